This is an optimization exercise on Yosys and OpenROAD, whose aim is small area and a short achievable clock period, not a production implementation.
Where RTL was checked, it was by simulation tests only, not by an equivalence proof against the original.
Runs are listed by start time; runs that overlapped did not see each other's results, and the first one shown may already differ from the original design.
The series may have gaps, and a smaller design here may also do less where the tests do not look.
The RTL of runs 2 and 6 was laid out without a check of its function.
Power is estimated from default activity; no workload was simulated.

==> flow/design.v <==
module pipelined_RISC(clk, rst, start, imem_addr, imem_rdata, dmem_addr, dmem_wdata, dmem_we, dmem_re, dmem_rdata);
  parameter word_size = 32;
  parameter reg_size = 5;
  parameter opcode_size = 6;
  input clk, rst, start;
  output [word_size-1:0] imem_addr;
  input [word_size-1:0] imem_rdata;
  output [word_size-1:0] dmem_addr, dmem_wdata;
  output dmem_we, dmem_re;
  input [word_size-1:0] dmem_rdata;
  wire [word_size-1:0] instruction_fetch_out;
  wire [word_size-1:0] PC_next_normal_fetch_out;
  wire [word_size-1:0] PC_next_branch;
  wire PCSrc;
  wire [63:0] IF_ID_data_in, IF_ID_data_out;
  assign IF_ID_data_in = {PC_next_normal_fetch_out, instruction_fetch_out};
  fetch_unit F (instruction_fetch_out, PC_next_normal_fetch_out, PC_next_branch, PCSrc, start, clk, rst, imem_addr, imem_rdata);
  Register_Unit IF_ID (IF_ID_data_out, IF_ID_data_in, 1'b1, clk, rst);
  defparam IF_ID.word_size = 64;
  wire [3:0] ex_control_signals_decode_out;
  wire [2:0] mem_control_signals_decode_out;
  wire [1:0] wb_control_signals_decode_out;
  wire [word_size-1: 0] PC_out_decode_out, ReadData1_decode_out, ReadData2_decode_out, sign_extend_out_decode_out;
  wire [reg_size-1:0] rt_decode_out, rd_decode_out;
  wire [word_size-1: 0] PC_next_normal_decode_in, instruction_decode_in, WriteData;
  wire RegWrite;
  wire [reg_size-1:0] WriteReg;
  wire [146:0] ID_EX_data_in, ID_EX_data_out;
  assign instruction_decode_in = IF_ID_data_out[31:0];
  assign PC_next_normal_decode_in = IF_ID_data_out[63:32];
  assign ID_EX_data_in = {ex_control_signals_decode_out, mem_control_signals_decode_out, wb_control_signals_decode_out, PC_out_decode_out, ReadData1_decode_out, ReadData2_decode_out, sign_extend_out_decode_out, rt_decode_out, rd_decode_out};
  decode_unit D (ex_control_signals_decode_out, mem_control_signals_decode_out, wb_control_signals_decode_out, PC_out_decode_out, ReadData1_decode_out, ReadData2_decode_out, sign_extend_out_decode_out, rt_decode_out, rd_decode_out, instruction_decode_in, PC_next_normal_decode_in, WriteReg, WriteData, RegWrite, clk, rst);
  Register_Unit ID_EX (ID_EX_data_out, ID_EX_data_in, 1'b1, clk, rst);
  defparam ID_EX.word_size = 147;
  wire zero_ex_out;
  wire [word_size-1:0] AddResult_ex_out, alu_result_ex_out;
  wire [word_size-1:0] WriteData_ex_out;
  wire [reg_size-1:0] destination_reg_ex_out;
  wire [2:0] mem_control_signals_out_ex_out;
  wire [1:0] wb_control_signals_out_ex_out;
  wire [3:0] ex_control_signals_ex_in;
  wire [reg_size-1:0] rt_ex_in, rd_ex_in;
  wire [word_size-1:0] PC_in_ex_in;
  wire [word_size-1:0] ReadData1_ex_in, ReadData2_ex_in, sign_extended_ex_in;
  wire [2:0] mem_control_signals_ex_in;
  wire [1:0] wb_control_signals_ex_in;
  wire [106:0] EX_MEM_data_out, EX_MEM_data_in;
  assign rd_ex_in = ID_EX_data_out[4:0];
  assign rt_ex_in = ID_EX_data_out[9:5];
  assign sign_extended_ex_in = ID_EX_data_out[41:10];
  assign ReadData2_ex_in = ID_EX_data_out[73:42];
  assign ReadData1_ex_in = ID_EX_data_out[105:74];
  assign PC_in_ex_in = ID_EX_data_out[137:106];
  assign wb_control_signals_ex_in = ID_EX_data_out[139:138];
  assign mem_control_signals_ex_in = ID_EX_data_out[142:140];
  assign ex_control_signals_ex_in = ID_EX_data_out[146:143];
  assign EX_MEM_data_in = {mem_control_signals_out_ex_out, wb_control_signals_out_ex_out, AddResult_ex_out, zero_ex_out, alu_result_ex_out, WriteData_ex_out, destination_reg_ex_out};
  EXStage E (WriteData_ex_out, alu_result_ex_out, zero_ex_out, AddResult_ex_out, destination_reg_ex_out, mem_control_signals_out_ex_out, wb_control_signals_out_ex_out, PC_in_ex_in, ReadData1_ex_in, ReadData2_ex_in, sign_extended_ex_in, rt_ex_in, rd_ex_in, ex_control_signals_ex_in, mem_control_signals_ex_in, wb_control_signals_ex_in);
  Register_Unit EX_MEM (EX_MEM_data_out, EX_MEM_data_in, 1'b1, clk, rst);
  defparam EX_MEM.word_size = 107;
  wire [word_size-1:0] ReadData_mem_out;
  wire [word_size-1:0] Address_mem_out;
  wire [reg_size-1:0] destination_reg_out_mem_out;
  wire [1:0] wb_control_signals_out_mem_out;
  wire [2:0] mem_control_signals_mem_in;
  wire [1:0] wb_control_signals_mem_in;
  wire [word_size-1:0] AddResult_mem_in;
  wire [word_size-1:0] WriteData_mem_in;
  wire [reg_size-1:0] destination_reg_mem_in;
  wire [word_size-1:0] Address_mem_in;
  wire zero_mem_in;
  wire [70:0] MEM_WB_data_out, MEM_WB_data_in;
  assign destination_reg_mem_in = EX_MEM_data_out[4:0];
  assign WriteData_mem_in = EX_MEM_data_out[36:5];
  assign Address_mem_in = EX_MEM_data_out[68:37];
  assign zero_mem_in = EX_MEM_data_out[69];
  assign AddResult_mem_in = EX_MEM_data_out[101:70];
  assign wb_control_signals_mem_in = EX_MEM_data_out[103:102];
  assign mem_control_signals_mem_in = EX_MEM_data_out[106:104];
  assign MEM_WB_data_in = {wb_control_signals_out_mem_out, ReadData_mem_out, Address_mem_out, destination_reg_out_mem_out};
  MEMStage M (ReadData_mem_out, Address_mem_out, destination_reg_out_mem_out, wb_control_signals_out_mem_out, PC_next_branch, PCSrc, AddResult_mem_in, Address_mem_in, zero_mem_in, WriteData_mem_in, destination_reg_mem_in,  mem_control_signals_mem_in, wb_control_signals_mem_in, clk, dmem_addr, dmem_wdata, dmem_we, dmem_re, dmem_rdata);
  Register_Unit MEM_WB (MEM_WB_data_out, MEM_WB_data_in, 1'b1, clk, rst);
  defparam MEM_WB.word_size = 71;
  wire [1:0] wb_control_signals_wb_in;
  wire [word_size-1:0] ReadData_wb_in;
  wire [reg_size-1:0] destination_reg_wb_in;
  wire [word_size-1:0] Address_wb_in;
  assign destination_reg_wb_in = MEM_WB_data_out[4:0];
  assign Address_wb_in = MEM_WB_data_out[36:5];
  assign ReadData_wb_in = MEM_WB_data_out[68:37];
  assign wb_control_signals_wb_in = MEM_WB_data_out[70:69];
  WBStage WB (WriteReg, WriteData, RegWrite, ReadData_wb_in, Address_wb_in, destination_reg_wb_in, wb_control_signals_wb_in);
endmodule
module fetch_unit (instruction, PC_next_normal, PC_next_branch, PCSrc, start, clk, rst, imem_addr, imem_rdata);
  parameter word_size = 32;
  output [word_size-1:0] instruction;
  output [word_size-1:0] PC_next_normal;
  input [word_size-1:0] PC_next_branch;
  input PCSrc, start;
  input clk, rst;
  output [word_size-1:0] imem_addr;
  input [word_size-1:0] imem_rdata;
  wire [word_size-1: 0] mux_out, inst_address, reg_out;
  wire cout;
  wire [word_size-1: 0] start_address = 0;
  mux_2 mux_fetch (mux_out, PC_next_normal, PC_next_branch, PCSrc);
  defparam mux_fetch.word_size = 32;
  mux_2 mux_start (reg_out, mux_out, start_address, start);
  defparam mux_start.word_size = 32;
  Register_Unit PC (inst_address, reg_out, 1'b1, clk, rst);
  carry_select_32bit CSA_fetch (PC_next_normal, cout, inst_address, 32'd4, 1'b0);
  assign imem_addr = inst_address;
  assign instruction = imem_rdata;
endmodule
module decode_unit (ex_control_signals, mem_control_signals, wb_control_signals, PC_out, ReadData1, ReadData2, sign_extend_out, rt, rd, instruction, PC_in, WriteReg, WriteData, RegWrite, clk, rst);
  parameter word_size = 32;
  parameter reg_size = 5;
  parameter opcode_size = 6;
  output [3:0] ex_control_signals;
  output [2:0] mem_control_signals;
  output [1:0] wb_control_signals;
  output [word_size-1: 0] PC_out, ReadData1, ReadData2, sign_extend_out;
  output [reg_size-1:0] rt, rd;
  input [word_size-1: 0] PC_in, instruction, WriteData;
  input RegWrite, clk, rst;
  input [reg_size-1:0] WriteReg;
  wire [opcode_size-1:0] opcode;
  wire [reg_size-1:0] rs, rt, rd;
  wire [15:0] address;
  assign rs = instruction[25:21];
  assign rt = instruction[20:16];
  assign rd = instruction[15:11];
  assign PC_out = PC_in;
  assign opcode = instruction[31:26];
  assign address = instruction[15:0];
  control_unit C (ex_control_signals, mem_control_signals, wb_control_signals, opcode);
  Register_Bank regs (ReadData1, ReadData2, rs, rt, WriteReg, WriteData, RegWrite, clk, rst);
  sign_extend S (.out(sign_extend_out), .in(address));
endmodule
module EXStage (WriteData, alu_result, zero, AddResult, destination_reg, mem_control_signals_out, wb_control_signals_out, PC_in, ReadData1, ReadData2, sign_extended, rt, rd, ex_control_signals, mem_control_signals, wb_control_signals);
  parameter word_size = 32;
  parameter reg_size = 5;
  parameter fun_size = 6;
  output zero;
  output [word_size-1:0] AddResult, alu_result;
  output [word_size-1:0] WriteData;
  output [reg_size-1:0] destination_reg;
  output [2:0] mem_control_signals_out;
  output [1:0] wb_control_signals_out;
  input [3:0] ex_control_signals;
  input [reg_size-1:0] rt, rd;
  input [word_size-1:0] PC_in;
  input [word_size-1:0] ReadData1, ReadData2, sign_extended;
  input [2:0] mem_control_signals;
  input [1:0] wb_control_signals;
  wire [word_size-1:0] mux_output;
  wire [fun_size-1:0] Functfield;
  wire [word_size-1:0] shift_left_out;
  wire [3:0] aluCTRL;
  wire RegDst, ALUSrc, ALUOp1, ALUOp0,Cout;
  wire [1:0] ALUOp;
  assign {RegDst, ALUSrc, ALUOp1, ALUOp0} = ex_control_signals;
  assign Functfield = sign_extended [5:0];
  assign ALUOp = {ALUOp1,ALUOp0};
  assign WriteData = ReadData2;
  assign mem_control_signals_out = mem_control_signals;
  assign wb_control_signals_out = wb_control_signals;
  mux_2 MUX1 (mux_output, ReadData2, sign_extended, ALUSrc);
  defparam MUX1.word_size = 32;
  mux_2 MUX2 (destination_reg, rt, rd, RegDst);
  defparam MUX2.word_size = 5;
  ALU_control alc (aluCTRL, ALUOp, Functfield);
  Shiftleft sl2 (.dout(shift_left_out), .din(sign_extended));
  carry_select_32bit Add (AddResult, Cout, PC_in, shift_left_out, 1'b0);
  alu  ALU (alu_result, zero, ReadData1, mux_output, aluCTRL);
endmodule
module MEMStage (ReadData, AluResult_out, destination_reg_out, wb_control_signals_out, PC_next_branch, PCSrc, AddResult, Address, zero, WriteData, destination_reg,  mem_control_signals, wb_control_signals, clk, dmem_addr, dmem_wdata, dmem_we, dmem_re, dmem_rdata);
    parameter word_size = 32;
    parameter reg_size = 5;
    output [word_size-1:0] ReadData;
    output [word_size-1:0] AluResult_out;
  	output [word_size-1:0] PC_next_branch;
    output [reg_size-1:0] destination_reg_out;
    output [1:0] wb_control_signals_out;
    output PCSrc;
    input [2:0] mem_control_signals;
    input [1:0] wb_control_signals;
    input [word_size-1:0] AddResult;
    input [word_size-1:0] WriteData;
    input [reg_size-1:0] destination_reg;
    input [word_size-1:0] Address;
    input zero;
    input clk;
    output [word_size-1:0] dmem_addr, dmem_wdata;
    output dmem_we, dmem_re;
    input [word_size-1:0] dmem_rdata;
    wire MemRead, MemWrite, Branch;
    assign PC_next_branch = AddResult;
    assign {MemRead, MemWrite, Branch} = mem_control_signals;
    assign wb_control_signals_out = wb_control_signals;
    assign AluResult_out = Address;
    assign destination_reg_out = destination_reg;
    and (PCSrc, Branch, zero);
    assign dmem_addr = Address;
    assign dmem_wdata = WriteData;
    assign dmem_we = MemWrite;
    assign dmem_re = MemRead;
    assign ReadData = dmem_rdata;
endmodule
module WBStage (WriteReg, WriteData, RegWrite, ReadData, AluResult, destination_reg, wb_control_signals);
    parameter word_size = 32;
    parameter reg_size = 5;
    output [word_size-1:0] WriteData;
    output [reg_size-1:0] WriteReg;
    output RegWrite;
    input [1:0] wb_control_signals;
    input [word_size-1:0] ReadData;
    input [reg_size-1:0] destination_reg;
    input [word_size-1:0] AluResult;
    wire MemtoReg;
    assign {RegWrite, MemtoReg} = wb_control_signals;
    assign WriteReg = destination_reg;
    mux_2 MUX3(WriteData, AluResult, ReadData, MemtoReg);
    defparam MUX3.word_size = 32;
endmodule
module Shiftleft(dout, din);
  parameter word_size = 32;
  output [word_size-1:0] dout;
  input [word_size-1:0] din;  
  assign dout = din << 2;  
endmodule 
module ALU_control (aluCTRL, ALUOp, Functfield);
  parameter fun_size = 6;
  output [3:0] aluCTRL;
  input [1:0] ALUOp;
  input [fun_size-1:0] Functfield;
  wire t1, t2;
  or (t1, Functfield[0], Functfield[3]);
  and (aluCTRL[0], ALUOp[1], t1);
  and (t2, Functfield[1], ALUOp[1]);
  or (aluCTRL[2], ALUOp[0], t2);
  or (aluCTRL[1], ~ALUOp[1], ~Functfield[2]);
  assign aluCTRL[3]= 1'b0;
endmodule
module alu (alu_result, zero, data1, data2, aluCTRL);
  parameter word_size = 32;
  output zero;
  output reg [word_size-1:0] alu_result;
  input [word_size-1:0] data1, data2;
  input [3:0] aluCTRL;
  reg [word_size-1:0] b;     
  reg [word_size-1:0] out;   
  wire [word_size-1:0] out_addsub;   
  reg cin;
  wire cout;
  carry_select_32bit CSA (out_addsub, cout, data1, b, cin);
  assign zero = ~|alu_result;   
  parameter ADD = 4'b0010;
  parameter SUB = 4'b0110;
  parameter AND = 4'b0000;
  parameter  OR = 4'b0001;
  parameter SLT = 4'b0111;
  parameter NOR = 4'b1100;
  always @(aluCTRL or data1 or data2) begin
    b = data2;
    cin = 1'b0;
    out = 0;
	case (aluCTRL)
      ADD: begin
        b = data2;
        cin = 1'b0;
      end
      SUB: begin
        b = ~data2;
        cin = 1'b1;
      end
      AND: out = data1 & data2;
      OR: out = data1 | data2;
      NOR: out = ~(data1 | data2);
      SLT: begin
        if(data1 < data2) out = 1'b1;
        else out = 1'b0;
      end
	endcase
  end
  always @(*) begin
    if (aluCTRL == ADD | aluCTRL == SUB) alu_result = out_addsub;
    else alu_result = out;
  end
endmodule
module control_unit (ex_control_signals, mem_control_signals, wb_control_signals, opcode);
  parameter opcode_size = 6;
  input [opcode_size-1:0] opcode;
  output [3:0] ex_control_signals;
  output [2:0] mem_control_signals;
  output [1:0] wb_control_signals;
  wire RegDst, ALUSrc, MemtoReg, RegWrite, MemRead, MemWrite, Branch, ALUOp1, ALUOp0;
  wire Rformat, lw, sw, beq;
  wire op2_neg, op3_neg, op4_neg;
  assign op2_neg = ~opcode[2];
  assign op3_neg = ~opcode[3];
  assign op4_neg = ~opcode[4];
  nor a1 (Rformat, opcode[0], opcode[1], opcode[2], opcode[3], opcode[4], opcode[5]);
  and a2 (lw, opcode[0], opcode[1], op2_neg, op3_neg, op4_neg, opcode[5]);
  and a3 (sw, opcode[0], opcode[1], op2_neg, opcode[3], op4_neg, opcode[5]);
  nor a4 (beq, opcode[0], opcode[1], op2_neg, opcode[3], opcode[4], opcode[5]);
  assign RegDst = Rformat;
  assign ALUSrc = (lw | sw);
  assign MemtoReg = lw;
  assign RegWrite = (Rformat | lw);
  assign MemRead = lw;
  assign MemWrite = sw;
  assign Branch = beq;
  assign ALUOp1 = Rformat;
  assign ALUOp0 = beq;
  assign ex_control_signals = {RegDst, ALUSrc, ALUOp1, ALUOp0};
  assign mem_control_signals = {MemRead, MemWrite, Branch};
  assign wb_control_signals = {RegWrite, MemtoReg};
endmodule
module Register_Bank (ReadData1, ReadData2, ReadReg1, ReadReg2, WriteReg, WriteData, RegWrite, clk, rst);
  parameter word_size = 32;
  parameter reg_size = 5;
  parameter RegTotal = 32;
  input [reg_size-1: 0] ReadReg1, ReadReg2, WriteReg;
  input [word_size-1: 0] WriteData;
  input RegWrite, clk, rst;
  output reg [word_size-1: 0] ReadData1, ReadData2;
  reg [RegTotal-1:0] LoadRegVector;
  wire [word_size-1: 0] RegDataOut [RegTotal-1: 0];
  genvar i;
  generate
    for (i = 0; i < RegTotal; i = i + 1) begin
      Register_Unit regs (.data_out(RegDataOut[i]), .data_in(WriteData), .load(LoadRegVector[i]), .clk(clk), .rst(rst));
    end
  endgenerate
  always @(*) begin 
    ReadData1 = RegDataOut[ReadReg1];
    ReadData2 = RegDataOut[ReadReg2];
    if (RegWrite) LoadRegVector = (1 << WriteReg);    
    else LoadRegVector = 0;
  end
endmodule
module sign_extend (out, in);
  parameter word_size = 32;
  input [(word_size/2)-1: 0] in;
  output wire [word_size-1: 0] out;
  assign out[(word_size/2)-1: 0] = in;
  assign out[word_size-1: word_size/2] = {(word_size/2){in[(word_size/2)-1]}};
endmodule
module Register_Unit (data_out, data_in, load, clk, rst);
  parameter word_size = 32;
  output [word_size-1: 0] data_out;
  input [word_size-1: 0] data_in;
  input load;
  input clk, rst;
  reg [word_size-1: 0] data_out;
  always @ (posedge clk or negedge rst) begin
    if (rst == 0) data_out <= 0; 
  	else if (load) data_out <= data_in;
  end
endmodule
module carry_select_32bit (out, cout, a, b, cin);
  parameter word_size = 32;
  output [word_size-1:0] out;
  output cout;
  input [word_size-1:0] a, b;
  input cin;
  wire c4, c8, c12, c16, c20, c24, c28;
  ripple_carry_4bit unit0 (out[3:0], c4, a[3:0], b[3:0], cin);
  adder_4bit unit1 (out[7:4], c8, a[7:4], b[7:4], c4);
  adder_4bit unit2 (out[11:8], c12, a[11:8], b[11:8], c8);
  adder_4bit unit3 (out[15:12], c16, a[15:12], b[15:12], c12);
  adder_4bit unit4 (out[19:16], c20, a[19:16], b[19:16], c16);
  adder_4bit unit5 (out[23:20], c24, a[23:20], b[23:20], c20);
  adder_4bit unit6 (out[27:24], c28, a[27:24], b[27:24], c24);
  adder_4bit unit7 (out[31:28], cout, a[31:28], b[31:28], c28);
endmodule
module adder_4bit (out, cout, a, b, cin);
  output [3:0] out;
  output cout;
  input [3:0] a, b;
  input cin;
  wire [3:0] out0, out1;
  wire cout_0, cout_1;
  ripple_carry_4bit RCA0 (out0, cout_0, a, b, 1'b0);
  ripple_carry_4bit RCA1 (out1, cout_1, a, b, 1'b1);
  mux_2 mbit0 (out[0], out0[0], out1[0], cin);
  mux_2 mbit1 (out[1], out0[1], out1[1], cin);
  mux_2 mbit2 (out[2], out0[2], out1[2], cin);
  mux_2 mbit3 (out[3], out0[3], out1[3], cin);
  mux_2 carry (cout, cout_0, cout_1, cin);
endmodule
module ripple_carry_4bit (out, cout, a, b, cin);
  output [3:0] out;
  output cout;
  input [3:0] a, b;
  input cin;
  wire c1, c2, c3;
  full_adder F0 (out[0], c1, a[0], b[0], cin);
  full_adder F1 (out[1], c2, a[1], b[1], c1);
  full_adder F2 (out[2], c3, a[2], b[2], c2);
  full_adder F3 (out[3], cout, a[3], b[3], c3);
endmodule
module full_adder (out, cout, a, b, cin);  
  output reg out, cout;
  input a, b, cin;
  always @ (*) begin
    out = a ^ b ^ cin;
    cout = (a & b) | (b & cin) | (a & cin);
  end
endmodule
module mux_2 (mux_out, data_a, data_b, sel);
  parameter word_size = 1;
  output reg [word_size-1: 0] mux_out;
  input [word_size-1: 0] data_a, data_b;
  input sel;
  always @ (*) begin
  	mux_out = (sel == 0) ? data_a: data_b; 
  end
endmodule
==> flow/run.sh <==
#!/bin/bash
# synth_recipe.tcl (not shown) runs the flow's synth.tcl, then flattens the netlist and writes it again
# the make line also repeats each setting of config.mk as NAME=value (left out here)
make -C /OpenROAD-flow-scripts/flow DESIGN_CONFIG=/design/flow/config.mk WORK_HOME=/design/flow/orfs CLKGATE_MAP_FILE= SYNTH_SCRIPT=/design/flow/synth_recipe.tcl finish
==> flow/config.mk <==
export PLATFORM = sky130hd
export DESIGN_NAME = pipelined_RISC
export DESIGN_NICKNAME = pipelined_RISC
export VERILOG_FILES = /design/flow/design.v
export SDC_FILE = /design/flow/constraint.sdc
export NUM_CORES = 4
export LEC_CHECK = 0
export CAP_MARGIN = 20
export CORE_MARGIN = 2
export CORE_UTILIZATION = 40
export SLEW_MARGIN = 20
==> flow/constraint.sdc <==
create_clock -name core_clock -period 8.0 [get_ports {clk}]
set_input_delay 1.6000 -clock core_clock [delete_from_list [all_inputs] [get_ports {clk}]]
set_output_delay 1.6000 -clock core_clock [all_outputs]
set_load 0.01 [all_outputs]
==> flow_summary.toml, run 1 <==
[outcome]
outcome = "timing/DRC/antenna clean"

[timing]
period_needed_ns = 6.95
tns_ns = 0
period_share = 0.869
worstMarginPinSlew_ns = 1.30
fmax_mhz = 144
final-hold-violation-count = 0
maxSlewHeadroom = 0.133
setup_ws_ns = 1.05
skew_ns = 0.0369
final_max_slew_viol_count = 0
rsz0062_at_grt = "false"
finalSetupViolCount = 0

[drt]
wirelength_met1_mm = 111
met2WireLength_mm = 123
drcViolationCount = 0
wl_met3_mm = 49.3
via_per_inst = 6.76
routed_wl_mm = 306
drtIter0Drc = 10017
antenna_left = 0
via_count = 59333
dr.pass1.iters = 12
wl_per_cell_um = 34.9
top_layer = "met5"

[pwr]
power_leakage_nw = 33.3
peakVddDrop_mv = 0.252
powerDensity_nw_per_um2 = 221

[floorplanning]
row_count = 149
fp.dieH_um = 411
core-area_um2 = 165000
dieArea_um2 = 169000
die_w_um = 411
start_util = 0.402
design.portCount = 165

[cells_and_area]
fillers = 15399
final_nets = 6705
layout.cells.non_filler = 8775
drive_above_1_share = 0.0982
final_cell_area_um2 = 75400
multi_input_area_um2 = 28400
post-route-util = 0.458
synthToLayoutAreaGrowth_pct = 13.8
seq_area_um2 = 35500

[placement]
dp_worst_setup_slack_ns = 1.13
dp.cells = 8479
place_hpwl_mm = 166
dpl_cell_area_um2 = 70100
io_buffers = 164
place.gp.congestion = 0.935

[yosys]
synth_edf_count = 0
ys_warn_count = 11
async_reset_ff_frac = 1.00
syn_inst = 6612
synth_seq_cells = 1420
ys.flop_type = "dfrtp_1"
syn_area_um2 = 66300
avgSynthCellArea_um2 = 10.0
ys_seq_area_frac = 0.536
ys_types = 103

[global_routing]
grt_antenna_before_repair = 20
grt_pass1_wl_mm = 428
grtUsageTotal = 0.355
gr-total-overflow = 0
grt_pass1_vias = 56513
grt_max_degree = 172

[worst_setup_path]
critical_path_buf_inv_count = 2
worstSetupPathType = "flip-flop to flip-flop"
critPathSlowestCell = "a2111oi_1"
cp-end-kind = "flip-flop"
cp_slowest_stage_delay_ns = 0.62
timing.rr.start = "ID_EX.data_out[144]"
crit_chain = "a21oi_2 -> buf_4 -> nor2_8 -> xnor2_1 -> fa_1 -> inv_1 -> fa_1 -> fa_1 -> mux2i_1 -> o31ai_1 -> nand4_1 -> a31oi_4 -> nor4b_1 -> or4b_4 -> nand4bb_1 -> a2111oi_1 -> nand4bb_1 -> nor4_1 -> o2111ai_1 -> nor4b_2"
arrival_ns = 7.65
critPathTopFamily = "compound AO/OA/AOI/OAI gates"
cp.required_ns = 8.70
path_max_fanout = 19
cp-startpoint = "ID_EX.data_out[144]"
cpMostUsedCell = "fa_1"
startpoint_type = "flip-flop"

[run]
maxCapViolations = 0

[clocking]
cts-resized-gates = 0
cts.sinks = 1420
cts_hold_buf = 0
tritoncts = "built"
cts-root-buf = "clkbuf_16"
numCtsBuffers = 152
h-tree-depth = 4
insertion_delay_ns = 0.82
postCtsSetupBuffers = 0
clkTransAtPathRegs_ns = 0.06
cts.path.max_buffers = 3

[worst_hold_path]
hp-start = "EX_MEM.data_out[4]"
hold_class = "flip-flop to flip-flop"
## per-layer routing
layer	track usage	vias up
met5	0.00735	-
met2	0.496	5065
met4	0.205	26
met3	0.170	1577
li1	-	23777
met1	0.446	28888
## report_power, final
part / internal [mW] / switching (mW) / total [mW]
Sequential: 7.48 / 0.304 / 7.79
Combinational: 0.448 / 1.04 / 1.49
Clock: 4.29 / 3.12 / 7.41
## final timing paths
path | to | cells past startpoint | slack, ns
setup / recovery | EX_MEM.data_out[69] | 20 | 1.05
hold / removal | MEM_WB.data_out[4] | 0 | 0.34
setup reg to reg | EX_MEM.data_out[69] | 20 | 1.05
hold reg to reg | MEM_WB.data_out[4] | 0 | 0.34
max in group asynchronous | D.regs.genblk1[6].regs.data_out[5] | 3 | 5.25
min in group asynchronous | IF_ID.data_out[33] | 1 | 0.82
## metrics by stage
step                      total power [mW]  hold WS (ns)
after floorplan                       8.54         0.331
after global placement                9.30         0.333
after detailed placement              9.33         0.335
after CTS                             16.6         0.343
after global routing                  17.1         0.350
final                                 16.7         0.343
## cells in the mapped netlist, types with 8 or more instances
master    instances  share of area
a211o_1           8         0.0011
a211oi_1         12         0.0014
a21oi_1         767          0.058
a221oi_1        322          0.043
a22o_1          354          0.047
a22oi_1         321          0.036
a31oi_1          12         0.0011
and3_1           13         0.0012
buf_1            30         0.0017
buf_4           101          0.011
clkbuf_1        511          0.029
dfrtp_1        1420           0.54
ha_1            186          0.035
inv_1           117         0.0066
mux2_2           21         0.0036
mux2i_1          58         0.0088
nand2_1         455          0.026
nand2b_1         11         0.0010
nand3_1          90         0.0068
nand4_1         139          0.013
nor2_1          810          0.046
nor2b_1          14         0.0013
nor3_1           34         0.0026
nor3b_1          10         0.0011
nor4_1           18         0.0017
o211ai_1         14         0.0016
o21ai_0         429          0.032
o21bai_1         11         0.0012
o22ai_1           8        0.00076
o31ai_1          16         0.0018
o32a_1           64         0.0097
or2_2            21         0.0020
or3_1             9        0.00085
xnor2_1          61         0.0081
xor2_1           13         0.0017
## cell families after synthesis
| group | Yosys count | share of synthesized area |
|---|---|---|
| AND/OR/NAND/NOR | 1671 | 0.110 |
| XOR/XNOR | 74 | 0.00978 |
| flip-flops | 1420 | 0.536 |
| adder cells (fa/ha/maj) | 190 | 0.0363 |
| buffers and inverters | 767 | 0.0494 |
| multiplexers | 85 | 0.0139 |
| AO/OA/AOI/OAI | 2405 | 0.244 |
## layout by cell type (no fill, tap or decap), types with 26 or more instances in the layout
cell type and count:
clkbuf_16 159, a22oi_1 321, nand2_1 443, nor2_1 732, a21oi_1 766, a22o_1 354
nand3_1 90, dfrtp_1 1418, buf_4 153, nor3_1 30, clkdlybuf4s50_1 163, inv_1 117
nand4_1 139, ha_1 186, mux2i_1 26, clkinv_2 27, a221oi_1 322, o32a_1 64
o21ai_0 429, mux2i_2 27, nor2_4 77, clkbuf_8 35, xnor2_1 61
## sequential cells by signal, indices dropped and copies added, names as in the netlist
signal / count
D.regs.genblk1.regs.data_out: 1024
IF_ID.data_out: 64
EX_MEM.data_out: 106
MEM_WB.data_out: 71
ID_EX.data_out: 123
F.PC.data_out: 32
## worst reg2reg max path, delay by kind of cell, from the launching register on
family	cells	cell delay [ns]
AO/OA/AOI/OAI	5	2.16
AND/OR/NAND/NOR	8	2.16
adder cells (fa/ha/maj)	3	1.18
flip-flops	1	0.56
buffers and inverters	2	0.34
XOR/XNOR	1	0.24
multiplexers	1	0.21
## cell type report
type                            instances  share of cell area
Sequential cell                      1420               0.471
Multi-Input combinational cell       4425               0.377
Clock buffer                          219              0.0604
Timing Repair Buffer                  329              0.0406
Tap cell                             2189              0.0363
Clock inverter                         58             0.00843
Inverter                              120             0.00597
Antenna cell                           15            0.000498
==> run 2: changes to the inputs <==
==> flow/design.v (replaced) <==
module pipelined_RISC(clk, rst, start, imem_addr, imem_rdata, dmem_addr, dmem_wdata, dmem_we, dmem_re, dmem_rdata);
  input clk, rst, start;
  output [31:0] imem_addr;
  input  [31:0] imem_rdata;
  output [31:0] dmem_addr, dmem_wdata;
  output dmem_we, dmem_re;
  input  [31:0] dmem_rdata;
  reg  [31:2] pc;
  wire [31:2] pc_inc = pc + 30'd1;
  reg  [31:2] m_target;
  reg         m_take;
  always @(posedge clk or negedge rst)
    if (!rst)          pc <= 30'd0;
    else if (start)    pc <= 30'd0;
    else if (m_take)   pc <= m_target;
    else               pc <= pc_inc;
  assign imem_addr = {pc, 2'b00};
  wire [5:0] f_op  = imem_rdata[31:26];
  wire       f_isR = (f_op == 6'b000000);
  reg [31:0] d_ohs, d_oht;
  reg [15:0] d_imm;
  reg [31:2] d_pc;
  reg [4:0]  d_dest;
  reg        d_isR, d_isLW, d_isSW, d_isBEQ;
  reg [3:0]  d_fn;
  integer k;
  always @(posedge clk) begin
    for (k = 0; k < 32; k = k + 1) begin
      d_ohs[k] <= (imem_rdata[25:21] == k);
      d_oht[k] <= (imem_rdata[20:16] == k);
    end
    d_imm <= imem_rdata[15:0];
    d_pc  <= pc_inc;
  end
  always @(posedge clk or negedge rst)
    if (!rst) begin
      d_dest <= 5'd0; d_isR <= 1'b1; d_isLW <= 1'b0; d_isSW <= 1'b0;
      d_isBEQ <= 1'b0; d_fn <= 4'd0;
    end else begin
      d_dest  <= f_isR ? imem_rdata[15:11] : imem_rdata[20:16];
      d_isR   <= f_isR;
      d_isLW  <= (f_op == 6'b100011);
      d_isSW  <= (f_op == 6'b101011);
      d_isBEQ <= (f_op == 6'b000100);
      d_fn    <= imem_rdata[3:0];
    end
  wire f2  = d_fn[2];
  wire f1  = d_fn[1];
  wire f03 = d_fn[0] | d_fn[3];
  wire sub = d_isR & ~f2 & f1;            
  wire [31:0] se_imm = {{16{d_imm[15]}}, d_imm};
  reg [31:0] R [0:31];
  reg [31:0] valid;
  reg [31:0] w_data;
  reg [4:0]  w_dest;
  reg        w_regw;
  wire [31:0] sel1 = d_ohs & valid;
  wire [31:0] sel2 = d_oht & valid;
  reg  [31:0] rd1, rd2;
  integer j;
  always @(*) begin
    rd1 = 32'd0;
    rd2 = 32'd0;
    for (j = 0; j < 32; j = j + 1) begin
      rd1 = rd1 | ({32{sel1[j]}} & R[j]);
      rd2 = rd2 | ({32{sel2[j]}} & R[j]);
    end
  end
  reg [31:0] e_a, e_b, e_bx;
  reg [31:2] e_target;
  reg [4:0]  e_dest;
  reg        e_regw, e_lw, e_sw, e_beq;
  reg        e_sub, e_arith, e_and, e_or, e_slt;
  always @(posedge clk) begin
    e_a      <= rd1;
    e_b      <= rd2;
    e_bx     <= d_isR ? (rd2 ^ {32{sub}}) : se_imm;
    e_target <= d_pc + se_imm[29:0];
    e_dest   <= d_dest;
    e_sub    <= sub;
    e_arith  <= ~d_isR | (~f2 & ~f03);
    e_and    <= d_isR & f2 & ~f1 & ~f03;
    e_or     <= d_isR & f2 & ~f1 & f03;
    e_slt    <= d_isR & ~f2 & f1 & f03;
  end
  always @(posedge clk or negedge rst)
    if (!rst) begin
      e_regw <= 1'b0; e_lw <= 1'b0; e_sw <= 1'b0; e_beq <= 1'b0;
    end else begin
      e_regw <= d_isR | d_isLW;
      e_lw   <= d_isLW;
      e_sw   <= d_isSW;
      e_beq  <= d_isBEQ;
    end
  wire [33:0] sumx = {1'b0, e_a, 1'b1} + {1'b0, e_bx, e_sub};
  wire [32:0] sum  = sumx[33:1];
  wire [31:0] res  = ({32{e_arith}} & sum[31:0])
                   | ({32{e_and}} & (e_a & e_b))
                   | ({32{e_or}}  & (e_a | e_b))
                   | {31'd0, e_slt & ~sum[32]};
  wire eq = (e_a == e_b);
  reg [31:0] m_addr, m_wdata;
  reg [4:0]  m_dest;
  reg        m_we, m_re, m_regw;
  always @(posedge clk) begin
    m_addr   <= res;
    m_wdata  <= e_b;
    m_target <= e_target;
    m_dest   <= e_dest;
  end
  always @(posedge clk or negedge rst)
    if (!rst) begin
      m_take <= 1'b0; m_we <= 1'b0; m_re <= 1'b0; m_regw <= 1'b0;
    end else begin
      m_take <= e_beq & eq;
      m_we   <= e_sw;
      m_re   <= e_lw;
      m_regw <= e_regw;
    end
  assign dmem_addr  = m_addr;
  assign dmem_wdata = m_wdata;
  assign dmem_we    = m_we;
  assign dmem_re    = m_re;
  always @(posedge clk) begin
    w_data <= m_re ? dmem_rdata : m_addr;
    w_dest <= m_dest;
  end
  always @(posedge clk or negedge rst)
    if (!rst) w_regw <= 1'b0;
    else      w_regw <= m_regw;
  integer i;
  always @(posedge clk)
    for (i = 0; i < 32; i = i + 1)
      if (w_regw && w_dest == i) R[i] <= w_data;
  always @(posedge clk or negedge rst)
    if (!rst) valid <= 32'd0;
    else if (w_regw) valid[w_dest] <= 1'b1;
endmodule
--- a/flow/config.mk
+++ b/flow/config.mk
@@ -7,5 +7,7 @@
 export LEC_CHECK = 0
+export ABC_CLOCK_PERIOD_IN_PS = 3000
 export CAP_MARGIN = 20
 export CORE_MARGIN = 2
-export CORE_UTILIZATION = 40
+export CORE_UTILIZATION = 55
+export SETUP_SLACK_MARGIN = 5
 export SLEW_MARGIN = 20
==> run 2 against run 1 <==
  * Clock power about the same
  * First-iteration DRC count up 3.5%
  * Still clean
  * Largest cell class unchanged
  * Die area down 34%
==> flow_summary.toml, run 2 <==
[outcome]
outcome = "timing/DRC/antenna clean"

[yosys]
synth_top_area_cell = "edfxtp_1"
synth_edf_count = 1024
synth_seq_cells = 1490
synthMostInstantiatedCell = "edfxtp_1"
ys.flop_type = "edfxtp_1"
ys_seq_area_frac = 0.679
ys_warn_count = 2
ys_types = 75
syn_inst = 4285
avgSynthCellArea_um2 = 13.9
synth_area_leaders = "edfxtp_1 52%, dfxtp_1 13%, a22oi_1 8.1%"
synthTopCellsByCount = "1024 x edfxtp_1, 643 x a22oi_1, 382 x dfxtp_1, 272 x clkbuf_1"
async_reset_ff_frac = 0.0564
yosysTopAreaCellShare = 0.515
syn_area_um2 = 59700

[drt]
routed_wl_mm = 264
via_per_inst = 7.76
via_count = 46392
wl_per_cell_um = 44.2
drtIter0Drc = 10371
drcViolationCount = 0
antenna_left = 0
dr.pass1.iters = 13

[placement]
place_hpwl_mm = 141
place.gp.congestion = 0.931
dp_worst_setup_slack_ns = 4.59
io_buffers = 162
dp.cells = 5650

[global_routing]
met2_usage = 0.646
gr-usage-met1 = 0.586
grtUsageTotal = 0.468
grt_max_degree = 53
gr-max-usage-layer = "met2"
use_met3 = 0.237
grt_pass1_wl_mm = 354
grt_pass1_vias = 43348
grt_antenna_before_repair = 19
gr-total-overflow = 0

[pwr]
power_leakage_nw = 24.3
peakVddDrop_mv = 0.211
powerDensity_nw_per_um2 = 244

[cells_and_area]
post-route-util = 0.639
final_cell_mix = "1024 x edfxtp_1, 643 x a22oi_1, 368 x dfxtp_1, 192 x a22o_1, 192 x a221oi_1"
layout.cells.non_filler = 5976
final_common_cell = "edfxtp_1"
multi_input_area_um2 = 18100
final_nets = 4639
fillers = 7914
drive_above_1_share = 0.150
synthToLayoutAreaGrowth_pct = 14.9
largest_reg_flops = 1024
seq_area_um2 = 40500
top_register = "R"

[timing]
final-hold-violation-count = 0
worstMarginPinSlew_ns = 1.22
final_max_slew_viol_count = 0
tns_ns = 0
finalSetupViolCount = 0
skew_ns = 0.0354
period_needed_ns = 3.14
fmax_mhz = 318
setup_ws_ns = 4.86
period_share = 0.392
maxSlewHeadroom = 0.186
rsz0062_at_grt = "true"

[floorplanning]
core-area_um2 = 107000
design.portCount = 165
fp.dieH_um = 333
dieArea_um2 = 111000
die_w_um = 333
row_count = 120
start_util = 0.556

[clocking]
tritoncts = "built"
numCtsBuffers = 151
cts.path.max_buffers = 3
cts_hold_buf = 0
cts.sinks = 1490
insertion_delay_ns = 0.79
h-tree-depth = 4
cts-root-buf = "clkbuf_16"
clkTransAtPathRegs_ns = 0.06

[run]
maxCapViolations = 0

[worst_hold_path]
hold_class = "flip-flop to flip-flop"

[worst_setup_path]
cp.required_ns = 8.66
path_max_fanout = 19
worstSetupPathType = "flip-flop to flip-flop"
arrival_ns = 3.80
cp-end-kind = "flip-flop"
startpoint_type = "flip-flop"
run 2: changes by cell type after synthesis, moves of 322 or more:
cell	before	now
a21oi_1	767	68
a22oi_1	321	643
dfrtp_1	1420	83
dfxtp_1	0	382
edfxtp_1	0	1024
nand2_1	455	100
nor2_1	810	173
o21ai_0	429	26
run 2: area by class of cell:
cell class                 count  area share
sequential                  1490       0.591
timing repair buffer         311      0.0384
clock buffer                 207      0.0622
clock inverter                75      0.0128
inverter                      97     0.00531
antenna                        7    0.000255
tap                         1403      0.0256
multi-input combinational   2386       0.264
run 2: per-layer routing:
layer / vias to the layer above / share of wire
li1: 17432 / -
met1: 22292 / 0.33
met2: 5091 / 0.40
met3: 1551 / 0.19
met4: 26 / 0.081
met5: - / 0.0011
run 2: cell families (layout without fill, tap and decap cells):
family | Yosys count | count (layout) | share of synthesized area
xor gates and xnor gates | 118 | 118 | 0.0173
DFF | 1490 | 1490 | 0.679
buffers and inverters | 410 | 690 | 0.0260
AOI/OAI and AO/OA | 1277 | 1277 | 0.168
muxes | 59 | 59 | 0.0109
other | 1 | 9 | 0.0000628
and+or+nand+nor | 795 | 795 | 0.0710
adders and majority gates | 135 | 135 | 0.0286
run 2: what timing repair did:
| item | CTS | global route |
|---|---|---|
| pin swaps | 3 | 4 |
| endpoints found under the setup margin | 171 | 123 |
| buffers inserted | 33 | 4 |
| gates resized for setup | 255 | 67 |
run 2: final timing paths:
kind,from,end,slack (ns),cells past startpoint
worst max-delay path,valid[27],e_bx[7],4.86,8
worst min register to register,e_target[16],m_target[16],0.32,0
max in group asynchronous,rst,pc[26],5.83,2
worst min-delay path,e_target[16],m_target[16],0.32,0
min in group asynchronous,rst,m_regw,0.80,1
worst max register to register,valid[27],e_bx[7],4.86,8
run 2: power by group:
part / leakage (nW) / internal [mW] / switching, mW
Combinational: 8.27 / 0.230 / 0.380
Clock: 2.52 / 4.31 / 3.08
Sequential: 13.5 / 8.50 / 0.255
run 2: through the flow:
step                      instance area [µm²]  total power, mW  hold WS [ns]
after floorplan                         59700             9.09         0.310
after global placement                  63000             9.49         0.310
after detailed placement                63100             9.49         0.312
after CTS                               68400             16.7         0.319
after global routing                    68500             17.1         0.322
final                                   68600             16.8         0.319
run 2: critical path, stage by stage, from the launching register on:
cell and delay [ns]:
dfrtp_1 0.39, and2_2 0.41, buf_6 0.37, a22o_1 0.28, a221oi_1 0.24, nand4_1 0.12, or3_1 0.64, xnor2_1 0.21
mux2_2 0.28
==> run 3: changes to the inputs <==
--- a/flow/design.v
+++ b/flow/design.v
@@ -9,3 +9,3 @@
   wire [31:2] pc_inc = pc + 30'd1;
-  reg  [31:2] m_target;
+  reg  [31:0] m_wdata;
   reg         m_take;
@@ -14,3 +14,3 @@
     else if (start)    pc <= 30'd0;
-    else if (m_take)   pc <= m_target;
+    else if (m_take)   pc <= m_wdata[31:2];
     else               pc <= pc_inc;
@@ -19,3 +19,3 @@
   wire       f_isR = (f_op == 6'b000000);
-  reg [31:0] d_ohs, d_oht;
+  reg [31:0] d_sel1, d_sel2;    
   reg [15:0] d_imm;
@@ -25,8 +25,14 @@
   reg [3:0]  d_fn;
+  reg [31:0] R [0:31];
+  reg [31:0] valid;
+  reg [31:0] w_data;
+  reg [31:0] w_en;              
+  wire [31:0] valid_next = valid | w_en;
   integer k;
+  always @(posedge clk)
+      for (k = 0; k < 32; k = k + 1) begin
+        d_sel1[k] <= (imem_rdata[25:21] == k) & valid_next[k];
+        d_sel2[k] <= (imem_rdata[20:16] == k) & valid_next[k];
+      end
   always @(posedge clk) begin
-    for (k = 0; k < 32; k = k + 1) begin
-      d_ohs[k] <= (imem_rdata[25:21] == k);
-      d_oht[k] <= (imem_rdata[20:16] == k);
-    end
     d_imm <= imem_rdata[15:0];
@@ -37,3 +43,3 @@
       d_dest <= 5'd0; d_isR <= 1'b1; d_isLW <= 1'b0; d_isSW <= 1'b0;
-      d_isBEQ <= 1'b0; d_fn <= 4'd0;
+      d_isBEQ <= 1'b0; d_fn <= 4'b0110;
     end else begin
@@ -49,11 +55,7 @@
   wire f03 = d_fn[0] | d_fn[3];
-  wire sub = d_isR & ~f2 & f1;            
+  wire sub = (d_isR & ~f2 & f1) | d_isBEQ;    
   wire [31:0] se_imm = {{16{d_imm[15]}}, d_imm};
-  reg [31:0] R [0:31];
-  reg [31:0] valid;
-  reg [31:0] w_data;
-  reg [4:0]  w_dest;
-  reg        w_regw;
-  wire [31:0] sel1 = d_ohs & valid;
-  wire [31:0] sel2 = d_oht & valid;
+  wire use_rt = d_isR | d_isBEQ;
+  wire [31:0] sel1 = d_sel1;
+  wire [31:0] sel2 = d_sel2;
   reg  [31:0] rd1, rd2;
@@ -69,3 +71,2 @@
   reg [31:0] e_a, e_b, e_bx;
-  reg [31:2] e_target;
   reg [4:0]  e_dest;
@@ -75,5 +76,5 @@
     e_a      <= rd1;
-    e_b      <= rd2;
-    e_bx     <= d_isR ? (rd2 ^ {32{sub}}) : se_imm;
-    e_target <= d_pc + se_imm[29:0];
+    e_b      <= d_isBEQ ? {d_pc + se_imm[29:0], 2'b00} : rd2;
+    e_bx     <= ({32{use_rt & ~sub}} & rd2) | ({32{use_rt & sub}} & ~rd2)
+              | ({32{~use_rt}} & se_imm);
     e_dest   <= d_dest;
@@ -97,7 +98,7 @@
   wire [31:0] res  = ({32{e_arith}} & sum[31:0])
-                   | ({32{e_and}} & (e_a & e_b))
-                   | ({32{e_or}}  & (e_a | e_b))
+                   | ({32{e_and}} & (e_a & e_bx))
+                   | ({32{e_or}}  & (e_a | e_bx))
                    | {31'd0, e_slt & ~sum[32]};
-  wire eq = (e_a == e_b);
-  reg [31:0] m_addr, m_wdata;
+  wire eq = &(e_a ^ e_bx);
+  reg [31:0] m_addr;
   reg [4:0]  m_dest;
@@ -107,3 +108,2 @@
     m_wdata  <= e_b;
-    m_target <= e_target;
     m_dest   <= e_dest;
@@ -123,16 +123,16 @@
   assign dmem_re    = m_re;
-  always @(posedge clk) begin
+  always @(posedge clk)
     w_data <= m_re ? dmem_rdata : m_addr;
-    w_dest <= m_dest;
-  end
+  integer i;
   always @(posedge clk or negedge rst)
-    if (!rst) w_regw <= 1'b0;
-    else      w_regw <= m_regw;
-  integer i;
+    if (!rst) w_en <= 32'd0;
+    else
+      for (i = 0; i < 32; i = i + 1)
+        w_en[i] <= m_regw & (m_dest == i);
   always @(posedge clk)
     for (i = 0; i < 32; i = i + 1)
-      if (w_regw && w_dest == i) R[i] <= w_data;
+      if (w_en[i]) R[i] <= w_data;
   always @(posedge clk or negedge rst)
     if (!rst) valid <= 32'd0;
-    else if (w_regw) valid[w_dest] <= 1'b1;
+    else      valid <= valid_next;
 endmodule
--- a/flow/config.mk
+++ b/flow/config.mk
@@ -7,6 +7,7 @@
 export LEC_CHECK = 0
-export ABC_CLOCK_PERIOD_IN_PS = 3000
 export CAP_MARGIN = 20
 export CORE_MARGIN = 2
-export CORE_UTILIZATION = 55
+export CORE_UTILIZATION = 50
+export CTS_CLUSTER_DIAMETER = 100
+export CTS_CLUSTER_SIZE = 22
 export SETUP_SLACK_MARGIN = 5
==> run 3 against run 2 <==
  * Total power decreased by 21%
  * Combinational power down 18%
  * Critical endpoint is now e_b[22]
  * Sequential cell count shrank 34
  * Still clean on timing, DRC and antenna
  * Largest cell class unchanged
  * Maximum frequency grew 2.3%
  * Via count shrank 1.9%
  * Sequential share of layout area increased by 3.0 points
  * Design area shrank 5.8%
==> flow_summary.toml, run 3 <==
[drt]
antenna_left = 0
wl_per_cell_um = 43.2
drcViolationCount = 0
routed_wl_mm = 258
via_per_inst = 7.63
drtIter0Drc = 9021
via_count = 45498
dr.pass1.iters = 7

[placement]
io_buffers = 162
dp_worst_setup_slack_ns = 4.57
dpl_cell_area_um2 = 61900
dp.cells = 5772
place_hpwl_mm = 129
place.gp.congestion = 0.913

[yosys]
async_reset_ff_frac = 0.0790
synth_area_leaders = "edfxtp_1 53%, dfxtp_1 11%, a22oi_1 9.8%"
syn_inst = 4242
avgSynthCellArea_um2 = 13.8
synthXorXnorAreaFrac = 0.0105
synth_top_family_by_area = "compound AO/OA/AOI/OAI gates"
synth_adder_area_share = 0.0208
synth_top_area_cell = "edfxtp_1"
synth_edf_count = 1024
synthMostInstantiatedCell = "edfxtp_1"
muxShareOfSynthArea = 0.0129
yosysTopAreaCellShare = 0.526
synthTopCellsByCount = "1024 x edfxtp_1, 764 x a22oi_1, 317 x dfxtp_1, 227 x clkbuf_1, 162 x nor2_1"
ys_types = 78
ys_warn_count = 2
synth_seq_cells = 1456
ys_seq_area_frac = 0.684
yosys.area_share.simple = 0.0759
ys.flop_type = "edfxtp_1"
syn_area_um2 = 58400
synth-compound-area-share = 0.170

[worst_setup_path]
path_max_fanout = 27
arrival_ns = 3.62
cp.required_ns = 8.55
cp-end-kind = "flip-flop"
crit_chain = "buf_4 -> a22o_1 -> a221oi_1 -> nand3_1 -> or4_1 -> nand2_1 -> o31ai_1"
cp_slowest_stage_delay_ns = 0.89
critical_path_buf_inv_count = 1
worstSetupPathType = "flip-flop to flip-flop"
critPathTopFamily = "simple AND/OR/NAND/NOR gates"
critPathSlowestCell = "or4_1"
startpoint_type = "flip-flop"

[timing]
period_needed_ns = 3.07
period_share = 0.384
finalSetupViolCount = 0
tns_ns = 0
rsz0062_at_grt = "true"
fmax_mhz = 326
worstMarginPinSlew_ns = 1.24
final_max_slew_viol_count = 0
setup_ws_ns = 4.93
maxSlewHeadroom = 0.176
final-hold-violation-count = 0
hold_ws_ns = 0.330
skew_ns = 0.0281

[run]
maxCapViolations = 0

[cells_and_area]
largest_reg_flops = 1024
top_register = "R"
drive_above_1_share = 0.0978
final_common_cell = "edfxtp_1"
final_cell_mix = "1024 x edfxtp_1, 764 x a22oi_1, 235 x dfxtp_1, 162 x nor2_1, 157 x nand3_1"
fillers = 9394
post-route-util = 0.557
final_cell_area_um2 = 64600
layout.cells.non_filler = 5966
synthToLayoutAreaGrowth_pct = 10.6
final_nets = 4525

[clocking]
cts.path.max_buffers = 3
tritoncts = "built"
numCtsBuffers = 76
clkTransAtPathRegs_ns = 0.09
cts_hold_buf = 0
h-tree-depth = 3
cts.sinks = 1456
insertion_delay_ns = 0.70
cts-root-buf = "clkbuf_16"

[pwr]
finalPower_mw = 13.3
peakVddDrop_mv = 0.150
powerDensity_nw_per_um2 = 206
power_leakage_nw = 22.5

[global_routing]
grt_pass1_wl_mm = 346
grt_pass1_vias = 42555
gr-total-overflow = 0
grtUsageTotal = 0.419
grt_max_degree = 76
grt_antenna_before_repair = 15

[floorplanning]
core-area_um2 = 116000
design.portCount = 165
row_count = 125
fp.dieH_um = 346
dieArea_um2 = 120000
die_w_um = 346
start_util = 0.503

[worst_hold_path]
hold_class = "flip-flop to flip-flop"

[outcome]
outcome = "timing/DRC/antenna clean"
-- run 3: cell types whose count changed after synthesis, moves of 61 or more --
| cell | before | now |
|---|---|---|
| a221oi_1 | 192 | 131 |
| and2_1 | 68 | 4 |
| nand3_1 | 91 | 157 |
| nor3_1 | 20 | 102 |
| a22o_1 | 192 | 130 |
| dfxtp_1 | 382 | 317 |
| a22oi_1 | 643 | 764 |
-- run 3: timing repair --
item / CTS / global route
gates resized for setup: 131 / 45
buffers inserted: 26 / 8
pin swaps: 7 / 18
setup endpoints to repair: 105 / 23
-- run 3: worst register-to-register path, stage by stage, from the launching register on --
cell and delay (ns):
dfxtp_2 0.45, buf_4 0.43, a22o_1 0.37, a221oi_1 0.30
nand3_1 0.11, or4_1 0.89, nand2_1 0.27, o31ai_1 0.10
-- run 3: path summary, 6_finish.rpt --
check                            from    endpoint  slack (ns)  cells past startpoint
setup / recovery           d_sel2[25]     e_b[22]        4.93                      7
hold / removal                 e_b[8]  m_wdata[8]        0.33                      0
setup reg to reg           d_sel2[25]     e_b[22]        4.93                      7
hold reg to reg                e_b[8]  m_wdata[8]        0.33                      0
max in group asynchronous         rst       d_isR        5.95                      3
min in group asynchronous         rst      pc[21]        0.91                      1
-- run 3: per-layer routing --
layer  vias up  global-route usage  wire, µm
met5         -                   0       106
met4        16               0.259     20800
met1     22058               0.519     86000
li1      17285                   -         -
met3      1344               0.188     44700
met2      4795               0.600    106000
-- run 3: final cells by class --
cell class | instances | area [µm²] | share of cell area
Multi-Input combinational cell | 2395 | 17200 | 0.266
Sequential cell | 1456 | 40100 | 0.621
Tap cell | 1524 | 1910 | 0.0295
Inverter | 134 | 503 | 0.00778
Clock inverter | 6 | 67.6 | 0.00105
Clock buffer | 136 | 2180 | 0.0337
Antenna cell | 16 | 40.0 | 0.000620
Timing Repair Buffer | 299 | 2590 | 0.0400
-- run 3: kinds of logic (layout without fill, tap and decap cells) --
kind of cell | count (synthesis) | in the layout
adders and majority gates | 96 | 96
xor gates and xnor gates | 70 | 70
other | 1 | 18
and+or+nand+nor | 853 | 853
DFF | 1456 | 1456
buffers and inverters | 392 | 575
AOI/OAI and AO/OA | 1303 | 1303
muxes | 71 | 71
-- run 3: power by group --
| part | leakage [nW] | total (mW) | internal (mW) | switching [mW] |
|---|---|---|---|---|
| logic | 8.12 | 0.499 | 0.185 | 0.314 |
| registers | 13.4 | 8.43 | 8.23 | 0.192 |
| clock network | 1.07 | 4.39 | 1.88 | 2.51 |
| total | 22.5 | 13.3 | 10.3 | 3.01 |
==> run 4: changes to the inputs <==
--- a/flow/design.v
+++ b/flow/design.v
@@ -17,7 +17,8 @@
   assign imem_addr = {pc, 2'b00};
-  wire [5:0] f_op  = imem_rdata[31:26];
-  wire       f_isR = (f_op == 6'b000000);
+  wire [5:0] f_op    = imem_rdata[31:26];
+  wire       f_isR   = (f_op == 6'b000000);
+  wire       f_isBEQ = (f_op == 6'b000100);
+  wire [31:2] f_target = pc_inc + {{14{imem_rdata[15]}}, imem_rdata[15:0]};
   reg [31:0] d_sel1, d_sel2;    
-  reg [15:0] d_imm;
-  reg [31:2] d_pc;
+  reg [31:2] d_immx;            
   reg [4:0]  d_dest;
@@ -28,3 +29,5 @@
   reg [31:0] w_data;
-  reg [31:0] w_en;              
+  reg [4:0]  w_dest;
+  reg        w_regw;
+  wire [31:0] w_en = {31'd0, w_regw} << w_dest;    
   wire [31:0] valid_next = valid | w_en;
@@ -37,4 +40,4 @@
   always @(posedge clk) begin
-    d_imm <= imem_rdata[15:0];
-    d_pc  <= pc_inc;
+    d_immx[31:18] <= f_target[31:18];
+    d_immx[17:2]  <= f_isBEQ ? f_target[17:2] : imem_rdata[15:0];
   end
@@ -49,3 +52,3 @@
       d_isSW  <= (f_op == 6'b101011);
-      d_isBEQ <= (f_op == 6'b000100);
+      d_isBEQ <= f_isBEQ;
       d_fn    <= imem_rdata[3:0];
@@ -56,3 +59,3 @@
   wire sub = (d_isR & ~f2 & f1) | d_isBEQ;    
-  wire [31:0] se_imm = {{16{d_imm[15]}}, d_imm};
+  wire [31:0] se_imm = {{16{d_immx[17]}}, d_immx[17:2]};
   wire use_rt = d_isR | d_isBEQ;
@@ -76,3 +79,3 @@
     e_a      <= rd1;
-    e_b      <= d_isBEQ ? {d_pc + se_imm[29:0], 2'b00} : rd2;
+    e_b      <= d_isBEQ ? {d_immx, 2'b00} : rd2;
     e_bx     <= ({32{use_rt & ~sub}} & rd2) | ({32{use_rt & sub}} & ~rd2)
@@ -123,10 +126,10 @@
   assign dmem_re    = m_re;
-  always @(posedge clk)
+  always @(posedge clk) begin
     w_data <= m_re ? dmem_rdata : m_addr;
+    w_dest <= m_dest;
+  end
+  always @(posedge clk or negedge rst)
+    if (!rst) w_regw <= 1'b0;
+    else      w_regw <= m_regw;
   integer i;
-  always @(posedge clk or negedge rst)
-    if (!rst) w_en <= 32'd0;
-    else
-      for (i = 0; i < 32; i = i + 1)
-        w_en[i] <= m_regw & (m_dest == i);
   always @(posedge clk)
==> run 4 against run 3 <==
  * Final cell count is 1.2% lower
  * Sequential cell count down 42
  * Wire length up 0.37%
  * Clock-buffer cell count down 6
  * Still clean on timing, DRC and antenna
  * Register-to-register slack lost 0.39 ns
  * Hold slack is essentially flat
  * Utilization rose by 0.99 points
  * Critical endpoint is now d_immx[30]
  * First-iteration DRC count up 1.7%
  * Worst setup slack got worse by 0.39 ns
  * Combinational power increased by 1%
  * Area after synthesis decreased by 1.9%
  * Clock skew increased by 0.0015 ns
==> flow_summary.toml, run 4 <==
[outcome]
outcome = "timing/DRC/antenna clean"

[worst_setup_path]
critical_path_buf_inv_count = 1
crit_chain = "ha_2 -> nand2_2 -> nor3_4 -> buf_12 -> and4_4 -> nand3_4 -> xnor2_4 -> ha_4 -> and4_4 -> a2111oi_4 -> o21ai_2 -> a31oi_4 -> o31ai_4 -> a211o_1 -> a21oi_2 -> xnor2_1"
critPathSlowestCell = "dfrtp_1"
rr_worst_depth = 16
cp-end-kind = "flip-flop"
timing.rr.start = "pc[3]"
cp_slowest_stage_delay_ns = 0.37
reg2reg_to = "d_immx[30]"
worstSetupPathType = "flip-flop to flip-flop"
r2r_slack_ns = 4.54
arrival_ns = 4.07
critPathTopFamily = "compound AO/OA/AOI/OAI gates"
path_max_fanout = 4
cpMostUsedCell = "and4_4"
cp.required_ns = 8.61
startpoint_type = "flip-flop"

[cells_and_area]
post-route-util = 0.567
largest_reg_flops = 1024
synthToLayoutAreaGrowth_pct = 12.7
drive_above_1_share = 0.137
fillers = 9140
layout.cells.non_filler = 5896
top_register = "R"
final_common_cell = "edfxtp_1"
seq_area_um2 = 39100
final_cell_area_um2 = 64600
multi_input_area_um2 = 18000
final_nets = 4479
final_cell_mix = "1024 x edfxtp_1, 764 x a22oi_1, 232 x dfxtp_1, 171 x buf_4, 148 x nand3_1"

[yosys]
ys_types = 70
synth_area_leaders = "edfxtp_1 54%, dfxtp_1 11%, a22oi_1 10%"
synth_top_area_cell = "edfxtp_1"
syn_area_um2 = 57300
synth_seq_cells = 1414
avgSynthCellArea_um2 = 13.9
synthTopCellsByCount = "1024 x edfxtp_1, 764 x a22oi_1, 306 x dfxtp_1, 223 x clkbuf_1, 155 x nand3_1"
ys_warn_count = 2
synth_edf_count = 1024
async_reset_ff_frac = 0.0594
synthMostInstantiatedCell = "edfxtp_1"
syn_inst = 4136
ys.flop_type = "edfxtp_1"
ys_seq_area_frac = 0.680
yosysTopAreaCellShare = 0.536

[pwr]
power_frac_clock = 0.328
peakVddDrop_mv = 0.155
internal-power_mw = 10.0
p_seq_frac = 0.633
p_switching_mw = 2.91
power_leakage_nw = 22.6
finalPower_mw = 12.9
power.share.combinational = 0.039
powerDensity_nw_per_um2 = 200
switching_share = 0.225

[drt]
drcViolationCount = 0
drtIter0Drc = 9178
wl_per_cell_um = 43.8
via_per_inst = 7.63
via_count = 45008
dr.pass1.iters = 8
routed_wl_mm = 259
antenna_left = 0

[floorplanning]
core-area_um2 = 114000
design.portCount = 165
row_count = 124
fp.dieH_um = 343
die_w_um = 343
start_util = 0.503
dieArea_um2 = 117000

[placement]
dpl_cell_area_um2 = 61100
dp.cells = 5664
dp_worst_setup_slack_ns = 3.05
place.gp.congestion = 0.938
place_hpwl_mm = 133
io_buffers = 162

[global_routing]
grt_pass1_vias = 42222
gr-total-overflow = 0
grtUsageTotal = 0.431
grt_antenna_before_repair = 9
grt_pass1_wl_mm = 346
grt_max_degree = 44

[clocking]
cts.sinks = 1414
cts_hold_buf = 0
clkTransAtPathRegs_ns = 0.09
tritoncts = "built"
insertion_delay_ns = 0.70
cts-root-buf = "clkbuf_16"
h-tree-depth = 3
numCtsBuffers = 74
cts.path.max_buffers = 3

[timing]
skew_ns = 0.0296
finalSetupViolCount = 0
maxSlewHeadroom = 0.214
period_share = 0.432
hold_ws_ns = 0.330
fmax_mhz = 289
final_max_slew_viol_count = 0
final-hold-violation-count = 0
worstMarginPinSlew_ns = 1.18
rsz0062_at_grt = "true"
period_needed_ns = 3.46
tns_ns = 0
setup_ws_ns = 4.54

[run]
maxCapViolations = 0

[worst_hold_path]
hp-start = "e_b[22]"
holdPathStages = 0
hold_end = "m_wdata[22]"
hold_class = "flip-flop to flip-flop"
## run 4: changes by cell type after synthesis, moves of 14 or more
cell | before | now
o21ai_1 | 4 | 18
nor2_1 | 162 | 132
inv_1 | 133 | 118
a21oi_1 | 79 | 65
dfrtp_1 | 112 | 81
nor3_1 | 102 | 81
nand2_1 | 122 | 144
mux2_2 | 34 | 68
## run 4: worst max-delay path by stage
| stage | start | endpoint | slack, ns | cells after the start |
|---|---|---|---|---|
| final | pc[3] | d_immx[30] | 4.54 | 16 |
| after global routing | pc[2] | d_immx[31] | 4.38 | 15 |
| after CTS | pc[9] | d_immx[31] | 4.58 | 12 |
| after detailed placement | imem_rdata[15] | d_immx[31] | 3.05 | 10 |
| after global placement | imem_rdata[15] | d_immx[31] | 3.04 | 10 |
| after floorplan | imem_rdata[0] | d_immx[24] | 4.48 | 10 |
## run 4: per-layer routing
layer	track usage	vias up	wire length [µm]
li1	-	17042	-
met4	0.272	10	21500
met3	0.180	1358	45200
met1	0.532	21844	84300
met5	0	-	81
met2	0.626	4754	107000
## run 4: logic make-up (layout without fill, tap and decap cells)
logic type      Yosys count  count (layout)  synth area share
mux                      96              96            0.0182
flops                  1414            1414             0.680
xor+xnor                 79              79            0.0121
fa+ha+maj                96              96            0.0212
compound gates         1284            1284             0.171
buf+inv                 367             604            0.0248
other cells               1              12         0.0000654
simple gates            799             799            0.0721
## run 4: layout make-up
cell class,count,area share
clock buffers,130,0.0329
diodes,10,0.000387
inverters,118,0.00685
well taps,1512,0.0293
clock inverters,4,0.000600
multi-input cells,2356,0.278
flip-flops and latches,1414,0.605
repair buffers,352,0.0468
## run 4: timing repair
item | 4_1_cts | 5_1_grt
buffers inserted | 60 | 28
setup endpoints to repair | 135 | 63
resized for setup | 261 | 76
pin swaps | 40 | 41
cloned | 0 | 0
## run 4: power by group through the flow
stage	Combinational (mW)	Clock [mW]	Sequential, mW
finish	0.504	4.24	8.20
global route	0.532	4.47	8.22
CTS	0.478	4.22	8.19
detailed placement	0.473	0	8.36
global placement	0.470	0	8.36
floorplan	0.229	0	8.29
==> run 5: changes to the inputs <==
--- a/flow/design.v
+++ b/flow/design.v
@@ -17,8 +17,7 @@
   assign imem_addr = {pc, 2'b00};
-  wire [5:0] f_op    = imem_rdata[31:26];
-  wire       f_isR   = (f_op == 6'b000000);
-  wire       f_isBEQ = (f_op == 6'b000100);
-  wire [31:2] f_target = pc_inc + {{14{imem_rdata[15]}}, imem_rdata[15:0]};
+  wire [5:0] f_op  = imem_rdata[31:26];
+  wire       f_isR = (f_op == 6'b000000);
   reg [31:0] d_sel1, d_sel2;    
-  reg [31:2] d_immx;            
+  reg [15:0] d_imm;
+  reg [31:2] d_pc;
   reg [4:0]  d_dest;
@@ -40,4 +39,4 @@
   always @(posedge clk) begin
-    d_immx[31:18] <= f_target[31:18];
-    d_immx[17:2]  <= f_isBEQ ? f_target[17:2] : imem_rdata[15:0];
+    d_imm <= imem_rdata[15:0];
+    d_pc  <= pc_inc;
   end
@@ -52,3 +51,3 @@
       d_isSW  <= (f_op == 6'b101011);
-      d_isBEQ <= f_isBEQ;
+      d_isBEQ <= (f_op == 6'b000100);
       d_fn    <= imem_rdata[3:0];
@@ -59,3 +58,3 @@
   wire sub = (d_isR & ~f2 & f1) | d_isBEQ;    
-  wire [31:0] se_imm = {{16{d_immx[17]}}, d_immx[17:2]};
+  wire [31:0] se_imm = {{16{d_imm[15]}}, d_imm};
   wire use_rt = d_isR | d_isBEQ;
@@ -79,3 +78,3 @@
     e_a      <= rd1;
-    e_b      <= d_isBEQ ? {d_immx, 2'b00} : rd2;
+    e_b      <= d_isBEQ ? {d_pc + se_imm[29:0], 2'b00} : rd2;
     e_bx     <= ({32{use_rt & ~sub}} & rd2) | ({32{use_rt & sub}} & ~rd2)
==> run 5 against run 4 <==
  * Non-clock buffer count shrank 48
  * Die area grew 0.20%
  * Still clean on timing, DRC and antenna
  * Largest cell class unchanged
  * Clock skew grew 0.0044 ns
==> flow_summary.toml, run 5 <==
[timing]
tns_ns = 0
hold_ws_ns = 0.331
fmax_mhz = 326
final-hold-violation-count = 0
maxSlewHeadroom = 0.159
rsz0062_at_grt = "true"
skew_ns = 0.0341
setup_ws_ns = 4.93
period_needed_ns = 3.07
final_max_slew_viol_count = 0
finalSetupViolCount = 0
worstMarginPinSlew_ns = 1.26
period_share = 0.383

[drt]
routed_wl_mm = 253
via_count = 44845
antenna_left = 0
drcViolationCount = 0
via_per_inst = 7.67
wl_per_cell_um = 43.3
drtIter0Drc = 9219
dr.pass1.iters = 10

[yosys]
synth_seq_cells = 1430
avgSynthCellArea_um2 = 13.9
ys.flop_type = "edfxtp_1"
async_reset_ff_frac = 0.0587
synth_top_area_cell = "edfxtp_1"
ys_types = 74
synth_edf_count = 1024
synth_area_leaders = "edfxtp_1 54%, dfxtp_1 11%, a22oi_1 10%"
ys_seq_area_frac = 0.684
synthTopCellsByCount = "1024 x edfxtp_1, 780 x a22oi_1, 322 x dfxtp_1, 206 x clkbuf_1, 160 x nor2_1"
synthMostInstantiatedCell = "edfxtp_1"
ys_warn_count = 2
syn_inst = 4133
yosysTopAreaCellShare = 0.535
syn_area_um2 = 57400

[placement]
place_hpwl_mm = 128
io_buffers = 162
dp_worst_setup_slack_ns = 4.46
dpl_cell_area_um2 = 61100
dp.cells = 5653
place.gp.congestion = 0.906

[pwr]
powerDensity_nw_per_um2 = 205
finalPower_mw = 13.1
p_seq_frac = 0.633
internal-power_mw = 10.2
switching_share = 0.224
power_leakage_nw = 22.1
power.share.combinational = 0.037
p_switching_mw = 2.94
power_frac_clock = 0.330
peakVddDrop_mv = 0.177

[outcome]
outcome = "timing/DRC/antenna clean"

[cells_and_area]
fillers = 9348
final_nets = 4431
largest_reg_flops = 1024
drive_above_1_share = 0.106
final_cell_area_um2 = 63900
synthToLayoutAreaGrowth_pct = 11.3
final_cell_mix = "1024 x edfxtp_1, 779 x a22oi_1, 239 x dfxtp_1, 158 x nand3_1, 141 x buf_4"
final_common_cell = "edfxtp_1"
layout.cells.non_filler = 5848
top_register = "R"
post-route-util = 0.560

[worst_setup_path]
crit_chain = "nand2b_1 -> nor2_4 -> buf_4"
path_max_fanout = 17
arrival_ns = 3.40
worstSetupPathType = "flip-flop to flip-flop"
critPathSlowestCell = "nor2_4"
cp_slowest_stage_delay_ns = 1.15
reg2reg_to = "R[21][23]"
timing.rr.start = "w_dest[1]"
rr_worst_depth = 3
critPathTopFamily = "simple AND/OR/NAND/NOR gates"
critical_path_buf_inv_count = 1
r2r_slack_ns = 4.93
cp.required_ns = 8.33
cp-end-kind = "flip-flop"
startpoint_type = "flip-flop"

[clocking]
clkTransAtPathRegs_ns = 0.09
cts-root-buf = "clkbuf_16"
cts.path.max_buffers = 3
cts.sinks = 1430
tritoncts = "built"
cts_hold_buf = 0
h-tree-depth = 3
numCtsBuffers = 75
insertion_delay_ns = 0.70

[floorplanning]
dieArea_um2 = 118000
fp.dieH_um = 343
die_w_um = 343
core-area_um2 = 114000
row_count = 124
design.portCount = 165
start_util = 0.503

[worst_hold_path]
hold_end = "m_dest[3]"
hp-start = "e_dest[3]"
holdPathStages = 0
hold_class = "flip-flop to flip-flop"

[global_routing]
grt_pass1_wl_mm = 338
grt_max_degree = 62
gr-total-overflow = 0
grt_antenna_before_repair = 13
grtUsageTotal = 0.422
grt_pass1_vias = 42161

[run]
maxCapViolations = 0
==> run 5: worst register-to-register path, cell delays in order (launching register included) <==
cell      delay, ns
dfxtp_1        0.36
nand2b_1       0.55
nor2_4         1.15
buf_4          0.60
==> run 5: cell families (layout without fill, tap and decap cells) <==
logic type	after synthesis	in the layout	synth area share
buffers and inverters	375	569	0.0250
other	1	10	0.0000653
adder cells (fa/ha/maj)	96	96	0.0212
AO/OA/AOI/OAI	1272	1272	0.170
AND/OR/NAND/NOR	815	815	0.0756
XOR/XNOR	79	79	0.0120
flip-flops	1430	1430	0.684
multiplexers	65	65	0.0121
==> run 5: worst max-delay path by stage <==
stage | startpoint | endpoint | depth (start not counted)
after floorplan | e_a[0] | m_addr[30] | 12
after global placement | imem_rdata[27] | d_dest[0] | 6
after detailed placement | imem_rdata[27] | d_dest[4] | 6
after CTS | m_re | dmem_re | 1
after global routing | d_imm[15] | e_b[30] | 10
final | w_dest[1] | R[21][23] | 3
==> run 5: layout make-up <==
type                            instances  area (µm²)  area share
Antenna cell                            8        20.0    0.000313
Clock buffer                          135        2200      0.0344
Clock inverter                          2        28.8    0.000450
Inverter                              128         483     0.00755
Multi-Input combinational cell       2329       17300       0.270
Sequential cell                      1430       39500       0.617
Tap cell                             1512        1890      0.0296
Timing Repair Buffer                  304        2600      0.0407
==> run 5: layer usage <==
layer  vias up  global-route usage  wire [µm]
li1      16900                   -          -
met4        14               0.219      17300
met3      1197               0.209      48700
met2      4827               0.592     102000
met1     21907               0.537      84800
met5         -             0.00200        282
==> run 5: power groups by stage <==
stage	Sequential [mW]	Combinational (mW)	Clock, mW
after global routing	8.32	0.510	4.55
after global placement	8.45	0.457	0
after detailed placement	8.46	0.457	0
after floorplan	8.39	0.218	0
final	8.30	0.480	4.33
after CTS	8.29	0.459	4.30
==> run 5: what timing repair did <==
action	4_1_cts	5_1_grt
pin swaps	10	20
resized for setup	155	54
buffers inserted	36	14
setup endpoints to repair	111	30
==> run 6: changes to the inputs <==
--- a/flow/design.v
+++ b/flow/design.v
@@ -20,2 +20,3 @@
   reg [31:0] d_sel1, d_sel2;    
+  reg [31:0] d_sel2n;           
   reg [15:0] d_imm;
@@ -37,2 +38,3 @@
         d_sel2[k] <= (imem_rdata[20:16] == k) & valid_next[k];
+        d_sel2n[k] <= ~((imem_rdata[20:16] == k) & valid_next[k]);
       end
@@ -69,3 +71,3 @@
       rd1 = rd1 | ({32{sel1[j]}} & R[j]);
-      rd2 = rd2 | ({32{sel2[j]}} & R[j]);
+      rd2 = rd2 | ({{16{~d_sel2n[j]}}, {16{sel2[j]}}} & R[j]);
     end
==> run 6 against run 5 <==
  * Sequential share of layout area decreased by 0.77 points
  * Clock power increased by 2%
  * Hold slack got worse by 0.0072 ns
  * Critical path type unchanged
==> flow_summary.toml, run 6 <==
[yosys]
synth_area_leaders = "edfxtp_1 52%, dfxtp_1 12%, a22oi_1 8.1%"
ys_warn_count = 2
synthMostInstantiatedCell = "edfxtp_1"
syn_inst = 4322
avgSynthCellArea_um2 = 13.6
ys.flop_type = "edfxtp_1"
syn_area_um2 = 58600
synth_top_area_cell = "edfxtp_1"
synth_edf_count = 1024
synthTopCellsByCount = "1024 x edfxtp_1, 631 x a22oi_1, 354 x dfxtp_1, 249 x inv_1, 221 x clkbuf_1"
async_reset_ff_frac = 0.0575
ys_seq_area_frac = 0.681
yosysTopAreaCellShare = 0.525
synth_seq_cells = 1462
ys_types = 71

[timing]
final_max_slew_viol_count = 0
finalSetupViolCount = 0
skew_ns = 0.0413
rsz0062_at_grt = "true"
maxSlewHeadroom = 0.182
final-hold-violation-count = 0
period_needed_ns = 3.09
period_share = 0.386
fmax_mhz = 324
tns_ns = 0
worstMarginPinSlew_ns = 1.23

[cells_and_area]
final_cell_mix = "1024 x edfxtp_1, 631 x a22oi_1, 293 x dfxtp_1, 231 x inv_1, 188 x buf_4"
final_nets = 4685
final_cell_area_um2 = 65700
synthToLayoutAreaGrowth_pct = 12.1
top_register = "R"
drive_above_1_share = 0.109
fillers = 9411
final_common_cell = "edfxtp_1"
largest_reg_flops = 1024

[worst_setup_path]
r2r_slack_ns = 4.91
path_max_fanout = 20
startpoint_type = "flip-flop"
critPathSlowestCell = "nor2_4"
cp_slowest_stage_delay_ns = 0.89
worstSetupPathType = "flip-flop to flip-flop"
crit_chain = "nor2b_1 -> nand3_1 -> nor2_4 -> buf_4"
cp.required_ns = 8.34
arrival_ns = 3.43
cp-end-kind = "flip-flop"

[drt]
via_count = 46551
wl_per_cell_um = 42.7
dr.pass1.iters = 10
routed_wl_mm = 262
drtIter0Drc = 9519
antenna_left = 0
via_per_inst = 7.60
drcViolationCount = 0

[global_routing]
grt_pass1_wl_mm = 350
grtUsageTotal = 0.425
grt_pass1_vias = 43350
gr-total-overflow = 0
grt_antenna_before_repair = 15
grt_max_degree = 56

[floorplanning]
design.portCount = 165
start_util = 0.505
core-area_um2 = 116000
fp.dieH_um = 346
row_count = 125
die_w_um = 346
dieArea_um2 = 120000

[clocking]
cts.sinks = 1462
h-tree-depth = 3
clkTransAtPathRegs_ns = 0.10
insertion_delay_ns = 0.73
numCtsBuffers = 76
cts_hold_buf = 0
cts-root-buf = "clkbuf_16"
tritoncts = "built"
cts.path.max_buffers = 3

[worst_hold_path]
hold_class = "flip-flop to flip-flop"

[outcome]
outcome = "timing/DRC/antenna clean"

[run]
maxCapViolations = 0

[placement]
io_buffers = 162
dpl_cell_area_um2 = 62200
place_hpwl_mm = 142
place.gp.congestion = 0.967

[pwr]
power_leakage_nw = 23.6
powerDensity_nw_per_um2 = 203
peakVddDrop_mv = 0.149
-- run 6: final cells by class --
class,count,area (µm²),share of cell area
inverters,249,1000,0.0152
repair inverters,1,5.00,0.0000761
diodes,20,50.0,0.000761
flip-flops and latches,1462,40100,0.610
repair buffers,369,3270,0.0497
multi-input cells,2363,17200,0.262
well taps,1524,1910,0.0290
clock inverters,6,62.6,0.000952
clock buffers,135,2180,0.0331
-- run 6: worst paths after layout --
check                               start   endpoint  cells past startpoint
max in group asynchronous             rst   valid[7]                      2
worst min register to register  m_dest[2]  w_dest[2]                      0
worst min-delay path            m_dest[2]  w_dest[2]                      0
worst max-delay path               w_regw  R[13][27]                      4
min in group asynchronous             rst     pc[26]                      1
worst max register to register     w_regw  R[13][27]                      4
-- run 6: report_power, final --
| group | leakage (nW) | internal [mW] | switching [mW] |
|---|---|---|---|
| clock network | 1.07 | 1.88 | 2.54 |
| registers | 13.3 | 8.26 | 0.196 |
| logic | 9.25 | 0.177 | 0.297 |
| total | 23.6 | 10.3 | 3.04 |
-- run 6: cell families after synthesis --
kind of cell,count (synthesis),share of synthesized area
adders and majority gates,96,0.0207
other,1,0.0000640
and+or+nand+nor,823,0.0725
buffers and inverters,498,0.0320
xor gates and xnor gates,77,0.0115
AOI/OAI and AO/OA,1296,0.169
muxes,69,0.0125
DFF,1462,0.681
-- run 6: critical path, delay by kind of cell (launching register included) --
| kind | cells | cell delay [ns] |
|---|---|---|
| buffers and inverters | 1 | 0.65 |
| and+or+nand+nor | 3 | 1.57 |
| DFF | 1 | 0.42 |
-- run 6: routing by layer --
layer  routed length, µm  track usage  part of all wire  up-vias
met5                 446       0.0208            0.0017        -
met4               18500        0.226             0.071       26
met3               48500        0.209              0.19     1290
met2              107000        0.605              0.41     5133
met1               87100        0.528              0.33    22573
li1                    -            -                 -    17529
-- run 6: repair_timing --
item | in CTS | in global routing
pin swaps | 20 | 10
setup endpoints to repair | 164 | 67
setup buffers | 82 | 32
cloned | 1 | 0
gates resized for setup | 156 | 51
-- run 6: through the flow --
step | instances | utilization | power [mW] | hold WS, ns | setup WS, ns
2_1_floorplan | 4323 | - | 8.76 | 0.310 | 5.09
3_3_place_gp | 5852 | 0.536 | 9.07 | 0.310 | 4.29
3_5_place_dp | 5852 | 0.536 | 9.08 | 0.312 | 4.26
4_1_cts | 6076 | 0.562 | 13.3 | 0.327 | 4.90
5_1_grt | 6115 | 0.565 | 13.6 | 0.331 | 4.87
6_report | 6129 | 0.566 | 13.4 | 0.324 | 4.91
==> run 7: changes to the inputs <==
--- a/flow/design.v
+++ b/flow/design.v
@@ -20,3 +20,2 @@
   reg [31:0] d_sel1, d_sel2;    
-  reg [31:0] d_sel2n;           
   reg [15:0] d_imm;
@@ -29,5 +28,3 @@
   reg [31:0] w_data;
-  reg [4:0]  w_dest;
-  reg        w_regw;
-  wire [31:0] w_en = {31'd0, w_regw} << w_dest;    
+  reg [31:0] w_en;              
   wire [31:0] valid_next = valid | w_en;
@@ -38,3 +35,2 @@
         d_sel2[k] <= (imem_rdata[20:16] == k) & valid_next[k];
-        d_sel2n[k] <= ~((imem_rdata[20:16] == k) & valid_next[k]);
       end
@@ -71,3 +67,3 @@
       rd1 = rd1 | ({32{sel1[j]}} & R[j]);
-      rd2 = rd2 | ({{16{~d_sel2n[j]}}, {16{sel2[j]}}} & R[j]);
+      rd2 = rd2 | ({32{sel2[j]}} & R[j]);
     end
@@ -127,10 +123,10 @@
   assign dmem_re    = m_re;
-  always @(posedge clk) begin
+  always @(posedge clk)
     w_data <= m_re ? dmem_rdata : m_addr;
-    w_dest <= m_dest;
-  end
+  integer i;
   always @(posedge clk or negedge rst)
-    if (!rst) w_regw <= 1'b0;
-    else      w_regw <= m_regw;
-  integer i;
+    if (!rst) w_en <= 32'd0;
+    else
+      for (i = 0; i < 32; i = i + 1)
+        w_en[i] <= m_regw & (m_dest == i);
   always @(posedge clk)
==> flow/flow/run.sh (new file) <==
#!/bin/bash
set -euo pipefail
bash standard.sh SETUP_SLACK_MARGIN=5.3 finish > flow_make.log 2>&1
==> flow/standard.sh (new file) <==
#!/bin/bash
# synth_recipe.tcl (not shown) runs the flow's synth.tcl, then flattens the netlist and writes it again
# the make line also repeats each setting of config.mk as NAME=value (left out here)
make -C /OpenROAD-flow-scripts/flow DESIGN_CONFIG=/design/flow/config.mk WORK_HOME=/design/flow/orfs CLKGATE_MAP_FILE= SYNTH_SCRIPT=/design/flow/synth_recipe.tcl "${@:-finish}"
--- a/flow/config.mk
+++ b/flow/config.mk
@@ -12,3 +12,3 @@
 export CTS_CLUSTER_SIZE = 22
-export SETUP_SLACK_MARGIN = 5
 export SLEW_MARGIN = 20
+export TNS_END_PERCENT = 10
removed: flow/run.sh
==> run 7 against run 6 <==
  * Clock skew increased by 0.0045 ns
  * Still clean
  * Non-clock buffer count decreased by 37
  * Sequential share of layout area is 0.69 points higher
  * Design area is 0.78% lower
  * Highest routed layer unchanged
  * Area after synthesis decreased by 0.37%
==> flow_summary.toml, run 7 <==
[outcome]
outcome = "timing/DRC/antenna clean"

[drt]
via_per_inst = 7.56
drtIter0Drc = 9338
via_count = 45357
dr.pass1.iters = 10
drcViolationCount = 0
routed_wl_mm = 257
antenna_left = 0
wl_per_cell_um = 42.9

[cells_and_area]
largest_reg_flops = 1024
synthToLayoutAreaGrowth_pct = 11.7
final_nets = 4558
final_common_cell = "edfxtp_1"
final_cell_mix = "1024 x edfxtp_1, 764 x a22oi_1, 208 x dfxtp_1, 163 x buf_4, 160 x nor2_1"
final_cell_area_um2 = 65200
post-route-util = 0.562
drive_above_1_share = 0.133
top_register = "R"

[timing]
skew_ns = 0.0457
rsz0062_at_grt = "true"
worstMarginPinSlew_ns = 1.16
maxSlewHeadroom = 0.229
final-hold-violation-count = 0
period_share = 0.381
period_needed_ns = 3.05
finalSetupViolCount = 0
final_max_slew_viol_count = 0
tns_ns = 0
fmax_mhz = 328

[yosys]
ys_types = 78
synthTopCellsByCount = "1024 x edfxtp_1, 764 x a22oi_1, 317 x dfxtp_1, 227 x clkbuf_1, 162 x nor2_1"
synth_edf_count = 1024
yosysTopAreaCellShare = 0.526
async_reset_ff_frac = 0.0790
synth_seq_cells = 1456
synth_area_leaders = "edfxtp_1 53%, dfxtp_1 11%, a22oi_1 9.8%"
avgSynthCellArea_um2 = 13.8
synth_top_area_cell = "edfxtp_1"
ys.flop_type = "edfxtp_1"
synthMostInstantiatedCell = "edfxtp_1"
ys_seq_area_frac = 0.684
syn_inst = 4242
syn_area_um2 = 58400
ys_warn_count = 2

[global_routing]
grtUsageTotal = 0.417
gr-total-overflow = 0
grt_max_degree = 76
grt_pass1_wl_mm = 344
grt_antenna_before_repair = 29
grt_pass1_vias = 42444

[worst_setup_path]
cp_slowest_stage_delay_ns = 0.79
cp.required_ns = 8.56
critPathSlowestCell = "or4_1"
crit_chain = "buf_4 -> a22oi_1 -> nand4_1 -> or4_1 -> mux2i_1 -> nand2_1"
worstSetupPathType = "flip-flop to flip-flop"
arrival_ns = 3.61
path_max_fanout = 27
critical_path_buf_inv_count = 1
cp-end-kind = "flip-flop"
critPathTopFamily = "simple AND/OR/NAND/NOR gates"
startpoint_type = "flip-flop"

[pwr]
peakVddDrop_mv = 0.157
powerDensity_nw_per_um2 = 204
power_leakage_nw = 22.5

[floorplanning]
fp.dieH_um = 346
row_count = 125
core-area_um2 = 116000
die_w_um = 346
design.portCount = 165
dieArea_um2 = 120000
start_util = 0.503

[clocking]
insertion_delay_ns = 0.73
numCtsBuffers = 76
h-tree-depth = 3
cts.path.max_buffers = 3
tritoncts = "built"
clkTransAtPathRegs_ns = 0.10
cts-root-buf = "clkbuf_16"
cts.sinks = 1456

[placement]
place_hpwl_mm = 130
place.gp.congestion = 0.923
io_buffers = 162
dpl_cell_area_um2 = 61900

[worst_hold_path]
hold_class = "flip-flop to flip-flop"

[run]
maxCapViolations = 0
run 7: cell types whose count changed in the layout (fill, tap and decap cells not counted), moves of 42 or more:
cell           change
inv_1            -111
nor3_1            +42
a22o_1            -44
a221oi_1          -52
a22oi_1          +133
dfxtp_2           +47
dlygate4sd2_1     -46
dfxtp_1           -85
run 7: repair_timing:
action                                 4_1_cts  5_1_grt
endpoints found under the hold margin        0        0
pin swaps                                   10       49
setup buffers                               37       34
setup endpoints to repair                  152      185
gates resized for setup                    315      123
cloned                                       0        0
hold buffers                                 0        0
run 7: final cells by class:
cell class	instances	area, µm²
repair buffers	332	2840
clock inverters	6	71.3
flip-flops and latches	1456	40200
fillers	9435	50800
well taps	1524	1910
inverters	134	503
diodes	20	50.0
multi-input cells	2395	17500
clock buffers	133	2160
run 7: kinds of logic after synthesis:
kind of cell / share of synthesized area
muxes: 0.0129
buffers and inverters: 0.0253
DFF: 0.684
AOI/OAI and AO/OA: 0.170
xor gates and xnor gates: 0.0105
and+or+nand+nor: 0.0759
adders and majority gates: 0.0208
other: 0.0000642
run 7: worst reg2reg max path, cell delays in order, from the launching register on:
cell and delay [ns]:
dfxtp_2 0.61, buf_4 0.72, a22oi_1 0.27, nand4_1 0.13
or4_1 0.80, mux2i_1 0.29, nand2_1 0.10
run 7: worst paths after layout:
| check | start | end | slack, ns | cells after the start |
|---|---|---|---|---|
| min in group asynchronous | rst | d_fn[3] | 0.90 | 1 |
| max | d_sel2[12] | e_bx[23] | 4.95 | 6 |
| max reg2reg | d_sel2[12] | e_bx[23] | 4.95 | 6 |
| min | e_dest[2] | m_dest[2] | 0.33 | 0 |
| max in group asynchronous | rst | w_en[6] | 5.62 | 2 |
| min reg2reg | e_dest[2] | m_dest[2] | 0.33 | 0 |
run 7: power by group:
part	internal, mW	switching [mW]	total [mW]
logic	0.206	0.326	0.532
clock network	1.87	2.50	4.37
registers	8.23	0.193	8.43
total	10.3	3.02	13.3
run 7: per-layer routing:
metal	global-route usage	vias to the layer above	part of all wire
li1	-	17344	-
met1	0.512	21984	0.33
met2	0.597	4677	0.41
met3	0.197	1330	0.18
met4	0.253	22	0.081
met5	0.000800	-	0.00061
run 7: through the flow:
step	power [mW]	setup WS, ns	std cells	hold slack [ns]
floorplan	8.74	5.20	4243	0.310
global placement	9.05	4.59	5770	0.311
detailed placement	9.06	4.59	5770	0.312
CTS	13.2	5.07	5946	0.330
global route	13.6	5.05	5987	0.337
finish	13.3	4.95	6000	0.328
==> run 8: changes to the inputs <==
==> flow/flow/run.sh (replaced) <==
#!/bin/bash
set -euo pipefail
bash standard.sh SETUP_SLACK_MARGIN=5.35 \
  "BUFFER_PORTS_ARGS=-buffer_cell sky130_fd_sc_hd__buf_2" \
  finish > flow_make.log 2>&1
==> run 8 against run 7 <==
  * Via count decreased by 0.26%
  * Wire length about the same
  * Highest routed layer unchanged
  * Total power decreased by 0.37%
  * Register-to-register slack improved by 0.03 ns
  * Largest power group unchanged
  * Utilization decreased by 0.83 points
  * Synthesized cell count unchanged
  * Clock-buffer cell count decreased by 3
  * Clock power about the same
  * Critical path depth increased by 1
  * First-iteration DRC count decreased by 3.1%
  * Final cell count decreased by 0.78%
  * Combinational power decreased by 7.7%
==> flow_summary.toml, run 8 <==
[placement]
dp_worst_setup_slack_ns = 4.78
io_buffers = 162
dpl_cell_area_um2 = 61100
dp.cells = 5772
place.gp.congestion = 0.919
place_hpwl_mm = 130

[clocking]
clkTransAtPathRegs_ns = 0.09
cts_hold_buf = 0
h-tree-depth = 3
cts-root-buf = "clkbuf_16"
cts.sinks = 1456
tritoncts = "built"
insertion_delay_ns = 0.71
cts.path.max_buffers = 3
numCtsBuffers = 76

[timing]
tns_ns = 0
skew_ns = 0.0365
final_max_slew_viol_count = 0
maxSlewHeadroom = 0.188
worstMarginPinSlew_ns = 1.22
period_share = 0.377
finalSetupViolCount = 0
period_needed_ns = 3.02
setup_ws_ns = 4.98
final-hold-violation-count = 0
fmax_mhz = 332
rsz0062_at_grt = "true"

[yosys]
synthMostInstantiatedCell = "edfxtp_1"
synth_top_area_cell = "edfxtp_1"
syn_inst = 4242
synth_area_leaders = "edfxtp_1 53%, dfxtp_1 11%, a22oi_1 9.8%"
async_reset_ff_frac = 0.0790
ys_warn_count = 2
synth_edf_count = 1024
synthTopCellsByCount = "1024 x edfxtp_1, 764 x a22oi_1, 317 x dfxtp_1, 227 x clkbuf_1, 162 x nor2_1"
avgSynthCellArea_um2 = 13.8
syn_area_um2 = 58400
ys_types = 78
ys_seq_area_frac = 0.684
yosysTopAreaCellShare = 0.526
ys.flop_type = "edfxtp_1"
synth_seq_cells = 1456

[worst_setup_path]
critPathTopFamily = "simple AND/OR/NAND/NOR gates"
crit_chain = "buf_4 -> a22o_1 -> a221oi_1 -> nand3_1 -> or4_1 -> nor2_2 -> a311oi_1"
worstSetupPathType = "flip-flop to flip-flop"
startpoint_type = "flip-flop"
arrival_ns = 3.54
reg2reg_to = "e_b[16]"
path_max_fanout = 32
critPathSlowestCell = "or4_1"
cp.required_ns = 8.53
cp-end-kind = "flip-flop"
r2r_slack_ns = 4.98
cp-startpoint = "d_sel2[24]"
critical_path_buf_inv_count = 1
cp_slowest_stage_delay_ns = 0.86
rr_worst_depth = 7
timing.rr.start = "d_sel2[24]"

[cells_and_area]
largest_reg_flops = 1024
post-route-util = 0.554
layout.cells.non_filler = 5953
final_nets = 4527
drive_above_1_share = 0.145
top_register = "R"
fillers = 9474
synthToLayoutAreaGrowth_pct = 10.0
final_cell_area_um2 = 64300
final_common_cell = "edfxtp_1"
final_cell_mix = "1024 x edfxtp_1, 764 x a22oi_1, 231 x dfxtp_1, 157 x nor2_1, 156 x nand3_1"

[drt]
antenna_left = 0
dr.pass1.iters = 7
wl_per_cell_um = 43.2
drtIter0Drc = 9046
routed_wl_mm = 257
via_count = 45240
via_per_inst = 7.60
drcViolationCount = 0

[worst_hold_path]
holdPathStages = 0
hold_class = "flip-flop to flip-flop"
hold_end = "m_wdata[22]"
hp-start = "e_b[22]"

[floorplanning]
fp.dieH_um = 346
start_util = 0.503
core-area_um2 = 116000
row_count = 125
dieArea_um2 = 120000
die_w_um = 346
design.portCount = 165

[pwr]
powerDensity_nw_per_um2 = 207
peakVddDrop_mv = 0.144
power_leakage_nw = 22.4

[global_routing]
grt_pass1_wl_mm = 345
grtUsageTotal = 0.418
grt_antenna_before_repair = 18
grt_max_degree = 69
gr-total-overflow = 0
grt_pass1_vias = 42567

[outcome]
outcome = "timing/DRC/antenna clean"

[run]
maxCapViolations = 0
[run 8: cell counts after synthesis]
Identical to the previous run, type by type.
[run 8: area by class of cell]
cell class              instances  area [µm²]  area share
diodes                         11        27.5    0.000428
multi-input cells            2395       17500       0.272
inverters                     134         503     0.00783
well taps                    1524        1910      0.0297
flip-flops and latches       1456       40200       0.625
clock buffers                 130        2210      0.0344
clock inverters                 2        20.0    0.000312
repair buffers                301        1960      0.0304
[run 8: stage by stage]
stage               hold WS, ns  power [mW]
floorplan                 0.310        8.74
global placement          0.311        9.02
detailed placement        0.312        9.02
CTS                       0.332        13.2
global route              0.336        13.6
finish                    0.331        13.3
[run 8: worst max-delay path by stage]
stage	to	cells past startpoint	slack (ns)
after floorplan	d_dest[2]	6	5.20
after detailed placement	w_en[30]	2	4.78
after CTS	dmem_re	1	5.07
final	e_b[16]	7	4.98
after global placement	w_en[30]	2	4.83
after global routing	m_addr[30]	11	5.07
[run 8: cell families after synthesis]
logic type	after synthesis	share of synthesized area
flip-flops	1456	0.684
AO/OA/AOI/OAI	1303	0.170
AND/OR/NAND/NOR	853	0.0759
buffers and inverters	392	0.0253
adder cells (fa/ha/maj)	96	0.0208
multiplexers	71	0.0129
XOR/XNOR	70	0.0105
other	1	0.0000642
[run 8: timing repair]
action / in CTS / in global routing
resized for setup: 95 / 59
endpoints found under the setup margin: 153 / 200
setup buffers: 22 / 16
pin swaps: 21 / 21
endpoints found under the hold margin: 0 / 0
[run 8: layer usage]
metal,up-vias,share of wire,track usage,wire length [µm]
met4,20,0.086,0.269,22200
li1,17273,-,-,-
met5,-,0.00073,0.00240,188
met3,1394,0.18,0.193,45300
met1,21875,0.33,0.517,85800
met2,4678,0.40,0.589,104000
[run 8: where the power goes]
part	switching [mW]	internal, mW
logic	0.320	0.171
clock network	2.45	1.90
registers	0.196	8.24
total	2.97	10.3
==> run 9: changes to the inputs <==
--- a/flow/design.v
+++ b/flow/design.v
@@ -28,3 +28,5 @@
   reg [31:0] w_data;
-  reg [31:0] w_en;              
+  reg [4:0]  w_dest;
+  reg        w_regw;
+  wire [31:0] w_en = {31'd0, w_regw} << w_dest;    
   wire [31:0] valid_next = valid | w_en;
@@ -123,10 +125,10 @@
   assign dmem_re    = m_re;
-  always @(posedge clk)
+  always @(posedge clk) begin
     w_data <= m_re ? dmem_rdata : m_addr;
+    w_dest <= m_dest;
+  end
+  always @(posedge clk or negedge rst)
+    if (!rst) w_regw <= 1'b0;
+    else      w_regw <= m_regw;
   integer i;
-  always @(posedge clk or negedge rst)
-    if (!rst) w_en <= 32'd0;
-    else
-      for (i = 0; i < 32; i = i + 1)
-        w_en[i] <= m_regw & (m_dest == i);
   always @(posedge clk)
==> run 9 against run 8 <==
  * Design area down 1.2%
  * Combinational power down 3%
  * Sequential cell count down 26
==> flow_summary.toml, run 9 <==
[clocking]
cts.sinks = 1430
numCtsBuffers = 74
cts_hold_buf = 0
h-tree-depth = 3
insertion_delay_ns = 0.71
tritoncts = "built"
clkTransAtPathRegs_ns = 0.09
cts-root-buf = "clkbuf_16"
cts.path.max_buffers = 3

[worst_setup_path]
path_max_fanout = 20
cp-end-kind = "flip-flop"
startpoint_type = "flip-flop"
cp.required_ns = 8.55
worstSetupPathType = "flip-flop to flip-flop"
arrival_ns = 3.52

[pwr]
power_leakage_nw = 21.9
powerDensity_nw_per_um2 = 206
peakVddDrop_mv = 0.163

[worst_hold_path]
hold_class = "flip-flop to flip-flop"

[yosys]
ys_seq_area_frac = 0.684
synthTopCellsByCount = "1024 x edfxtp_1, 780 x a22oi_1, 322 x dfxtp_1, 206 x clkbuf_1, 160 x nor2_1"
avgSynthCellArea_um2 = 13.9
syn_inst = 4133
synth_seq_cells = 1430
synth_area_leaders = "edfxtp_1 54%, dfxtp_1 11%, a22oi_1 10%"
ys.flop_type = "edfxtp_1"
async_reset_ff_frac = 0.0587
synth_edf_count = 1024
yosysTopAreaCellShare = 0.535
synth_top_area_cell = "edfxtp_1"
synthMostInstantiatedCell = "edfxtp_1"
syn_area_um2 = 57400
ys_types = 74
ys_warn_count = 2

[timing]
hold_ws_ns = 0.332
skew_ns = 0.0317
period_share = 0.372
final-hold-violation-count = 0
final_max_slew_viol_count = 0
fmax_mhz = 336
tns_ns = 0
period_needed_ns = 2.97
maxSlewHeadroom = 0.192
finalSetupViolCount = 0
rsz0062_at_grt = "true"
worstMarginPinSlew_ns = 1.21

[drt]
via_count = 44654
wl_per_cell_um = 43.4
dr.pass1.iters = 12
drcViolationCount = 0
routed_wl_mm = 254
via_per_inst = 7.63
drtIter0Drc = 9118
antenna_left = 0

[placement]
place_hpwl_mm = 130
io_buffers = 162
place.gp.congestion = 0.924

[floorplanning]
die_w_um = 343
row_count = 124
dieArea_um2 = 118000
design.portCount = 165
core-area_um2 = 114000
fp.dieH_um = 343
start_util = 0.503

[global_routing]
gr-total-overflow = 0
grt_pass1_vias = 41946
grt_max_degree = 64
grt_antenna_before_repair = 14
grtUsageTotal = 0.422
grt_pass1_wl_mm = 339

[outcome]
outcome = "timing/DRC/antenna clean"

[cells_and_area]
top_register = "R"
final_nets = 4430
final_common_cell = "edfxtp_1"
final_cell_mix = "1024 x edfxtp_1, 778 x a22oi_1, 235 x dfxtp_1, 156 x nand3_1, 151 x buf_2"
post-route-util = 0.556
synthToLayoutAreaGrowth_pct = 10.5
largest_reg_flops = 1024
drive_above_1_share = 0.150

[run]
maxCapViolations = 0
-- run 9: cells by family (layout without fill, tap and decap cells) --
| kind of cell | after synthesis | after routing | share of synthesized area |
|---|---|---|---|
| other | 1 | 16 | 0.0000653 |
| AO/OA/AOI/OAI | 1272 | 1272 | 0.170 |
| flip-flops | 1430 | 1430 | 0.684 |
| multiplexers | 65 | 65 | 0.0121 |
| adder cells (fa/ha/maj) | 96 | 96 | 0.0212 |
| AND/OR/NAND/NOR | 815 | 815 | 0.0756 |
| buffers and inverters | 375 | 569 | 0.0250 |
| XOR/XNOR | 79 | 79 | 0.0120 |
-- run 9: critical path, stage by stage, from the launching register on --
cell and delay, ns:
dfxtp_2 0.54, buf_4 0.42, a221oi_1 0.41, nand3_1 0.10, or4_1 0.82, a221o_1 0.52
-- run 9: final timing paths --
path | from | to | slack [ns] | cells after the start
min in group asynchronous | rst | m_re | 0.90 | 1
hold reg to reg | e_b[3] | m_wdata[3] | 0.33 | 0
max in group asynchronous | rst | valid[5] | 6.03 | 2
hold / removal | e_b[3] | m_wdata[3] | 0.33 | 0
setup / recovery | d_sel2[25] | e_bx[10] | 5.03 | 5
setup reg to reg | d_sel2[25] | e_bx[10] | 5.03 | 5
-- run 9: power by group --
part           total (mW)  switching [mW]  internal [mW]  leakage [nW]
Combinational       0.477           0.302          0.175          7.87
Clock                4.28            2.41           1.87          1.05
Sequential           8.31           0.201           8.10          13.0
-- run 9: stage by stage --
stage	worst slack, ns	instances	total power [mW]	instance area, µm²
after global placement	4.66	5656	8.88	60300
after detailed placement	4.68	5656	8.88	60300
final	5.03	5854	13.1	63500
after CTS	5.06	5816	13.0	63000
after floorplan	5.20	4134	8.61	57500
after global routing	5.08	5840	13.3	63500
-- run 9: timing repair --
item                                    4_1_cts  5_1_grt
buffers inserted                             23       24
hold endpoints to repair                      0        0
resized for setup                            61       77
pin swaps                                    37       33
endpoints found under the setup margin      175      223
-- run 9: area by class of cell --
cell class | instances | area, µm²
sequential | 1430 | 39500
multi-input combinational | 2329 | 17500
clock buffer | 136 | 2190
fill | 9240 | 50700
clock inverter | 1 | 8.76
timing repair buffer | 304 | 1980
inverter | 128 | 480
antenna | 14 | 35.0
tap | 1512 | 1890
-- run 9: layer usage --
layer	up-vias	routed length (µm)	global-route usage
li1	16879	-	-
met1	21726	83800	0.520
met2	4643	104000	0.607
met3	1398	44300	0.186
met4	8	21600	0.267
met5	-	237	0.00601
==> run 10: changes to the inputs <==
==> flow/flow/run.sh (replaced) <==
#!/bin/bash
set -euo pipefail
bash standard.sh SETUP_SLACK_MARGIN=5.5 \
  "BUFFER_PORTS_ARGS=-buffer_cell sky130_fd_sc_hd__buf_2" \
  finish > flow_make.log 2>&1
==> run 10 against run 9 <==
  * Highest routed layer unchanged
  * Utilization increased by 0.32 points
  * Sequential cell count unchanged
  * Die area stayed put
  * Area after synthesis unchanged
  * Non-clock buffer count grew 28
  * Design area increased by 0.57%
  * Worst setup slack better by 0.052 ns
  * Largest cell class unchanged
  * Via count grew 1.1%
==> flow_summary.toml, run 10 <==
[timing]
finalSetupViolCount = 0
fmax_mhz = 342
maxSlewHeadroom = 0.179
rsz0062_at_grt = "true"
worstMarginPinSlew_ns = 1.23
period_needed_ns = 2.92
tns_ns = 0
skew_ns = 0.0286
final_max_slew_viol_count = 0
hold_ws_ns = 0.315
final-hold-violation-count = 0
period_share = 0.365

[drt]
wl_per_cell_um = 43.5
drtIter0Drc = 8554
via_count = 45151
via_per_inst = 7.69
antenna_left = 0
drcViolationCount = 0
dr.pass1.iters = 9
routed_wl_mm = 255

[pwr]
power_leakage_nw = 22.1
power.share.combinational = 0.038
p_switching_mw = 2.96
power_frac_clock = 0.327
peakVddDrop_mv = 0.145
internal-power_mw = 10.1
powerDensity_nw_per_um2 = 205
p_seq_frac = 0.635
switching_share = 0.226

[worst_setup_path]
path_max_fanout = 19
startpoint_type = "flip-flop"
crit_chain = "buf_4 -> a22o_1 -> a221oi_1 -> nand3_1 -> or4_1 -> nor2_1 -> a21oi_1"
worstSetupPathType = "flip-flop to flip-flop"
cp-end-kind = "flip-flop"
arrival_ns = 3.46
cp.required_ns = 8.54
timing.rr.start = "d_sel2[31]"
critPathSlowestCell = "dfxtp_2"
cp_slowest_stage_delay_ns = 0.61
cp-startpoint = "d_sel2[31]"

[global_routing]
grt_antenna_before_repair = 18
grt_pass1_vias = 41734
grt_pass1_wl_mm = 340
gr-total-overflow = 0
grt_max_degree = 62
grtUsageTotal = 0.423

[yosys]
synth_area_leaders = "edfxtp_1 54%, dfxtp_1 11%, a22oi_1 10%"
async_reset_ff_frac = 0.0587
synth_top_area_cell = "edfxtp_1"
syn_area_um2 = 57400
ys_seq_area_frac = 0.684
ys_types = 74
synthMostInstantiatedCell = "edfxtp_1"
avgSynthCellArea_um2 = 13.9
synth_edf_count = 1024
ys_warn_count = 2
synthTopCellsByCount = "1024 x edfxtp_1, 780 x a22oi_1, 322 x dfxtp_1, 206 x clkbuf_1, 160 x nor2_1"
yosysTopAreaCellShare = 0.535
syn_inst = 4133
synth_seq_cells = 1430
ys.flop_type = "edfxtp_1"

[worst_hold_path]
hp-start = "e_b[5]"
hold_class = "flip-flop to flip-flop"

[clocking]
clkTransAtPathRegs_ns = 0.10
cts-root-buf = "clkbuf_16"
insertion_delay_ns = 0.71
h-tree-depth = 3
cts_hold_buf = 0
tritoncts = "built"
numCtsBuffers = 75
cts.path.max_buffers = 3
cts.sinks = 1430

[cells_and_area]
multi_input_area_um2 = 17600
seq_area_um2 = 39500
final_nets = 4459
final_common_cell = "edfxtp_1"
synthToLayoutAreaGrowth_pct = 11.2
drive_above_1_share = 0.162
largest_reg_flops = 1024
post-route-util = 0.559
final_cell_area_um2 = 63900
top_register = "R"
fillers = 9243
final_cell_mix = "1024 x edfxtp_1, 778 x a22oi_1, 229 x dfxtp_1, 168 x buf_4, 157 x nand3_1"

[placement]
dpl_cell_area_um2 = 60400
io_buffers = 162
place.gp.congestion = 0.930
place_hpwl_mm = 125

[floorplanning]
die_w_um = 343
fp.dieH_um = 343
design.portCount = 165
start_util = 0.503
core-area_um2 = 114000
row_count = 124
dieArea_um2 = 118000

[run]
maxCapViolations = 0

[outcome]
outcome = "timing/DRC/antenna clean"
==> run 10: path summary, 6_finish.rpt <==
check                           slack (ns)  cells past startpoint    endpoint
min in group asynchronous             0.83                      1      pc[23]
worst min register to register        0.31                      0  m_wdata[5]
worst min-delay path                  0.31                      0  m_wdata[5]
max in group asynchronous             5.89                      2   valid[26]
worst max-delay path                  5.08                      7     e_b[30]
worst max register to register        5.08                      7     e_b[30]
==> run 10: metal layers <==
layer	up-vias	share of wire	track usage
met1	21963	0.33	0.526
met4	21	0.084	0.263
met5	-	0.00090	0.00200
met3	1391	0.18	0.188
met2	4812	0.41	0.603
li1	16964	-	-
==> run 10: cell type report <==
type / instances / area share
clock buffer: 127 / 0.0331
tap: 1512 / 0.0296
timing repair buffer: 332 / 0.0348
clock inverter: 4 / 0.000686
inverter: 128 / 0.00752
antenna: 13 / 0.000509
sequential: 1430 / 0.618
multi-input combinational: 2329 / 0.276
==> run 10: repair_timing <==
item                       CTS  global route
buffers inserted            38            33
pin swaps                   45            32
resized for setup           90            61
setup endpoints to repair  174           365
==> run 10: power groups by stage <==
| stage | combinational, mW | sequential, mW | clock [mW] |
|---|---|---|---|
| 2_1_floorplan | 0.226 | 8.39 | 0 |
| 3_3_place_gp | 0.429 | 8.45 | 0 |
| 3_5_place_dp | 0.431 | 8.46 | 0 |
| 4_1_cts | 0.465 | 8.29 | 4.26 |
| 5_1_grt | 0.528 | 8.32 | 4.51 |
| 6_report | 0.500 | 8.30 | 4.28 |
==> run 10: kinds of logic (layout without fill, tap and decap cells) <==
group,count (synthesis),count (layout),share of synthesized area
DFF,1430,1430,0.684
AOI/OAI and AO/OA,1272,1272,0.170
and+or+nand+nor,815,815,0.0756
buffers and inverters,375,591,0.0250
adders and majority gates,96,96,0.0212
xor gates and xnor gates,79,79,0.0120
muxes,65,65,0.0121
other,1,15,0.0000653
==> run 10: stage by stage <==
step / instances / setup slack (ns) / power (mW)
finish: 5875 / 5.08 / 13.1
global route: 5862 / 5.01 / 13.4
CTS: 5828 / 5.08 / 13.0
detailed placement: 5659 / 4.84 / 8.89
global placement: 5659 / 4.84 / 8.88
floorplan: 4134 / 5.20 / 8.62
==> run 10: critical path: cells and delay by family, from the launching register on <==
| family | cells | cell delay, ns |
|---|---|---|
| and+or+nand+nor | 3 | 0.98 |
| AOI/OAI and AO/OA | 3 | 0.67 |
| DFF | 1 | 0.61 |
| buffers and inverters | 1 | 0.46 |
==> run 11: changes to the inputs <==
==> flow/flow/run.sh (replaced) <==
#!/bin/bash
set -euo pipefail
bash standard.sh SETUP_SLACK_MARGIN=5.35 MATCH_CELL_FOOTPRINT=0 \
  "BUFFER_PORTS_ARGS=-buffer_cell sky130_fd_sc_hd__buf_2" \
  finish > flow_make.log 2>&1
==> run 11 against run 10 <==
  * Still clean
  * Utilization decreased by 0.61 points
  * Sequential cell count unchanged
  * Clock-buffer cell count grew 5
  * Clock skew up 0.013 ns
  * Critical endpoint is now e_bx[20]
  * Largest cell class unchanged
  * Largest power group unchanged
==> flow_summary.toml, run 11 <==
[outcome]
outcome = "timing/DRC/antenna clean"

[timing]
final_max_slew_viol_count = 0
period_needed_ns = 2.99
tns_ns = 0
worstMarginPinSlew_ns = 1.20
finalSetupViolCount = 0
rsz0062_at_grt = "true"
maxSlewHeadroom = 0.200
skew_ns = 0.0414
final-hold-violation-count = 0
fmax_mhz = 334
period_share = 0.374

[global_routing]
grt_antenna_before_repair = 19
grtUsageTotal = 0.426
grt_pass1_wl_mm = 341
gr-total-overflow = 0
grt_pass1_vias = 41752
grt_max_degree = 64

[placement]
io_buffers = 162
place.gp.congestion = 0.906
place_hpwl_mm = 128

[pwr]
power_leakage_nw = 21.8
finalPower_mw = 13.1
peakVddDrop_mv = 0.138
powerDensity_nw_per_um2 = 207

[yosys]
yosysTopAreaCellShare = 0.535
synth_top_family_by_area = "compound AO/OA/AOI/OAI gates"
yosys.area_share.simple = 0.0756
avgSynthCellArea_um2 = 13.9
synth_adder_area_share = 0.0212
synth_top_area_cell = "edfxtp_1"
syn_area_um2 = 57400
async_reset_ff_frac = 0.0587
ys_seq_area_frac = 0.684
ys.flop_type = "edfxtp_1"
ys_warn_count = 2
synth-compound-area-share = 0.170
synth_area_leaders = "edfxtp_1 54%, dfxtp_1 11%, a22oi_1 10%"
synthMostInstantiatedCell = "edfxtp_1"
synth_edf_count = 1024
synthXorXnorAreaFrac = 0.0120
syn_inst = 4133
muxShareOfSynthArea = 0.0121
synth_seq_cells = 1430
synthTopCellsByCount = "1024 x edfxtp_1, 780 x a22oi_1, 322 x dfxtp_1, 206 x clkbuf_1, 160 x nor2_1"
ys_types = 74

[cells_and_area]
drive_above_1_share = 0.139
final_common_cell = "edfxtp_1"
seq_area_um2 = 39400
fillers = 9242
synthToLayoutAreaGrowth_pct = 9.97
final_cell_mix = "1024 x edfxtp_1, 778 x a22oi_1, 241 x dfxtp_1, 157 x nand3_1, 156 x buf_2"
final_nets = 4408
multi_input_area_um2 = 17400
post-route-util = 0.553
top_register = "R"
largest_reg_flops = 1024

[worst_hold_path]
hold_class = "flip-flop to flip-flop"
holdPathStages = 0

[worst_setup_path]
crit_chain = "buf_4 -> a22o_1 -> a221oi_1 -> nand3_1 -> or4_1 -> mux2i_1 -> nand2_1"
critPathSlowestCell = "or4_1"
cp.depth = 7
critical_path_buf_inv_count = 1
cp.required_ns = 8.57
worstSetupPathType = "flip-flop to flip-flop"
arrival_ns = 3.56
rr_worst_depth = 7
cp-end-kind = "flip-flop"
startpoint_type = "flip-flop"
critPathTopFamily = "simple AND/OR/NAND/NOR gates"
path_max_fanout = 25
cp_slowest_stage_delay_ns = 0.79

[clocking]
numCtsBuffers = 74
cts_hold_buf = 0
cts.path.max_buffers = 3
h-tree-depth = 3
tritoncts = "built"
clkTransAtPathRegs_ns = 0.09
insertion_delay_ns = 0.71
cts.sinks = 1430
cts-root-buf = "clkbuf_16"

[drt]
drcViolationCount = 0
drtIter0Drc = 8987
via_per_inst = 7.68
via_count = 44751
wl_per_cell_um = 43.8
routed_wl_mm = 255
dr.pass1.iters = 11
antenna_left = 0

[floorplanning]
core-area_um2 = 114000
row_count = 124
start_util = 0.503
dieArea_um2 = 118000
design.portCount = 165
die_w_um = 343
fp.dieH_um = 343

[run]
maxCapViolations = 0
-- run 11: cell counts after synthesis --
No cell type changed its count.
-- run 11: timing repair --
| item | 4_1_cts | 5_1_grt |
|---|---|---|
| pin swaps | 35 | 28 |
| buffers inserted | 20 | 4 |
| resized for setup | 60 | 31 |
| gates cloned | 0 | 0 |
| setup endpoints to repair | 178 | 229 |
-- run 11: power breakdown --
| part | total (mW) | leakage (nW) | internal [mW] | switching (mW) |
|---|---|---|---|---|
| logic | 0.472 | 7.74 | 0.169 | 0.304 |
| clock network | 4.30 | 1.04 | 1.86 | 2.44 |
| registers | 8.31 | 13.0 | 8.10 | 0.202 |
-- run 11: kinds of logic (layout without fill, tap and decap cells) --
kind of cell               Yosys count  in the layout
and+or+nand+nor                    815            815
DFF                               1430           1430
xor gates and xnor gates            79             79
muxes                               65             65
buffers and inverters              375            543
AOI/OAI and AO/OA                 1272           1272
other                                1             12
adders and majority gates           96             96
-- run 11: final cells by class --
type / count / share of cell area
antenna: 10 / 0.000396
sequential: 1430 / 0.624
clock inverter: 1 / 0.000139
tap: 1512 / 0.0299
multi-input combinational: 2329 / 0.275
inverter: 128 / 0.00765
clock buffer: 132 / 0.0344
timing repair buffer: 282 / 0.0279
-- run 11: path summary, 6_finish.rpt --
| kind | startpoint | endpoint | slack, ns |
|---|---|---|---|
| min in group asynchronous | rst | w_regw | 0.88 |
| hold reg to reg | e_b[10] | m_wdata[10] | 0.33 |
| setup reg to reg | d_sel2[26] | e_bx[20] | 5.01 |
| max in group asynchronous | rst | m_re | 6.00 |
| setup / recovery | d_sel2[26] | e_bx[20] | 5.01 |
| hold / removal | e_b[10] | m_wdata[10] | 0.33 |
-- run 11: through the flow --
step | setup slack, ns | area, µm² | instances | hold WS [ns]
floorplan | 5.21 | 57500 | 4134 | 0.310
global placement | 4.71 | 60300 | 5657 | 0.310
detailed placement | 4.71 | 60300 | 5657 | 0.312
CTS | 5.06 | 63000 | 5810 | 0.328
global route | 4.92 | 63100 | 5814 | 0.336
finish | 5.01 | 63200 | 5824 | 0.327
-- run 11: layer usage --
metal	GRT usage	routed length, µm
met4	0.262	20600
met3	0.194	44300
met5	0	136
met1	0.518	83900
met2	0.617	106000
==> run 12: changes to the inputs <==
==> flow/flow/run.sh (replaced) <==
#!/bin/bash
set -euo pipefail
bash standard.sh SETUP_SLACK_MARGIN=5.7 \
  "BUFFER_PORTS_ARGS=-buffer_cell sky130_fd_sc_hd__buf_2" \
  finish > flow_make.log 2>&1
==> run 12 against run 11 <==
  * Wire length grew 0.16%
  * Clock skew is 0.0055 ns lower
  * Hold slack got worse by 0.0039 ns
  * Via count increased by 0.39%
  * Clock power hardly changed
  * Register-to-register slack improved by 0.09 ns
  * Sequential cell count did not move
  * Clock-buffer cell count decreased by 3
  * Design area grew 2.3%
  * Largest cell class unchanged
  * Combinational power grew 8.9%
  * Highest routed layer unchanged
  * Final cell count rose by 1.4%
==> flow_summary.toml, run 12 <==
[outcome]
outcome = "timing/DRC/antenna clean"

[global_routing]
grtUsageTotal = 0.425
grt_max_degree = 65
gr-total-overflow = 0
grt_antenna_before_repair = 15
grt_pass1_wl_mm = 342
grt_pass1_vias = 42474

[yosys]
ys_types = 74
syn_inst = 4133
ys.flop_type = "edfxtp_1"
async_reset_ff_frac = 0.0587
synthTopCellsByCount = "1024 x edfxtp_1, 780 x a22oi_1, 322 x dfxtp_1, 206 x clkbuf_1, 160 x nor2_1"
syn_area_um2 = 57400
yosysTopAreaCellShare = 0.535
yosys.area_share.simple = 0.0756
ys_seq_area_frac = 0.684
avgSynthCellArea_um2 = 13.9
synth-compound-area-share = 0.170
synthXorXnorAreaFrac = 0.0120
ys_warn_count = 2
synth_seq_cells = 1430
synthMostInstantiatedCell = "edfxtp_1"
muxShareOfSynthArea = 0.0121
synth_edf_count = 1024
synth_top_family_by_area = "compound AO/OA/AOI/OAI gates"
synth_adder_area_share = 0.0212
synth_area_leaders = "edfxtp_1 54%, dfxtp_1 11%, a22oi_1 10%"
synth_top_area_cell = "edfxtp_1"

[pwr]
finalPower_mw = 13.1
power_leakage_nw = 22.4
switching_share = 0.223
p_seq_frac = 0.635
powerDensity_nw_per_um2 = 203
peakVddDrop_mv = 0.192
internal-power_mw = 10.2
power_frac_clock = 0.326
p_switching_mw = 2.93
power.share.combinational = 0.039

[timing]
worstMarginPinSlew_ns = 1.20
tns_ns = 0
period_share = 0.364
maxSlewHeadroom = 0.203
rsz0062_at_grt = "true"
period_needed_ns = 2.91
finalSetupViolCount = 0
final_max_slew_viol_count = 0
skew_ns = 0.0359
fmax_mhz = 343
final-hold-violation-count = 0

[worst_setup_path]
cp-end-kind = "output pin"
critPathTopFamily = "flip-flops"
worstSetupPathType = "flip-flop to output pin"
path_max_fanout = 2
startpoint_type = "flip-flop"
critPathSlowestCell = "dfrtp_4"
arrival_ns = 1.31
critical_path_buf_inv_count = 1
crit_chain = "buf_6"
cp.required_ns = 6.40
cp_slowest_stage_delay_ns = 0.51

[placement]
place_hpwl_mm = 125
place.gp.congestion = 0.913
io_buffers = 162

[floorplanning]
fp.dieH_um = 343
start_util = 0.503
row_count = 124
design.portCount = 165
dieArea_um2 = 118000
die_w_um = 343
core-area_um2 = 114000

[cells_and_area]
final_cell_mix = "1024 x edfxtp_1, 778 x a22oi_1, 200 x dfxtp_1, 169 x buf_4, 156 x nand3_1"
drive_above_1_share = 0.176
synthToLayoutAreaGrowth_pct = 12.5
final_nets = 4488
post-route-util = 0.566
final_common_cell = "edfxtp_1"
largest_reg_flops = 1024
top_register = "R"
fillers = 9130

[worst_hold_path]
hold_class = "flip-flop to flip-flop"

[drt]
via_count = 44927
routed_wl_mm = 255
antenna_left = 0
dr.pass1.iters = 10
wl_met3_mm = 45.2
drtIter0Drc = 9289
via_per_inst = 7.61
drcViolationCount = 0
wl_per_cell_um = 43.3
top_layer = "met5"
met2WireLength_mm = 106
wirelength_met1_mm = 83.5

[clocking]
cts.sinks = 1430
h-tree-depth = 3
numCtsBuffers = 74
cts_hold_buf = 0
insertion_delay_ns = 0.70
cts-root-buf = "clkbuf_16"
tritoncts = "built"
clkTransAtPathRegs_ns = 0.09
cts.path.max_buffers = 3

[run]
maxCapViolations = 0
## run 12: cell counts after synthesis
Identical to the previous run, type by type.
## run 12: layout make-up
class / instances / area [µm²] / share of cell area
inverter: 128 / 480 / 0.00743
clock inverter: 1 / 8.76 / 0.000136
clock buffer: 129 / 2160 / 0.0335
antenna: 15 / 37.5 / 0.000581
timing repair buffer: 360 / 2810 / 0.0435
multi-input combinational: 2331 / 17700 / 0.274
tap: 1512 / 1890 / 0.0293
sequential: 1430 / 39500 / 0.612
## run 12: layer usage
| layer | global-route usage | vias up |
|---|---|---|
| met5 | 0 | - |
| met4 | 0.259 | 12 |
| met3 | 0.184 | 1351 |
| met2 | 0.617 | 4764 |
| met1 | 0.525 | 21784 |
| li1 | - | 17016 |
## run 12: timing repair
item | CTS | global route
cloned | 2 | 0
setup buffers | 63 | 45
resized for setup | 148 | 107
endpoints found under the setup margin | 858 | 1188
pin swaps | 48 | 44
## run 12: metrics by stage
stage	hold WS [ns]	setup slack [ns]	instances	area (µm²)
6_report	0.323	5.09	5906	64600
5_1_grt	0.329	5.04	5892	64600
4_1_cts	0.327	5.05	5846	63800
3_5_place_dp	0.312	4.87	5651	60400
3_3_place_gp	0.310	4.89	5650	60400
2_1_floorplan	0.310	5.20	4134	57700
## run 12: final timing paths
check	start	end	slack, ns	cells after the start
max	m_re	dmem_re	5.09	1
min	e_b[13]	m_wdata[13]	0.32	0
max reg2reg	d_sel2[7]	e_bx[3]	5.10	6
min reg2reg	e_b[13]	m_wdata[13]	0.32	0
max in group asynchronous	rst	m_re	5.92	2
min in group asynchronous	rst	e_regw	0.91	1
## run 12: cells by family after synthesis
family / Yosys count
and+or+nand+nor: 815
other: 1
AOI/OAI and AO/OA: 1272
buffers and inverters: 375
DFF: 1430
muxes: 65
xor gates and xnor gates: 79
adders and majority gates: 96
## run 12: power by group through the flow
stage               Sequential [mW]  Clock, mW  Combinational, mW
detailed placement             8.46          0              0.434
finish                         8.31       4.27              0.514
floorplan                      8.39          0              0.231
global placement               8.46          0              0.429
CTS                            8.29       4.24              0.471
global route                   8.32       4.49              0.543
==> run 13: changes to the inputs <==
--- a/flow/design.v
+++ b/flow/design.v
@@ -28,5 +28,3 @@
   reg [31:0] w_data;
-  reg [4:0]  w_dest;
-  reg        w_regw;
-  wire [31:0] w_en = {31'd0, w_regw} << w_dest;    
+  reg [31:0] w_en;              
   wire [31:0] valid_next = valid | w_en;
@@ -125,10 +123,10 @@
   assign dmem_re    = m_re;
-  always @(posedge clk) begin
+  always @(posedge clk)
     w_data <= m_re ? dmem_rdata : m_addr;
-    w_dest <= m_dest;
-  end
+  integer i;
   always @(posedge clk or negedge rst)
-    if (!rst) w_regw <= 1'b0;
-    else      w_regw <= m_regw;
-  integer i;
+    if (!rst) w_en <= 32'd0;
+    else
+      for (i = 0; i < 32; i = i + 1)
+        w_en[i] <= m_regw & (m_dest == i);
   always @(posedge clk)
==> flow/flow/run.sh (replaced) <==
#!/bin/bash
set -euo pipefail
bash standard.sh SETUP_SLACK_MARGIN=5.5 \
  "BUFFER_PORTS_ARGS=-buffer_cell sky130_fd_sc_hd__buf_2" \
  finish > flow_make.log 2>&1
==> run 13 against run 12 <==
  * Wire length increased by 0.44%
  * Clock-buffer cell count increased by 1
  * Still clean
  * Clock skew increased by 0.0023 ns
  * Final cell count increased by 1.0%
  * Utilization decreased by 0.99 points
  * Critical path depth increased by 6
  * Synthesized cell count increased by 2.6%
  * Die area increased by 1.7%
  * First-iteration DRC count decreased by 0.20%
==> flow_summary.toml, run 13 <==
[outcome]
outcome = "timing/DRC/antenna clean"

[timing]
worstMarginPinSlew_ns = 1.23
maxSlewHeadroom = 0.183
period_needed_ns = 2.98
period_share = 0.373
tns_ns = 0
fmax_mhz = 335
hold_ws_ns = 0.331
finalSetupViolCount = 0
rsz0062_at_grt = "true"
final-hold-violation-count = 0
final_max_slew_viol_count = 0
skew_ns = 0.0382

[cells_and_area]
drive_above_1_share = 0.154
largest_reg_flops = 1024
final_nets = 4543
top_register = "R"
multi_input_area_um2 = 17500
final_common_cell = "edfxtp_1"
synthToLayoutAreaGrowth_pct = 10.5
seq_area_um2 = 40200
fillers = 9479
final_cell_mix = "1024 x edfxtp_1, 764 x a22oi_1, 224 x dfxtp_1, 157 x nor2_1, 156 x nand3_1"

[pwr]
power_leakage_nw = 22.5
peakVddDrop_mv = 0.146
p_switching_mw = 2.97
internal-power_mw = 10.3
power_frac_clock = 0.328
power.share.combinational = 0.038
powerDensity_nw_per_um2 = 206
switching_share = 0.224
p_seq_frac = 0.634

[floorplanning]
core-area_um2 = 116000
design.portCount = 165
start_util = 0.503
dieArea_um2 = 120000
die_w_um = 346
row_count = 125
fp.dieH_um = 346

[yosys]
ys_warn_count = 2
syn_area_um2 = 58400
synth_top_area_cell = "edfxtp_1"
syn_inst = 4242
avgSynthCellArea_um2 = 13.8
synthMostInstantiatedCell = "edfxtp_1"
ys_types = 78
yosysTopAreaCellShare = 0.526
synth_area_leaders = "edfxtp_1 53%, dfxtp_1 11%, a22oi_1 9.8%"
ys.flop_type = "edfxtp_1"
ys_seq_area_frac = 0.684
async_reset_ff_frac = 0.0790
synthTopCellsByCount = "1024 x edfxtp_1, 764 x a22oi_1, 317 x dfxtp_1, 227 x clkbuf_1, 162 x nor2_1"
synth_edf_count = 1024
synth_seq_cells = 1456

[drt]
wl_per_cell_um = 43.0
via_per_inst = 7.61
drcViolationCount = 0
antenna_left = 0
routed_wl_mm = 257
via_count = 45393
drtIter0Drc = 9270
dr.pass1.iters = 8

[clocking]
cts-root-buf = "clkbuf_16"
tritoncts = "built"
insertion_delay_ns = 0.71
cts.sinks = 1456
cts.path.max_buffers = 3
clkTransAtPathRegs_ns = 0.09
numCtsBuffers = 76
h-tree-depth = 3

[global_routing]
grt_pass1_wl_mm = 346
grtUsageTotal = 0.418
grt_antenna_before_repair = 19
grt_pass1_vias = 42712
grt_max_degree = 69
gr-total-overflow = 0

[worst_setup_path]
rr_worst_depth = 7
critical_path_buf_inv_count = 1
cp-end-kind = "flip-flop"
cp.required_ns = 8.54
path_max_fanout = 24
crit_chain = "buf_4 -> a22o_1 -> a221oi_1 -> nand3_1 -> or4_1 -> nor2_1 -> a21oi_1"
arrival_ns = 3.53
critPathSlowestCell = "or4_1"
worstSetupPathType = "flip-flop to flip-flop"
reg2reg_to = "e_b[10]"
r2r_slack_ns = 5.02
critPathTopFamily = "simple AND/OR/NAND/NOR gates"
timing.rr.start = "d_sel2[0]"
startpoint_type = "flip-flop"
cp_slowest_stage_delay_ns = 0.68

[placement]
place_hpwl_mm = 130
io_buffers = 162
place.gp.congestion = 0.919

[worst_hold_path]
hp-start = "e_b[22]"
holdPathStages = 0
hold_class = "flip-flop to flip-flop"
hold_end = "m_wdata[22]"

[run]
maxCapViolations = 0
run 13: worst max path at each step:
stage | startpoint | end | cells after the start
after floorplan | imem_rdata[27] | d_dest[2] | 6
after global placement | rst | w_en[30] | 2
after detailed placement | rst | w_en[30] | 2
after CTS | m_re | dmem_re | 1
after global routing | e_bx[7] | m_addr[30] | 11
final | d_sel2[0] | e_b[10] | 7
run 13: power groups by stage:
stage / registers (mW) / clock network (mW) / logic (mW)
floorplan: 8.52 / 0 / 0.216
global placement: 8.59 / 0 / 0.429
detailed placement: 8.59 / 0 / 0.428
CTS: 8.42 / 4.34 / 0.471
global route: 8.45 / 4.62 / 0.525
finish: 8.43 / 4.36 / 0.499
run 13: final cells by class:
type,count,share of cell area
flip-flops and latches,1456,0.623
multi-input cells,2395,0.272
clock buffers,130,0.0343
repair buffers,317,0.0335
well taps,1524,0.0296
inverters,134,0.00779
clock inverters,2,0.000310
diodes,8,0.000310
run 13: routing by layer:
layer	up-vias	wire length [µm]	global-route usage
li1	17283	-	-
met1	21891	85200	0.519
met2	4794	104000	0.590
met3	1403	45300	0.191
met4	22	22100	0.269
met5	-	241	0.00640
run 13: metrics by stage:
step	area, µm²	total power, mW	cells	setup WS, ns	util
global placement	61100	9.02	5772	4.83	0.526
floorplan	58400	8.74	4243	5.20	-
CTS	64000	13.2	5931	5.07	0.552
finish	64500	13.3	5966	5.02	0.556
global route	64500	13.6	5958	5.05	0.556
detailed placement	61100	9.02	5772	4.78	0.526
run 13: cells by family (layout without fill, tap and decap cells):
kind of cell,Yosys count,count (layout),synth area share
fa+ha+maj,96,96,0.0208
buf+inv,392,583,0.0253
simple gates,853,853,0.0759
flops,1456,1456,0.684
compound gates,1303,1303,0.170
xor+xnor,70,70,0.0105
mux,71,71,0.0129
other cells,1,10,0.0000642
run 13: repair_timing:
action,in CTS,in global routing
setup endpoints to repair,177,263
hold buffers,0,0
buffers inserted,27,27
resized for setup,133,67
pin swaps,36,20

## static timing again, ports no longer ideal
No port has a modelled driver above. Below, the same layouts with a new extraction and two added sets of constraints. Step 1 (the two cells are an assumption about what drives the block):
set clk [get_ports {clk}]
set_driving_cell -lib_cell sky130_fd_sc_hd__clkbuf_16 $clk
set_driving_cell -lib_cell sky130_fd_sc_hd__buf_2 [delete_from_list [all_inputs] $clk]
Step 2 adds t to the input delays and takes it off the output delays; t is the mean of the earliest and latest rising clock arrival at the registers after step 1. Input paths then give back, and output paths get back, about the clock's delay inside the block. Slacks: ideal / step 1 / step 2; pairs: ideal / step 1.
run	t, ns	setup slack, ns	clock arrival spread, ns
run 1	0.885	1.049 / 1.049 / 1.049	0.037 / 0.037
run 2	0.846	4.860 / 4.860 / 4.574	0.039 / 0.040
run 3	0.769	4.931 / 4.931 / 4.561	0.029 / 0.030
run 4	0.768	4.542 / 4.542 / 3.929	0.038 / 0.039
run 5	0.764	4.932 / 4.932 / 4.501	0.052 / 0.051
run 6	0.785	4.910 / 4.910 / 4.483	0.042 / 0.042
run 7	0.788	4.950 / 4.950 / 4.557	0.047 / 0.047
run 8	0.768	4.984 / 4.984 / 4.855	0.041 / 0.042
run 9	0.760	5.027 / 5.027 / 5.009	0.033 / 0.033
run 10	0.772	5.079 / 5.022 / 4.840	0.034 / 0.035
run 11	0.768	5.010 / 5.000 / 5.010	0.041 / 0.041
run 12	0.759	5.085 / 5.012 / 4.995	0.037 / 0.038
run 13	0.768	5.016 / 5.016 / 4.862	0.042 / 0.042
After both steps setup and hold are still met in every run listed. The setup slack of run 4, which loses most, moves by 0.000 ns with the drivers and by -0.613 ns with both steps.
